This is an optimization exercise on Yosys and OpenROAD, whose aim is small area, not a production implementation.
At most, simulation tests tie the RTL to the original design; equivalence was not proved.
Runs are listed by start time; runs that overlapped did not see each other's results, and the first one shown may already differ from the original design.
The series may have gaps, and a smaller design here may also do less where the tests do not look.
The RTL of runs 2, 3, 5, 7, 14 and 18 was laid out without a check of its function.
Power and IR drop assume default switching activity.

`config.mk`:
```
export PLATFORM = sky130hd
export DESIGN_NAME = ALU
export DESIGN_NICKNAME = ALU
export VERILOG_FILES = /design/flow/design.v
export SDC_FILE = /design/flow/constraint.sdc
export NUM_CORES = 4
export LEC_CHECK = 0
export CAP_MARGIN = 20
export CORE_MARGIN = 2
export CORE_UTILIZATION = 40
export SLEW_MARGIN = 20
```
`design.v`:
```
module ALU(
    input clk,  
  input [7:0] A,B,  
  input [3:0] opcode, 
  output reg [7:0] out 
);
  reg [7:0] acc;
always@(posedge clk)  
    begin
      case(opcode)
            4'b0000:   
                acc = A + B;
            4'b0001:   
                acc = A - B;
            4'b0010:   
                acc = B * A;
            4'b0011:   
                acc = (B == 8'd0) ? 8'hFF : A / B;
        	4'b0100:  
              	acc= acc + A;
        	4'b0101:  
              	acc= acc * A;
        	4'b0110:  
              	acc= acc + (A * B);
        	4'b0111:  
              	acc= A << 1;
        	4'b1000:  
              	acc= A >> 1;
        	4'b1001:  
              	acc= A & B;
        	4'b1010:  
              	acc= A | B;
        	4'b1011:  
              	acc= A ^ B;
        	4'b1100:  
              	acc= ~(A & B);
        	4'b1101:  
              begin
                if(A == B)
                  acc= 8'hFF;
                else
                  acc=0;
              end
        	4'b1110:  
              begin
                if(A>B)
                  acc=8'hFF;
                else
                  acc=0;
              end
        	4'b1111:  
              begin
                if (A<B)
                  acc=8'hFF;
                else
                  acc= 0;
              end
            default: acc = A;
        endcase
        out = acc;
    end    
endmodule 
```
`constraint.sdc`:
```
create_clock -name core_clock -period 15.0 [get_ports {clk}]
set_input_delay 3.0000 -clock core_clock [delete_from_list [all_inputs] [get_ports {clk}]]
set_output_delay 3.0000 -clock core_clock [all_outputs]
set_load 0.01 [all_outputs]
```
`run.sh`:
```
#!/bin/bash
# synth_recipe.tcl (not shown) runs the flow's synth.tcl, then flattens the netlist and writes it again
# the make line also repeats each setting of config.mk as NAME=value (left out here)
make -C /OpenROAD-flow-scripts/flow DESIGN_CONFIG=/design/flow/config.mk WORK_HOME=/design/flow/orfs CLKGATE_MAP_FILE= SYNTH_SCRIPT=/design/flow/synth_recipe.tcl finish
```
==> run_results.csv, run 1 <==
group,metric,value,unit
sta,hold_viol,0,
routing,post-route-drc-count,0,
floorplanning,fp.dieH,118,um
setup_path,arrival,14.24,ns
sta,worst_pin_slew,0.857,ns
place,dp_hpwl,13300,um
clocking,cts_tree,"built",
global_route,grt_pass1_wl,27400,um
setup_path,start_kind,"primary input",
layout,utilization,0.458,
sta,fin_crit_sh,0.941,
power,power_density,84.0,mW/mm2
sta,setup_violations,0,
setup_path,critPathRequiredTime,15.13,ns
layout,area_delta_synth_final,11.4,%
place,port_buffers,28,
floorplanning,io_pins,29,
sta,max_freq,0.0709,GHz
sta,slew_headroom,0.427,
routing,antenna_left,0,
layout,num-fill-cells,1333,
global_route,antenna_found_initial,0,
clocking,clk_latency,0.24,ns
clocking,cts.hold.buffers_added,0,
clocking,postCtsSetupBuffers,0,
power,peakVddDrop,0.0000368,V
routing,wl_per_cell,19.6,um
clocking,numClockSinks,8,
sta,worst_slack,0.886,ns
setup_path,rr_startpoint,"out[0]",
setup_path,critPathSlowestCell,"clkdlybuf4s50_1",
layout,drive_gt1_frac,0.0589,
synth,netlist_area,0.00524,mm2
floorplanning,core-area,0.0127,mm2
floorplanning,die_x,118,um
synth,synth_edf_count,0,
routing,drtIter0Drc,467,
synth,yosysWarnings,1,
global_route,grt-ovfl-total,0,
sta,slew_violations,0,
clocking,root_buffer,"clkbuf_16",
global_route,grt_usage,0.245,
place,place_ws,0.483,ns
min_path,whs_path_depth,3,
layout,largest_reg_flops,8,
routing,dr.pass1.iters,5,
synth,synth_cells,675,
setup_path,critPathKind,"in2reg",
layout,multi_input_area,0.00473,mm2
global_route,grt_max_degree,35,
global_route,grt_pass1_vias,5163,
place,globalplace.congestion,0.993,
setup_path,crit_top_cell,"o21a_1",
sta,period_needed,14.11,ns
clocking,ctsResizeCount,0,
layout,diodes,0,
layout,seqCellArea,160,um2
synth,ys_seq_area_frac,0.0306,
floorplanning,start_util,0.412,
clocking,cts.clk_slew.worst_paths,0.04,ns
synth,syn_nets,825,
routing,drt_wl_total,17000,um
outcome,outcome,"finished clean",
setup_path,r2r_cells,18,
setup_path,crit_path_max_incr_delay,0.53,ns
synth,synthArstFlopShare,0,
synth,synth.distinct_cells,68,
min_path,min_path_type,"reg2reg",
synth,ys.flop_type,"dfxtp_1",
clocking,htree_levels,1,
layout,final_nets,848,
power,p_leak,2.76,nW
setup_path,cp_max_fo,12,
power,finalPower,0.000490,W
synth,ys_ff_latch,8,
synth,avgSynthCellArea,7.76,um2
clocking,clk_path_buf_depth,2,
sta,fin_skew,0.00636,ns
clocking,numCtsBuffers,3,
floorplanning,dieArea,0.0140,mm2
setup_path,cp-end-kind,"flop",
min_path,hp-start,"out[7]",
setup_path,cp-startpoint,"B[2]",
floorplanning,fp-row-count,41,
job,max-cap-violations,0,
routing,vias_per_cell,5.90,
routing,vias,5121,
final timing paths:
path | slack [ns] | endpoint
worst min-delay path | 0.71 | out[7]
worst max register to register | 10.49 | out[7]
worst max-delay path | 0.89 | out[0]
worst min register to register | 0.71 | out[7]
worst max-delay path: cells and delay by family:
family          cells  cell delay (ns)
simple gates        8             1.38
buf+inv             1             0.53
compound gates     30             5.71
fa+ha+maj           7             2.04
mux                 5             1.54
cells by family after synthesis:
family / after synthesis / share of synthesized area
AOI/OAI and AO/OA: 169 / 0.218
xor gates and xnor gates: 51 / 0.0958
adders and majority gates: 129 / 0.347
buffers and inverters: 93 / 0.0667
DFF: 8 / 0.0306
muxes: 22 / 0.0504
and+or+nand+nor: 203 / 0.192
metal layers:
layer / share of wire / routed length [um] / vias up / GRT usage
met4: 0.028 / 469 / 0 / 0.0766
met1: 0.42 / 7150 / 2460 / 0.312
met5: 0 / 0 / - / 0
met3: 0.071 / 1210 / 39 / 0.0236
li1: - / - / 2423 / -
met2: 0.48 / 8160 / 199 / 0.434
cell type report:
type	instances	share of cell area
flip-flops and latches	8	0.0275
well taps	172	0.0369
repair buffers	43	0.0674
inverters	68	0.0438
multi-input cells	574	0.812
clock buffers	3	0.0129
cell usage after synthesis (9+ instances only):
| cell type | count | area share |
|---|---|---|
| a21o_1 | 14 | 0.020 |
| a21oi_1 | 34 | 0.032 |
| and2_1 | 19 | 0.023 |
| clkbuf_1 | 24 | 0.017 |
| fa_1 | 27 | 0.10 |
| ha_1 | 102 | 0.24 |
| inv_1 | 67 | 0.048 |
| mux2_2 | 9 | 0.019 |
| nand2_1 | 54 | 0.039 |
| nand2b_1 | 10 | 0.012 |
| nor2_1 | 57 | 0.041 |
| nor3_1 | 25 | 0.024 |
| o21a_1 | 25 | 0.036 |
| o21ai_0 | 33 | 0.032 |
| xnor2_1 | 34 | 0.057 |
| xor2_1 | 13 | 0.022 |
power breakdown:
group | internal (W) | leakage, nW | switching [W] | total [W]
clock | 0.0000346 | 0.0370 | 0.0000123 | 0.0000468
sequential | 0.0000276 | 0.0673 | 0.0000103 | 0.0000379
combinational | 0.000192 | 2.65 | 0.000214 | 0.000406
total | 0.000254 | 2.76 | 0.000236 | 0.000490
through the flow:
stage	cell area, um2	hold slack (ns)	cells	setup TNS [ns]
floorplan	5240	0.708	675	0
detailed placement	5750	0.703	865	0
global route	5830	0.795	868	-0.00406
finish	5830	0.707	868	0
CTS	5830	0.716	868	0
global placement	5750	0.716	865	0
cells in the final DEF (no fill, tap or decap), types with 19 or more instances in the layout:
cell type	n
o21ai_0	33
nand2_1	54
inv_1	67
nor3_1	25
ha_1	102
nor2_1	57
and2_1	19
fa_1	27
a21oi_1	33
xnor2_1	34
clkdlybuf4s50_1	28
o21a_1	25
==> run 2: changes to the inputs <==
==> design.v (replaced) <==
module ALU(
  input            clk,
  input      [7:0] A, B,
  input      [3:0] opcode,
  output reg [7:0] out
);
  wire op_add  = (opcode == 4'd0);
  wire op_sub  = (opcode == 4'd1);
  wire op_mul  = (opcode == 4'd2);
  wire op_div  = (opcode == 4'd3);
  wire op_adda = (opcode == 4'd4);
  wire op_mula = (opcode == 4'd5);
  wire op_mac  = (opcode == 4'd6);
  wire op_rol  = (opcode == 4'd7);
  wire op_cmp  = (opcode[3:2] == 2'b11) & (opcode[1:0] != 2'b00);
  reg [7:0] x, c;
  always @* begin
    x = 8'd0;
    c = 8'd0;
    if (op_add)  begin x = 8'd1; c = B;   end
    if (op_sub | op_cmp) begin x = 8'd1; c = ~B; end
    if (op_adda) begin x = 8'd1; c = out; end
    if (op_mul)  begin x = B;             end
    if (op_mula) begin x = out;           end
    if (op_mac)  begin x = B;    c = out; end
    if (op_rol)  begin x = 8'd2;          end
    if (op_div)  begin c = A;             end
  end
  wire [7:0] y    = op_div ? ~B : A;
  wire       cin0 = op_div | op_sub | op_cmp;
  wire [8:1] hz;
  genvar w;
  generate
    for (w = 1; w <= 8; w = w + 1) begin : g_hz
      if (w == 8) begin : g_top
        assign hz[w] = 1'b1;
      end else begin : g_mid
        assign hz[w] = ~|B[7:w];
      end
    end
  endgenerate
  wire [7:0] r7;  wire [7:0] q;
  wire [7:0] rr [0:8];
  assign rr[8] = 8'd0;
  wire       cout0;
  genvar k, j;
  generate
    for (k = 7; k >= 0; k = k - 1) begin : g_row
      localparam integer W = 8 - k;
      wire [W-1:0] xx, ss;
      wire [W:0]   cc;
      if (W == 1) begin : g_x1
        assign xx = c[k];
      end else begin : g_xn
        assign xx = {rr[k+1][W-2:0], c[k]};
      end
      assign cc[0] = (k == 0) ? cin0 : op_div;
      for (j = 0; j < W; j = j + 1) begin : g_bit
        assign ss[j]   = xx[j] ^ y[j] ^ cc[j];
        assign cc[j+1] = (xx[j] & y[j]) | (cc[j] & (xx[j] ^ y[j]));
      end
      wire sel = op_div ? (cc[W] & hz[W]) : x[k];
      assign q[k] = sel;
      assign rr[k] = {{(8-W){1'b0}}, (sel ? ss : xx)};
      if (k == 0) begin : g_c0
        assign cout0 = cc[W];
      end
    end
  endgenerate
  wire ge = cout0;             
  wire eq = (A == B);
  always @(posedge clk) begin
    case (opcode)
      4'd3:    out <= q;
      4'd8:    out <= {1'b0, A[7:1]};
      4'd9:    out <= A & B;
      4'd10:   out <= A | B;
      4'd11:   out <= A ^ B;
      4'd12:   out <= ~(A & B);
      4'd13:   out <= {8{eq}};
      4'd14:   out <= {8{ge & ~eq}};
      4'd15:   out <= {8{~ge}};
      default: out <= rr[0];
    endcase
  end
endmodule
==> run_results.csv, run 2 <==
group,metric,value,unit
sta,max_freq,0.0538,GHz
setup_path,critPathSlowestCell,"fa_2",
clocking,clk_path_buf_depth,2,
layout,diodes,0,
global_route,grt_pass1_wl,18900,um
routing,drt_wl_total,12000,um
routing,wl_per_cell,19.0,um
power,peakVddDrop,0.0000614,V
clocking,htree_levels,1,
layout,largest_reg_flops,8,
synth,syn_nets,454,
global_route,grt-ovfl-total,0,
layout,area_delta_synth_final,62.4,%
sta,worst_pin_slew,0.779,ns
setup_path,crit_path_max_incr_delay,0.41,ns
synth,synth_most_common_cell,"inv_1",
routing,drtIter0Drc,328,
layout,drive_gt1_frac,0.470,
clocking,numClockSinks,8,
setup_path,crit_top_cell,"fa_2",
sta,setup_violations,8,
clocking,cts.clk_slew.worst_paths,0.05,ns
setup_path,crit_buf_inv,13,
synth,synth_cells,381,
synth,synthArstFlopShare,0,
floorplanning,start_util,0.410,
global_route,grt_usage,0.296,
layout,utilization,0.667,
layout,layout_common_cells,"buf_4 (138), nand2_1 (30), inv_1 (29), fa_2 (29), nor2_1 (25)",
sta,hold_ws,0.938,ns
place,globalplace.congestion,0.936,
setup_path,arrival,18.72,ns
sta,period_needed,18.58,ns
synth,ys_seq_area_frac,0.0544,
sta,rsz0062_at_grt,"yes",
synth,yosys.area.top_type_share,0.245,
global_route,grt_pass1_vias,3638,
outcome,outcome,"failed layout checks",
job,max-cap-violations,0,
floorplanning,die_x,89.8,um
synth,netlist_area,0.00295,mm2
power,power_density,66.5,mW/mm2
sta,slew_violations,0,
power,finalPower,0.000318,W
sta,hold_viol,0,
place,dp_hpwl,8670,um
synth,yosysTopAreaCell,"fa_1",
layout,final_common_cell,"buf_4",
global_route,antenna_found_initial,0,
setup_path,start_kind,"primary input",
routing,dr.pass1.iters,5,
place,place_ws,-4.83,ns
clocking,clk_latency,0.25,ns
clocking,root_buffer,"clkbuf_8",
synth,synth.distinct_cells,64,
routing,antenna_left,0,
floorplanning,fp-row-count,31,
place,port_buffers,28,
global_route,use_met2,0.473,
global_route,use_met1,0.396,
synth,synthTopCellsByArea,"fa_1 (24%), ha_1 (6.8%), dfxtp_1 (5.4%), inv_1 (5.2%), mux2i_1 (5.1%)",
clocking,cts.hold.buffers_added,0,
power,p_leak,2.07,nW
global_route,top_usage_layer,"met2",
sta,fin_skew,0.00297,ns
global_route,grt_use_met3,0.0738,
setup_path,cp_max_fo,5,
routing,vias,3579,
floorplanning,fp.dieH,89.8,um
synth,ys.flop_type,"dfxtp_1",
layout,num-fill-cells,619,
outcome,failed_checks,"setup timing",
synth,ys_ff_latch,8,
layout,final_cell_count_no_fill,631,
clocking,numCtsBuffers,3,
synth,yosys-top-cells-count,"inv_1 (41), fa_1 (36), nand2_1 (34)",
clocking,cts_tree,"built",
setup_path,critPathKind,"in2reg",
routing,post-route-drc-count,0,
setup_path,cp-end-kind,"flop",
min_path,min_path_type,"reg2reg",
layout,final_nets,607,
synth,avgSynthCellArea,7.73,um2
setup_path,critPathRequiredTime,15.13,ns
floorplanning,dieArea,0.00807,mm2
synth,yosysWarnings,1,
routing,vias_per_cell,5.67,
floorplanning,io_pins,29,
sta,fin_crit_sh,1.24,
setup_path,critPathTopFamily,"adder cells",
synth,synth_edf_count,0,
place,dp.cells,584,
sta,slew_headroom,0.479,
sta,worst_slack,-3.58,ns
floorplanning,core-area,0.00718,mm2
global_route,grt_max_degree,38,
## run 2: cell types whose count changed after synthesis, sizes merged, moves of 14 or more
cell,change
ha,-86
xnor2,-34
nor2,-27
inv,-25
o21a,-23
nand2,-19
nor3,-16
clkbuf,-15
buf,+14
## run 2: area by class of cell
cell class              instances  area [um2]  area share
well taps                      99         124      0.0259
flip-flops and latches          8         160      0.0335
multi-input cells             308        2920       0.609
clock buffers                   3        41.3     0.00863
repair buffers                171        1380       0.289
inverters                      42         160      0.0335
## run 2: power breakdown
group / switching [W] / internal (W) / total [W]
combinational: 0.000123 / 0.000131 / 0.000255
clock: 0.0000118 / 0.0000177 / 0.0000295
sequential: 0.00000690 / 0.0000268 / 0.0000337
total: 0.000142 / 0.000176 / 0.000318
## run 2: worst register-to-register path, delay by kind of cell (launching register included)
kind                     cells  cell delay, ns
adder cells (fa/ha/maj)     29            9.23
AO/OA/AOI/OAI               17            2.96
AND/OR/NAND/NOR             11            1.45
multiplexers                 4            0.97
buffers and inverters       12            0.80
flip-flops                   1            0.41
## run 2: per-stage QoR
stage | instance area (um2) | setup TNS [ns]
after floorplan | 3200 | -30.72
after global placement | 4180 | -36.69
after global routing | 4780 | -33.68
after CTS | 4620 | -27.82
after detailed placement | 4180 | -37.81
final | 4780 | -28.29
## run 2: path summary, 6_finish.rpt
kind / to / from / slack [ns] / depth (start not counted)
max: out[2] / opcode[2] / -3.58 / 74
min: out[0] / out[0] / 0.94 / 5
max reg2reg: out[2] / out[7] / -0.96 / 73
min reg2reg: out[0] / out[0] / 0.94 / 5
## run 2: per-layer routing
metal | part of all wire | wire length, um
met1 | 0.41 | 4930
met2 | 0.47 | 5640
met3 | 0.092 | 1100
met4 | 0.027 | 320
met5 | 0 | 0
## run 2: kinds of logic after synthesis
group,Yosys count,synth area share
compound gates,121,0.281
fa+ha+maj,52,0.313
buf+inv,66,0.0896
flops,8,0.0544
mux,21,0.0739
simple gates,113,0.189
## run 2: what timing repair did
action | in CTS | in global routing
buffers inserted | 38 | 5
cloned | 1 | 0
pin swaps | 54 | 18
gates resized for setup | 61 | 27
endpoints found under the setup margin | 8 | 8
==> run 3: changes to the inputs <==
==> design.v (replaced) <==
module ALU(
  input            clk,
  input      [7:0] A, B,
  input      [3:0] opcode,
  output reg [7:0] out
);
  wire op_div  = (opcode == 4'd3);
  wire op_cmp  = (opcode[3:2] == 2'b11) & (opcode[1:0] != 2'b00);
  reg [7:0] x;
  always @* begin
    case (opcode)
      4'd0, 4'd1, 4'd4,
      4'd13, 4'd14, 4'd15: x = 8'd1;
      4'd2, 4'd6:          x = B;
      4'd5:                x = out;
      4'd7:                x = 8'd2;
      default:             x = 8'd0;
    endcase
  end
  reg [3:0] t;       
  reg       use_acc, use_sr;
  always @* begin
    t = 4'b0000; use_acc = 1'b0; use_sr = 1'b0;
    case (opcode)
      4'd0:                t = 4'b1010;    
      4'd1, 4'd13,
      4'd14, 4'd15:        t = 4'b0101;    
      4'd3:                t = 4'b1100;    
      4'd4, 4'd6:          use_acc = 1'b1;
      4'd8:                use_sr = 1'b1;
      4'd9:                t = 4'b1000;    
      4'd10:               t = 4'b1110;    
      4'd11:               t = 4'b0110;    
      4'd12:               t = 4'b0111;    
      default:             t = 4'b0000;
    endcase
  end
  wire [7:0] asr = {1'b0, A[7:1]};
  reg  [7:0] c;
  integer i;
  always @* begin
    for (i = 0; i < 8; i = i + 1)
      c[i] = t[{A[i], B[i]}] | (use_acc & out[i]) | (use_sr & asr[i]);
  end
  wire [7:0] y    = op_div ? ~B : A;
  wire       cin0 = op_div | op_cmp | (opcode == 4'd1);
  wire [7:0] q;
  wire [7:0] rr [0:8];
  assign rr[8] = 8'd0;
  wire       cout0;
  genvar k, j;
  generate
    for (k = 7; k >= 0; k = k - 1) begin : g_row
      localparam integer W = 8 - k;
      wire [W-1:0] xx, ss;
      wire [W:0]   cc;
      if (W == 1) begin : g_x1
        assign xx = c[k];
      end else begin : g_xn
        assign xx = {rr[k+1][W-2:0], c[k]};
      end
      assign cc[0] = (k == 0) ? cin0 : op_div;
      for (j = 0; j < W; j = j + 1) begin : g_bit
        assign ss[j]   = xx[j] ^ y[j] ^ cc[j];
        if (W <= 5) begin : g_fa assign cc[j+1] = (xx[j] & y[j]) | (cc[j] & (xx[j] ^ y[j])); end else begin : g_mx assign cc[j+1] = y[j] ? (xx[j] | cc[j]) : (xx[j] & cc[j]); end
      end
      wire hz;
      if (W == 8) begin : g8
        assign hz = 1'b1;
      end else begin : gn
        assign hz = ~|B[7:W];
      end
      wire sel = op_div ? (cc[W] & hz) : x[k];
      assign q[k] = sel;
      assign rr[k] = {{(8-W){1'b0}}, (sel ? ss : xx)};
      if (k == 0) begin : g_c0
        assign cout0 = cc[W];
      end
    end
  endgenerate
  wire eq = ~|rr[0];
  reg  flag;
  always @* begin
    case (opcode[1:0])
      2'd1:    flag = eq;
      2'd2:    flag = cout0 & ~eq;
      default: flag = ~cout0;
    endcase
  end
  always @(posedge clk) begin
    if (op_div)      out <= q;
    else if (op_cmp) out <= {8{flag}};
    else             out <= rr[0];
  end
endmodule
==> run_results.csv, run 3 <==
group,metric,value,unit
global_route,grt_pass1_wl,29100,um
global_route,top_usage_layer,"met2",
clocking,cts.hold.buffers_added,0,
outcome,outcome,"failed layout checks",
routing,wl_per_cell,20.3,um
setup_path,critPathSlowestCell,"or4_4",
routing,antenna_left,0,
synth,yosys-top-cells-count,"nand2_1 (72), nor2_1 (53), a21oi_1 (31)",
sta,setup_violations,8,
floorplanning,dieArea,0.0115,mm2
power,p_seq_frac,0.077,
synth,ys_ff_latch,8,
power,peakVddDrop,0.000109,V
power,netSwitchingFraction,0.487,
power,p_int,0.000309,W
synth,ys_seq_area_frac,0.0374,
setup_path,start_kind,"primary input",
power,p_sw,0.000293,W
setup_path,arrival,16.29,ns
sta,worst_slack,-1.18,ns
synth,synth.distinct_cells,106,
global_route,antenna_found_initial,0,
floorplanning,start_util,0.413,
min_path,hold_path_end,"out[0]",
synth,synth_edf_count,0,
place,place_ws,-1.85,ns
floorplanning,core-area,0.0104,mm2
layout,area_delta_synth_final,57.5,%
routing,drtIter0Drc,603,
synth,synth_most_common_cell,"nand2_1",
power,pwr-share-comb,0.880,
floorplanning,fp.dieH,107,um
clocking,numCtsBuffers,3,
clocking,root_buffer,"clkbuf_8",
min_path,min_path_type,"reg2reg",
sta,hold_ws,1.09,ns
routing,post-route-drc-count,0,
sta,max_freq,0.0618,GHz
layout,final_nets,842,
clocking,cts.clk_slew.worst_paths,0.04,ns
clocking,numClockSinks,8,
setup_path,crit_top_cell,"fa_2",
layout,layout_common_cells,"buf_4 (204), nand2_1 (64), nor2_1 (48)",
layout,final_common_cell,"buf_4",
synth,yosysTopAreaCell,"nand2_1",
global_route,grt-ovfl-total,0,
job,max-cap-violations,0,
floorplanning,die_x,107,um
setup_path,crit_path_max_incr_delay,0.59,ns
synth,synth_cells,600,
place,globalplace.congestion,1.06,
global_route,grt_pass1_vias,5637,
power,pwr-share-clk,0.043,
routing,vias,5856,
setup_path,rr_startpoint,"out[7]",
layout,largest_reg_flops,8,
min_path,hp-start,"out[0]",
global_route,grt_usage,0.317,
synth,yosys.area.top_type_share,0.0632,
synth,synthArstFlopShare,0,
synth,synthTopCellsByArea,"nand2_1 (6.3%), fa_1 (6.1%), xnor2_1 (5.9%), nor2_1 (4.7%), dfxtp_1 (3.7%)",
clocking,cts_tree,"built",
outcome,failed_checks,"setup timing",
setup_path,critPathKind,"in2reg",
synth,ys.flop_type,"dfxtp_1",
setup_path,cp-end-kind,"flop",
layout,utilization,0.650,
floorplanning,io_pins,29,
sta,fin_crit_sh,1.08,
sta,slew_violations,0,
clocking,clk_path_buf_depth,2,
routing,vias_per_cell,6.26,
setup_path,r2r_cells,61,
synth,syn_nets,640,
synth,netlist_area,0.00428,mm2
place,place_area,0.00616,mm2
sta,hold_viol,0,
place,port_buffers,28,
sta,period_needed,16.18,ns
layout,drive_gt1_frac,0.424,
layout,diodes,0,
global_route,use_met2,0.542,
sta,fin_skew,0.00197,ns
setup_path,cp_max_fo,5,
global_route,grt_max_degree,25,
routing,drt_wl_total,19000,um
clocking,htree_levels,1,
synth,avgSynthCellArea,7.13,um2
place,dp_hpwl,14800,um
sta,worst_pin_slew,1.01,ns
layout,stdcell_area,0.00674,mm2
power,power_density,89.3,mW/mm2
setup_path,critPathRequiredTime,15.11,ns
clocking,clk_latency,0.23,ns
sta,rsz0062_at_grt,"yes",
setup_path,r2r_setup_slack,1.91,ns
power,p_leak,2.85,nW
synth,yosysWarnings,1,
min_path,whs_path_depth,6,
global_route,use_met1,0.426,
setup_path,regToRegEndpoint,"out[3]",
global_route,grt_use_met3,0.0369,
sta,slew_headroom,0.321,
routing,dr.pass1.iters,6,
floorplanning,fp-row-count,37,
run 3: layout make-up:
type / instances / area, um2
fill: 915 / 3630
multi-input combinational: 527 / 4410
clock buffer: 3 / 41.3
inverter: 27 / 105
timing repair buffer: 235 / 1850
sequential: 8 / 160
tap: 136 / 170
run 3: metal layers:
| metal | up-vias | routed length, um |
|---|---|---|
| met5 | - | 0 |
| met4 | 0 | 483 |
| met3 | 54 | 1580 |
| met2 | 304 | 8920 |
| met1 | 2793 | 8050 |
| li1 | 2705 | - |
run 3: how the worst max path moves through the flow:
stage / cells past startpoint / end / start
after global placement: 61 / out[3] / opcode[0]
after CTS: 64 / out[3] / opcode[0]
after global routing: 65 / out[3] / opcode[0]
final: 65 / out[3] / opcode[0]
after detailed placement: 62 / out[3] / opcode[0]
after floorplan: 62 / out[3] / opcode[0]
run 3: worst max-delay path: cells and delay by family:
kind / cells / cell delay, ns
AOI/OAI and AO/OA: 23 / 4.41
xor gates and xnor gates: 3 / 0.44
adders and majority gates: 12 / 3.62
buffers and inverters: 9 / 0.94
muxes: 3 / 0.87
and+or+nand+nor: 15 / 2.96
run 3: cell families (layout without fill, tap and decap cells):
| family | count (synthesis) | count (layout) | synth area share |
|---|---|---|---|
| AO/OA/AOI/OAI | 211 | 211 | 0.390 |
| XOR/XNOR | 38 | 38 | 0.0778 |
| adder cells (fa/ha/maj) | 23 | 23 | 0.0886 |
| buffers and inverters | 65 | 265 | 0.0661 |
| flip-flops | 8 | 8 | 0.0374 |
| multiplexers | 14 | 14 | 0.0380 |
| AND/OR/NAND/NOR | 241 | 241 | 0.302 |
run 3: timing repair:
item | 4_1_cts | 5_1_grt
pin swaps | 39 | 31
cloned | 0 | 0
buffers inserted | 18 | 14
endpoints found under the hold margin | 0 | 0
gates resized for setup | 27 | 46
endpoints found under the setup margin | 8 | 8
run 3: power by group through the flow:
stage	logic [W]	registers (W)	clock network (W)
2_1_floorplan	0.000274	0.0000430	0
3_3_place_gp	0.000457	0.0000455	0
3_5_place_dp	0.000467	0.0000453	0
4_1_cts	0.000492	0.0000450	0.0000260
5_1_grt	0.000563	0.0000460	0.0000276
6_report	0.000529	0.0000464	0.0000257
run 3: through the flow:
| stage | power, W | instances | TNS, ns |
|---|---|---|---|
| after floorplan | 0.000317 | 600 | -7.11 |
| after global placement | 0.000503 | 902 | -10.89 |
| after detailed placement | 0.000512 | 902 | -13.85 |
| after CTS | 0.000563 | 923 | -9.35 |
| after global routing | 0.000637 | 936 | -11.23 |
| final | 0.000602 | 936 | -8.42 |
==> run 4: changes to the inputs <==
--- a/design.v
+++ b/design.v
@@ -64,3 +64,3 @@
         assign ss[j]   = xx[j] ^ y[j] ^ cc[j];
-        if (W <= 5) begin : g_fa assign cc[j+1] = (xx[j] & y[j]) | (cc[j] & (xx[j] ^ y[j])); end else begin : g_mx assign cc[j+1] = y[j] ? (xx[j] | cc[j]) : (xx[j] & cc[j]); end
+        assign cc[j+1] = y[j] ? (xx[j] | cc[j]) : (xx[j] & cc[j]);
       end
==> run_results.csv, run 4 <==
group,metric,value,unit
floorplanning,die_x,113,um
global_route,grt_pass1_vias,5234,
layout,stdcell_area,0.00518,mm2
setup_path,cp-end-kind,"flop",
synth,synth.distinct_cells,100,
synth,yosys.area.top_type_share,0.0610,
power,p_leak,1.84,nW
power,netSwitchingFraction,0.539,
floorplanning,core-area,0.0115,mm2
sta,setup_violations,0,
global_route,grt_max_degree,36,
routing,dr.pass1.iters,6,
setup_path,critPathSlowestCell,"clkdlybuf4s50_1",
global_route,grt_usage,0.270,
synth,netlist_area,0.00474,mm2
sta,rsz0062_at_grt,"no",
power,p_seq_frac,0.097,
synth,avgSynthCellArea,6.83,um2
setup_path,cp_max_fo,10,
job,max-cap-violations,0,
power,p_int,0.000210,W
setup_path,critPathKind,"in2reg",
synth,synthTopCellsByArea,"xnor2_1 (6.1%), a21oi_1 (5.3%), nand2_1 (5.2%), o21ai_0 (4.2%), nor2_1 (4.2%)",
power,p_sw,0.000245,W
synth,synth_most_common_cell,"nand2_1",
global_route,grt-ovfl-total,0,
clocking,cts.clk_slew.worst_paths,0.04,ns
routing,wl_per_cell,21.1,um
place,globalplace.congestion,0.959,
synth,syn_nets,720,
layout,area_delta_synth_final,9.30,%
sta,period_needed,14.18,ns
sta,slew_headroom,0.340,
synth,synth_cells,694,
routing,antenna_left,0,
setup_path,arrival,14.28,ns
sta,hold_viol,0,
layout,num-fill-cells,1166,
synth,ys_ff_latch,8,
routing,drtIter0Drc,549,
setup_path,crit_path_max_incr_delay,0.68,ns
clocking,numCtsBuffers,3,
sta,max_freq,0.0705,GHz
synth,yosys-top-cells-count,"nand2_1 (66), nor2_1 (53), a21oi_1 (50)",
layout,diodes,0,
routing,vias,5734,
clocking,cts_tree,"built",
floorplanning,io_pins,29,
synth,yosysWarnings,1,
global_route,grt_pass1_wl,28300,um
power,power_density,87.8,mW/mm2
sta,tns,0,ns
routing,post-route-drc-count,0,
layout,layout_common_cells,"nand2_1 (66), nor2_1 (53), a21oi_1 (50)",
place,place_area,0.00510,mm2
layout,utilization,0.452,
sta,worst_pin_slew,0.979,ns
clocking,clk_latency,0.23,ns
synth,yosysTopAreaCell,"xnor2_1",
clocking,root_buffer,"clkbuf_16",
layout,final_common_cell,"nand2_1",
routing,vias_per_cell,6.84,
floorplanning,dieArea,0.0127,mm2
synth,ys_seq_area_frac,0.0338,
layout,largest_reg_flops,8,
sta,fin_skew,0.000761,ns
place,dp_hpwl,13600,um
floorplanning,fp-row-count,39,
setup_path,start_kind,"primary input",
clocking,htree_levels,1,
power,pwr-share-clk,0.097,
setup_path,critPathTopFamily,"compound AO/OA/AOI/OAI gates",
floorplanning,fp.dieH,113,um
setup_path,crit_buf_inv,2,
clocking,numClockSinks,8,
synth,synthArstFlopShare,0,
synth,synth_edf_count,0,
layout,drive_gt1_frac,0.0978,
global_route,antenna_found_initial,0,
power,pwr-share-comb,0.806,
clocking,clk_path_buf_depth,2,
floorplanning,start_util,0.413,
power,finalPower,0.000455,W
min_path,min_path_type,"reg2reg",
sta,slew_violations,0,
power,peakVddDrop,0.0000966,V
synth,ys.flop_type,"dfxtp_1",
sta,fin_crit_sh,0.945,
layout,final_nets,723,
routing,drt_wl_total,17700,um
outcome,outcome,"finished clean",
clocking,cts.hold.buffers_added,0,
setup_path,critPathRequiredTime,15.10,ns
place,port_buffers,28,
[run 4: worst paths after layout]
kind,from,to,slack [ns],depth (start not counted)
worst max-delay path,opcode[1],out[6],0.82,38
worst min-delay path,out[7],out[7],0.92,4
worst max register to register,out[6],out[6],4.54,35
worst min register to register,out[7],out[7],0.92,4
[run 4: layout make-up]
| cell class | instances | area, um2 | area share |
|---|---|---|---|
| multi-input combinational | 630 | 4340 | 0.838 |
| timing repair buffer | 41 | 378 | 0.0730 |
| tap | 143 | 179 | 0.0346 |
| sequential | 8 | 160 | 0.0309 |
| clock buffer | 3 | 75.1 | 0.0145 |
| inverter | 13 | 48.8 | 0.00942 |
[run 4: layer usage]
metal,up-vias,global-route usage,part of all wire,wire [um]
met3,41,0.0289,0.087,1550
met1,2693,0.379,0.44,7790
met5,-,0,0,0
met4,0,0.0821,0.029,514
li1,2706,-,-,-
met2,294,0.434,0.44,7860
[run 4: cell families (layout without fill, tap and decap cells)]
kind of cell	after synthesis	in the layout	share of synthesized area
adders and majority gates	10	10	0.0238
AOI/OAI and AO/OA	285	285	0.450
buffers and inverters	56	57	0.0528
DFF	8	8	0.0338
xor gates and xnor gates	40	40	0.0755
and+or+nand+nor	269	269	0.298
muxes	26	26	0.0668
[run 4: worst reg2reg max path: cells and delay by family (launching register included)]
family,cells,cell delay [ns]
and+or+nand+nor,10,2.58
AOI/OAI and AO/OA,24,7.20
DFF,1,0.34
muxes,1,0.21
[run 4: metrics by stage]
stage               worst slack [ns]  hold slack [ns]  std cells
finish                         0.820            0.922        838
global route                   0.124             1.01        838
CTS                            0.990            0.908        838
detailed placement             0.779            0.902        835
global placement                1.05            0.902        835
floorplan                       2.61            0.755        694
[run 4: power groups by stage]
stage	Clock, W	Combinational (W)	Sequential (W)
floorplan	0	0.000262	0.0000421
global placement	0	0.000352	0.0000428
detailed placement	0	0.000357	0.0000431
CTS	0.0000448	0.000359	0.0000430
global route	0.0000461	0.000396	0.0000443
finish	0.0000441	0.000366	0.0000442
[run 4: timing repair]
item / 4_1_cts / 5_1_grt
endpoints found under the setup margin: 0 / 1
gates resized for setup: 0 / 1
setup buffers: 0 / 0
hold endpoints to repair: 0 / 0
==> run 5: changes to the inputs <==
--- a/design.v
+++ b/design.v
@@ -64,3 +64,3 @@
         assign ss[j]   = xx[j] ^ y[j] ^ cc[j];
-        assign cc[j+1] = y[j] ? (xx[j] | cc[j]) : (xx[j] & cc[j]);
+        if (W <= 5) begin : g_fa assign cc[j+1] = (xx[j] & y[j]) | (cc[j] & (xx[j] ^ y[j])); end else begin : g_mx assign cc[j+1] = y[j] ? (xx[j] | cc[j]) : (xx[j] & cc[j]); end
       end
--- a/config.mk
+++ b/config.mk
@@ -7,2 +7,3 @@
 export LEC_CHECK = 0
+export ABC_AREA = 1
 export CAP_MARGIN = 20
==> run_results.csv, run 5 <==
group,metric,value,unit
clocking,numClockSinks,8,
sta,slew_violations,0,
synth,ys.flop_type,"dfxtp_1",
setup_path,cp-end-kind,"flop",
routing,antenna_left,0,
routing,vias,3960,
synth,synth_most_common_cell,"nand2_1",
layout,stdcell_area,0.00465,mm2
floorplanning,io_pins,29,
setup_path,crit_top_cell,"nand2_2",
sta,setup_violations,0,
clocking,clk_latency,0.23,ns
min_path,min_path_type,"reg2reg",
clocking,numCtsBuffers,3,
synth,synthArstFlopShare,0,
clocking,root_buffer,"clkbuf_8",
floorplanning,start_util,0.417,
synth,yosys.area.top_type_share,0.231,
sta,max_freq,0.0712,GHz
synth,yosys-top-cells-count,"nand2_1 (188), inv_1 (76), nand3_1 (48)",
routing,wl_per_cell,13.5,um
sta,hold_viol,0,
synth,synth.distinct_cells,46,
sta,slew_headroom,0.312,
synth,avgSynthCellArea,5.67,um2
setup_path,r2r_cells,94,
floorplanning,die_x,91.4,um
floorplanning,fp-row-count,31,
place,globalplace.congestion,1.00,
place,dp_hpwl,8540,um
synth,ys_ff_latch,8,
setup_path,crit_path_max_incr_delay,0.54,ns
clocking,cts.clk_slew.worst_paths,0.05,ns
global_route,grt_usage,0.252,
synth,ys_seq_area_frac,0.0524,
setup_path,critPathTopFamily,"simple AND/OR/NAND/NOR gates",
routing,drt_wl_total,10600,um
layout,area_delta_synth_final,52.2,%
sta,period_needed,14.05,ns
power,peakVddDrop,0.0000638,V
routing,post-route-drc-count,0,
layout,final_nets,731,
place,port_buffers,28,
global_route,grt_max_degree,25,
global_route,grt_pass1_vias,3760,
synth,synth_edf_count,0,
sta,worst_pin_slew,1.02,ns
routing,vias_per_cell,5.03,
setup_path,r2r_setup_slack,4.11,ns
setup_path,arrival,14.16,ns
setup_path,start_kind,"primary input",
sta,fin_crit_sh,0.936,
routing,drtIter0Drc,224,
clocking,cts.hold.buffers_added,0,
setup_path,critPathKind,"in2reg",
setup_path,critPathRequiredTime,15.11,ns
power,p_leak,2.51,nW
place,place_area,0.00427,mm2
global_route,grt_pass1_wl,17500,um
sta,fin_skew,0.00884,ns
job,max-cap-violations,0,
setup_path,rr_startpoint,"out[7]",
synth,yosysTopAreaCell,"nand2_1",
layout,diodes,0,
synth,yosysWarnings,1,
synth,netlist_area,0.00306,mm2
synth,synth_cells,539,
global_route,grt-ovfl-total,0,
setup_path,worst-path-stages,97,
setup_path,cp-startpoint,"A[7]",
power,power_density,83.5,mW/mm2
power,finalPower,0.000388,W
clocking,htree_levels,1,
setup_path,critPathSlowestCell,"clkdlybuf4s50_1",
outcome,outcome,"finished clean",
clocking,clk_path_buf_depth,2,
floorplanning,dieArea,0.00835,mm2
setup_path,crit_buf_inv,14,
clocking,cts_tree,"built",
layout,largest_reg_flops,8,
routing,dr.pass1.iters,5,
layout,drive_gt1_frac,0.380,
setup_path,regToRegEndpoint,"out[0]",
floorplanning,fp.dieH,91.4,um
floorplanning,core-area,0.00733,mm2
synth,synthTopCellsByArea,"nand2_1 (23%), inv_1 (9.3%), fa_1 (8.5%), nand3_1 (7.9%), dfxtp_1 (5.2%)",
synth,syn_nets,579,
layout,layout_common_cells,"nand2_1 (162), buf_4 (123), inv_1 (73)",
setup_path,cp_max_fo,8,
global_route,antenna_found_initial,0,
setup_path,cp-endpoint,"out[0]",
layout,final_common_cell,"nand2_1",
sta,hold_ws,0.852,ns
run 5: changes by cell type after synthesis, sizes merged, moves of 14 or more:
cell / change
a211oi: -20
a21oi: -30
clkbuf: -29
inv: +75
nand2: +147
nand3: +40
nor2: -26
nor2b: -15
nor3: -20
o21ai: -20
or3: -14
xnor2: -31
run 5: cell type report:
type / count / area [um2]
multi-input cells: 437 / 2770
fillers: 668 / 2680
repair buffers: 152 / 1220
inverters: 89 / 337
flip-flops and latches: 8 / 160
well taps: 99 / 124
clock buffers: 3 / 41.3
run 5: where the power goes:
group | total (W) | internal (W) | switching (W)
clock network | 0.0000264 | 0.0000174 | 0.00000900
logic | 0.000325 | 0.000155 | 0.000169
registers | 0.0000374 | 0.0000290 | 0.00000834
run 5: worst min-delay path by stage:
stage                  end  slack, ns   start  cells past startpoint
floorplan           out[0]       0.77  out[0]                      6
CTS                 out[0]       0.85  out[0]                      6
global placement    out[0]       0.85  out[0]                      6
finish              out[0]       0.85  out[0]                      6
global route        out[0]       0.92  out[0]                      6
detailed placement  out[0]       0.83  out[0]                      6
run 5: logic make-up after synthesis:
group | count (synthesis) | share of synthesized area
simple gates | 321 | 0.494
buf+inv | 95 | 0.124
xor+xnor | 18 | 0.0516
fa+ha+maj | 19 | 0.110
flops | 8 | 0.0524
compound gates | 74 | 0.155
mux | 4 | 0.0131
run 5: per-layer routing:
metal / wire [um] / vias to the layer above / GRT usage
met2: 5120 / 104 / 0.438
met5: 0 / - / 0
li1: - / 2013 / -
met3: 444 / 22 / 0.0241
met1: 4740 / 1821 / 0.334
met4: 294 / 0 / 0.0606
run 5: worst register-to-register path: cells and delay by family, from the launching register on:
kind                     cells  cell delay [ns]
adder cells (fa/ha/maj)     11             3.25
flip-flops                   1             0.39
AO/OA/AOI/OAI                4             0.32
AND/OR/NAND/NOR             65             5.39
multiplexers                 2             0.56
buffers and inverters       12             0.90
run 5: repair_timing:
action / CTS / global route
resized for setup: 12 / 66
buffers inserted: 1 / 10
pin swaps: 4 / 19
endpoints found under the setup margin: 8 / 8
cloned: 1 / 0
run 5: through the flow:
stage | util | TNS (ns) | instances | setup slack, ns
global placement | 0.582 | -2.13 | 773 | -0.285
global route | 0.634 | -0.647 | 788 | -0.104
floorplan | - | 0 | 539 | 1.10
detailed placement | 0.582 | -3.83 | 773 | -0.501
CTS | 0.595 | 0 | 778 | 0.0172
finish | 0.634 | 0 | 788 | 0.954
==> run 6: changes to the inputs <==
--- a/design.v
+++ b/design.v
@@ -64,3 +64,3 @@
         assign ss[j]   = xx[j] ^ y[j] ^ cc[j];
-        if (W <= 5) begin : g_fa assign cc[j+1] = (xx[j] & y[j]) | (cc[j] & (xx[j] ^ y[j])); end else begin : g_mx assign cc[j+1] = y[j] ? (xx[j] | cc[j]) : (xx[j] & cc[j]); end
+        assign cc[j+1] = y[j] ? (xx[j] | cc[j]) : (xx[j] & cc[j]);
       end
==> run_results.csv, run 6 <==
group,metric,value,unit
clocking,numClockSinks,8,
setup_path,cp-end-kind,"flop",
layout,final_cell_count_no_fill,723,
min_path,hp-start,"out[7]",
floorplanning,start_util,0.414,
synth,syn_nets,621,
power,p_seq_frac,0.114,
synth,ys_seq_area_frac,0.0498,
synth,synth_edf_count,0,
routing,post-route-drc-count,0,
global_route,antenna_found_initial,0,
power,p_leak,1.98,nW
floorplanning,fp-row-count,32,
global_route,grt_max_degree,41,
setup_path,cp_max_fo,40,
synth,synthAdderAreaFrac,0.0195,
setup_path,critPathSlowestCell,"clkdlybuf4s50_1",
synth,synth-simple-area-share,0.587,
clocking,clk_latency,0.24,ns
place,place_ws,2.71,ns
synth,synthMuxAreaShare,0,
layout,area_delta_synth_final,13.5,%
routing,dr.pass1.iters,5,
sta,setup_violations,0,
clocking,postCtsSetupBuffers,0,
synth,synth_compound_area_frac,0.131,
clocking,root_buffer,"clkbuf_8",
place,globalplace.congestion,0.895,
power,p_int,0.000144,W
synth,synth_xor_area_frac,0.120,
place,port_buffers,28,
sta,tns,0,ns
job,max-cap-violations,0,
synth,synthArstFlopShare,0,
layout,layout_common_cells,"nand2_1 (219), nand3_1 (73), inv_1 (60)",
setup_path,start_kind,"primary input",
clocking,cts_tree,"built",
setup_path,r2r_setup_slack,7.33,ns
setup_path,rr_startpoint,"out[7]",
synth,ys.flop_type,"dfxtp_1",
setup_path,critPathRequiredTime,15.13,ns
layout,largest_reg_flops,8,
sta,fin_crit_sh,0.811,
floorplanning,die_x,93.7,um
sta,fin_skew,0.00264,ns
power,power_density,88.4,mW/mm2
clocking,htree_levels,1,
power,pwr-share-comb,0.792,
setup_path,critPathKind,"in2reg",
synth,synth_most_common_cell,"nand2_1",
floorplanning,core-area,0.00777,mm2
min_path,min_path_type,"reg2reg",
layout,final_common_cell,"nand2_1",
routing,vias,3888,
synth,yosys.area.top_type_share,0.256,
power,p_sw,0.000179,W
synth,yosys-top-cells-count,"nand2_1 (219), nand3_1 (73), inv_1 (60)",
routing,antenna_left,0,
clocking,numCtsBuffers,3,
clocking,cts.hold.buffers_added,0,
sta,worst_slack,2.83,ns
clocking,ctsResizeCount,0,
routing,drtIter0Drc,231,
synth,synth_cells,595,
sta,slew_violations,0,
setup_path,r2r_cells,83,
sta,period_needed,12.17,ns
power,netSwitchingFraction,0.554,
global_route,grt_pass1_vias,3748,
clocking,clk_path_buf_depth,2,
place,dp_hpwl,8630,um
setup_path,crit_path_max_incr_delay,0.65,ns
sta,hold_viol,0,
global_route,grt-ovfl-total,0,
global_route,grt_pass1_wl,17900,um
floorplanning,fp.dieH,93.7,um
routing,vias_per_cell,5.38,
outcome,outcome,"finished clean",
clocking,cts.clk_slew.worst_paths,0.05,ns
sta,rsz0062_at_grt,"no",
place,dp.cells,720,
sta,worst_pin_slew,0.815,ns
synth,netlist_area,0.00322,mm2
floorplanning,dieArea,0.00877,mm2
synth,avgSynthCellArea,5.40,um2
power,peakVddDrop,0.0000350,V
synth,synthTopCellsByArea,"nand2_1 (26%), nand3_1 (11%), xor2_1 (10%), inv_1 (7.0%), nand2_2 (6.8%)",
setup_path,regToRegEndpoint,"out[3]",
global_route,grt_usage,0.256,
routing,drt_wl_total,10900,um
sta,slew_headroom,0.451,
power,finalPower,0.000323,W
synth,yosysTopAreaCell,"nand2_1",
synth,synth.distinct_cells,40,
routing,wl_per_cell,15.1,um
min_path,hold_path_end,"out[7]",
power,pwr-share-clk,0.094,
synth,synth_top_family_by_area,"simple AND/OR/NAND/NOR gates",
sta,max_freq,0.0822,GHz
layout,drive_gt1_frac,0.132,
min_path,whs_path_depth,5,
layout,diodes,0,
setup_path,arrival,12.30,ns
setup_path,crit_top_cell,"nand2_1",
synth,ys_ff_latch,8,
synth,yosysWarnings,1,
layout,final_nets,649,
floorplanning,io_pins,29,
==> run 6: changes by cell type after synthesis, sizes merged, moves of 4 or more <==
cell,before,now
xnor2,3,7
fa,13,0
inv,88,70
nand3b,2,6
o21ai,34,23
nor2,28,20
a21boi,0,4
mux2i,4,0
nand4,1,9
nand3,60,85
or2,11,2
nand2,213,265
xor2,15,37
==> run 6: routing by layer <==
| layer | routed length, um | global-route usage | vias to the layer above | share of wire |
|---|---|---|---|---|
| met2 | 5070 | 0.443 | 118 | 0.46 |
| met4 | 211 | 0.0688 | 0 | 0.019 |
| met5 | 0 | 0 | - | 0 |
| met3 | 584 | 0.0377 | 20 | 0.054 |
| li1 | - | - | 1981 | - |
| met1 | 5050 | 0.330 | 1769 | 0.46 |
==> run 6: logic make-up after synthesis <==
| logic type | count (synthesis) |
|---|---|
| AO/OA/AOI/OAI | 69 |
| adder cells (fa/ha/maj) | 5 |
| buffers and inverters | 78 |
| flip-flops | 8 |
| AND/OR/NAND/NOR | 391 |
| XOR/XNOR | 44 |
==> run 6: power by group through the flow <==
stage                     Clock (W)  Sequential, W  Combinational [W]
after floorplan                   0      0.0000388           0.000184
after global placement            0      0.0000376           0.000251
after CTS                 0.0000299      0.0000369           0.000254
after detailed placement          0      0.0000371           0.000252
final                     0.0000303      0.0000368           0.000256
after global routing      0.0000315      0.0000378           0.000287
==> run 6: cell type report <==
class	count	area, um2
timing repair buffer	30	295
tap	102	128
clock buffer	3	41.3
sequential	8	160
fill	860	4120
inverter	71	267
multi-input combinational	509	2760
==> run 6: how the worst max path moves through the flow <==
stage	startpoint	end	slack [ns]	cells after the start
after floorplan	opcode[1]	out[6]	5.24	90
after global placement	opcode[0]	out[3]	2.94	89
after detailed placement	opcode[0]	out[3]	2.71	89
after CTS	opcode[0]	out[3]	2.94	89
after global routing	opcode[0]	out[3]	1.70	86
final	opcode[3]	out[3]	2.83	89
==> run 6: worst max-delay path, delay by kind of cell <==
family	cells	cell delay, ns
simple gates	86	8.29
buf+inv	2	0.71
compound gates	1	0.25
==> run 6: through the flow <==
| stage | hold WS, ns | area (um2) | util |
|---|---|---|---|
| floorplan | 0.764 | 3220 | - |
| global placement | 0.759 | 3610 | 0.464 |
| global route | 0.843 | 3650 | 0.470 |
| detailed placement | 0.784 | 3610 | 0.464 |
| finish | 0.796 | 3650 | 0.470 |
| CTS | 0.790 | 3650 | 0.470 |
==> run 7: changes to the inputs <==
--- a/design.v
+++ b/design.v
@@ -64,3 +64,3 @@
         assign ss[j]   = xx[j] ^ y[j] ^ cc[j];
-        assign cc[j+1] = y[j] ? (xx[j] | cc[j]) : (xx[j] & cc[j]);
+        if (W <= 5) begin : g_fa assign cc[j+1] = (xx[j] & y[j]) | (cc[j] & (xx[j] ^ y[j])); end else begin : g_mx assign cc[j+1] = y[j] ? (xx[j] | cc[j]) : (xx[j] & cc[j]); end
       end
--- a/config.mk
+++ b/config.mk
@@ -11,2 +11,3 @@
 export CORE_UTILIZATION = 40
+export GPL_TIMING_DRIVEN = 0
 export SLEW_MARGIN = 20
==> run_results.csv, run 7 <==
group,metric,value,unit
outcome,outcome,"finished clean",
routing,dr.pass1.iters,5,
layout,final_nets,646,
clocking,numCtsBuffers,3,
clocking,cts_tree,"built",
synth,synthMuxAreaShare,0.0131,
place,dp_hpwl,8010,um
floorplanning,start_util,0.417,
synth,syn_nets,579,
setup_path,start_kind,"primary input",
synth,synth_cells,539,
synth,synthTopCellsByArea,"nand2_1 (23%), inv_1 (9.3%), fa_1 (8.5%), nand3_1 (7.9%), dfxtp_1 (5.2%)",
setup_path,crit_path_max_incr_delay,0.39,ns
global_route,grt-ovfl-total,0,
routing,wl_per_cell,15.3,um
setup_path,cp-end-kind,"flop",
synth,ys.flop_type,"dfxtp_1",
sta,worst_pin_slew,0.961,ns
global_route,grt_usage,0.243,
routing,drt_wl_total,10800,um
power,peakVddDrop,0.0000519,V
clocking,cts.clk_slew.worst_paths,0.04,ns
sta,worst_slack,0.683,ns
floorplanning,io_pins,29,
global_route,grt_pass1_wl,16600,um
layout,area_delta_synth_final,34.3,%
routing,vias,3760,
layout,num-fill-cells,750,
routing,routed-wl-met3,464,um
layout,drive_gt1_frac,0.329,
synth,yosysTopAreaCell,"nand2_1",
layout,final_common_cell,"nand2_1",
layout,diodes,0,
floorplanning,dieArea,0.00835,mm2
layout,layout_common_cells,"nand2_1 (150), inv_1 (69), nand2_2 (52)",
sta,fin_skew,0.00569,ns
place,globalplace.congestion,0.948,
routing,topRoutingLayerUsed,"met4",
setup_path,regToRegEndpoint,"out[2]",
setup_path,r2r_cells,96,
routing,antenna_left,0,
floorplanning,fp.dieH,91.4,um
min_path,hold_path_end,"out[0]",
floorplanning,fp-row-count,31,
sta,slew_headroom,0.355,
synth,netlist_area,0.00306,mm2
setup_path,critPathKind,"in2reg",
power,power_density,83.6,mW/mm2
sta,setup_violations,0,
routing,post-route-drc-count,0,
synth,synthArstFlopShare,0,
place,place_ws,-1.27,ns
power,p_leak,2.11,nW
setup_path,critPathSlowestCell,"fa_2",
setup_path,arrival,14.43,ns
setup_path,cp_max_fo,8,
min_path,hp-start,"out[0]",
layout,multi_input_area,0.00287,mm2
synth,synth_top_family_by_area,"simple AND/OR/NAND/NOR gates",
synth,yosys-top-cells-count,"nand2_1 (188), inv_1 (76), nand3_1 (48)",
job,max-cap-violations,0,
synth,ys_ff_latch,8,
synth,yosysWarnings,1,
global_route,grt_pass1_vias,3410,
synth,avgSynthCellArea,5.67,um2
setup_path,r2r_setup_slack,3.85,ns
layout,final_cell_count_no_fill,703,
sta,period_needed,14.32,ns
synth,synth_edf_count,0,
synth,synth_most_common_cell,"nand2_1",
layout,largest_reg_flops,8,
synth,ys_seq_area_frac,0.0524,
routing,drtIter0Drc,168,
clocking,cts.hold.buffers_added,0,
sta,max_freq,0.0698,GHz
setup_path,critPathRequiredTime,15.11,ns
layout,seqCellArea,160,um2
sta,hold_viol,0,
min_path,whs_path_depth,6,
routing,wl_met1,4840,um
synth,synth.distinct_cells,46,
setup_path,crit_top_cell,"nand2_2",
clocking,htree_levels,1,
synth,synth_xor_area_frac,0.0516,
power,finalPower,0.000343,W
floorplanning,die_x,91.4,um
global_route,grt_max_degree,15,
min_path,min_path_type,"reg2reg",
clocking,clk_latency,0.23,ns
setup_path,rr_startpoint,"out[7]",
sta,slew_violations,0,
routing,met2_length,5310,um
place,dp.cells,666,
global_route,antenna_found_initial,0,
routing,vias_per_cell,5.35,
synth,synth-simple-area-share,0.494,
floorplanning,core-area,0.00733,mm2
clocking,clk_path_buf_depth,2,
clocking,root_buffer,"clkbuf_8",
synth,synth_compound_area_frac,0.155,
clocking,numClockSinks,8,
sta,fin_crit_sh,0.954,
synth,synthAdderAreaFrac,0.110,
place,port_buffers,28,
synth,yosys.area.top_type_share,0.231,
## run 7: cell types whose count changed after synthesis, moves of 5 or more
cell / delta
a21oi_2: +5
xor2_1: -22
or2_2: +5
nand4_1: -6
nand2_1: -31
nand2_4: -7
nand3_1: -25
fa_1: +13
inv_1: +16
a21oi_1: -7
nand2_2: -14
o21ai_0: +8
nor2_1: +6
## run 7: kinds of logic (layout without fill, tap and decap cells)
kind of cell | after synthesis | after routing
AND/OR/NAND/NOR | 321 | 322
buffers and inverters | 95 | 159
AO/OA/AOI/OAI | 74 | 74
adder cells (fa/ha/maj) | 19 | 19
XOR/XNOR | 18 | 18
flip-flops | 8 | 8
multiplexers | 4 | 4
## run 7: worst max-delay path by stage
stage | start | end | slack (ns) | cells past startpoint
after global placement | opcode[0] | out[2] | -1.19 | 100
after global routing | opcode[1] | out[2] | -0.16 | 92
after floorplan | opcode[0] | out[0] | 1.10 | 101
after detailed placement | opcode[0] | out[2] | -1.27 | 98
final | opcode[1] | out[2] | 0.68 | 103
after CTS | opcode[0] | out[2] | 0.03 | 104
## run 7: what timing repair did
item	4_1_cts	5_1_grt
endpoints found under the setup margin	8	8
cloned	1	0
resized for setup	33	89
setup buffers	10	23
pin swaps	9	37
## run 7: per-stage QoR
stage               hold slack (ns)  TNS [ns]  utilization  area [um2]
finish                        0.915         0        0.560        4100
global route                  0.949     -1.09        0.560        4100
CTS                           0.903         0        0.502        3680
detailed placement            0.882     -9.90        0.472        3460
global placement              0.890     -9.26        0.472        3460
floorplan                     0.774         0            -        3060
## run 7: layout make-up
class | instances | share of cell area
clock buffer | 3 | 0.0101
buffer | 6 | 0.0119
timing repair buffer | 61 | 0.127
tap | 99 | 0.0302
multi-input combinational | 437 | 0.699
sequential | 8 | 0.0390
inverter | 89 | 0.0820
## run 7: per-layer routing
layer	global-route usage	vias up
met5	0	-
met4	0.0391	0
met3	0.0224	15
met2	0.425	110
met1	0.328	1787
li1	-	1848
## run 7: power by group
part | internal [W] | switching [W] | leakage (nW) | total [W]
Combinational | 0.000113 | 0.000167 | 2.03 | 0.000280
Sequential | 0.0000290 | 0.00000765 | 0.0675 | 0.0000367
Clock | 0.0000174 | 0.00000891 | 0.0216 | 0.0000263
## run 7: critical path, delay by kind of cell
kind	cells	cell delay (ns)
simple gates	68	5.54
fa+ha+maj	12	3.54
buf+inv	15	1.05
compound gates	6	0.81
mux	2	0.49
==> run 8: changes to the inputs <==
--- a/design.v
+++ b/design.v
@@ -64,3 +64,3 @@
         assign ss[j]   = xx[j] ^ y[j] ^ cc[j];
-        if (W <= 5) begin : g_fa assign cc[j+1] = (xx[j] & y[j]) | (cc[j] & (xx[j] ^ y[j])); end else begin : g_mx assign cc[j+1] = y[j] ? (xx[j] | cc[j]) : (xx[j] & cc[j]); end
+        assign cc[j+1] = y[j] ? (xx[j] | cc[j]) : (xx[j] & cc[j]);
       end
==> run_results.csv, run 8 <==
group,metric,value,unit
floorplanning,core-area,0.00777,mm2
routing,dr.pass1.iters,6,
min_path,hold_path_end,"out[7]",
global_route,grt_pass1_vias,3453,
synth,yosysTopAreaCell,"nand2_1",
clocking,clk_path_buf_depth,2,
setup_path,rr_startpoint,"out[7]",
min_path,min_path_type,"reg2reg",
sta,period_needed,11.70,ns
floorplanning,io_pins,29,
setup_path,crit_top_cell,"nand2_1",
setup_path,cp-end-kind,"flop",
floorplanning,fp.dieH,93.7,um
setup_path,crit_buf_inv,5,
synth,netlist_area,0.00322,mm2
clocking,root_buffer,"clkbuf_8",
synth,synth_cells,595,
sta,slew_violations,0,
floorplanning,fp-row-count,32,
floorplanning,dieArea,0.00877,mm2
sta,fin_skew,0.00105,ns
sta,hold_viol,0,
synth,ys.flop_type,"dfxtp_1",
layout,final_cell_count_no_fill,726,
min_path,whs_path_depth,5,
routing,vias_per_cell,5.36,
clocking,ctsResizeCount,0,
setup_path,r2r_cells,75,
clocking,numCtsBuffers,3,
setup_path,critPathSlowestCell,"clkdlybuf4s50_1",
routing,antenna_left,0,
sta,fin_crit_sh,0.780,
layout,drive_gt1_frac,0.135,
sta,max_freq,0.0855,GHz
synth,yosys.area.top_type_share,0.256,
global_route,grt_pass1_wl,17300,um
min_path,hp-start,"out[7]",
layout,area_delta_synth_final,13.3,%
clocking,cts.clk_slew.worst_paths,0.05,ns
routing,wl_per_cell,14.8,um
floorplanning,die_x,93.7,um
sta,tns,0,ns
place,dp.cells,723,
synth,synth_most_common_cell,"nand2_1",
synth,synth.distinct_cells,40,
setup_path,cp_max_fo,10,
routing,drt_wl_total,10700,um
floorplanning,start_util,0.414,
setup_path,start_kind,"primary input",
routing,post-route-drc-count,0,
synth,avgSynthCellArea,5.40,um2
routing,vias,3889,
global_route,antenna_found_initial,0,
clocking,postCtsSetupBuffers,0,
setup_path,critPathTopFamily,"simple AND/OR/NAND/NOR gates",
layout,diodes,0,
synth,ys_seq_area_frac,0.0498,
synth,syn_nets,621,
sta,rsz0062_at_grt,"no",
layout,final_common_cell,"nand2_1",
setup_path,r2r_setup_slack,7.18,ns
power,p_leak,1.97,nW
layout,layout_common_cells,"nand2_1 (219), nand3_1 (73), inv_1 (60)",
clocking,htree_levels,1,
power,power_density,87.6,mW/mm2
place,port_buffers,26,
global_route,grt_usage,0.247,
clocking,cts.hold.buffers_added,0,
layout,final_nets,652,
synth,yosysWarnings,1,
layout,largest_reg_flops,8,
setup_path,crit_path_max_incr_delay,0.54,ns
routing,drtIter0Drc,303,
global_route,grt_max_degree,11,
setup_path,critPathRequiredTime,15.13,ns
synth,ys_ff_latch,8,
clocking,numClockSinks,8,
sta,worst_pin_slew,0.830,ns
clocking,cts_tree,"built",
job,max-cap-violations,0,
synth,yosys-top-cells-count,"nand2_1 (219), nand3_1 (73), inv_1 (60)",
synth,synth_edf_count,0,
place,dp_hpwl,8630,um
sta,slew_headroom,0.443,
sta,setup_violations,0,
outcome,outcome,"finished clean",
place,globalplace.congestion,0.944,
power,peakVddDrop,0.0000380,V
clocking,clk_latency,0.24,ns
global_route,grt-ovfl-total,0,
setup_path,critPathKind,"in2reg",
synth,synthTopCellsByArea,"nand2_1 (26%), nand3_1 (11%), xor2_1 (10%), inv_1 (7.0%), nand2_2 (6.8%)",
setup_path,regToRegEndpoint,"out[6]",
synth,synthArstFlopShare,0,
setup_path,arrival,11.83,ns
[run 8: worst max-delay path by stage]
stage | start | endpoint | slack, ns | depth (start not counted)
after floorplan | opcode[1] | out[6] | 5.24 | 90
after global placement | opcode[0] | out[6] | 3.23 | 78
after detailed placement | opcode[0] | out[6] | 3.13 | 86
after CTS | opcode[0] | out[6] | 3.36 | 86
after global routing | opcode[0] | out[6] | 2.41 | 87
final | opcode[0] | out[6] | 3.30 | 82
[run 8: metal layers]
| metal | track usage | routed length [um] |
|---|---|---|
| met5 | 0 | 0 |
| met4 | 0.0423 | 100 |
| met3 | 0.0305 | 688 |
| met2 | 0.416 | 5000 |
| met1 | 0.344 | 4940 |
[run 8: kinds of logic (layout without fill, tap and decap cells)]
kind of cell	count (synthesis)	count (layout)	synth area share
AND/OR/NAND/NOR	391	391	0.587
XOR/XNOR	44	44	0.120
flip-flops	8	8	0.0498
buffers and inverters	78	107	0.0926
AO/OA/AOI/OAI	69	69	0.131
adder cells (fa/ha/maj)	5	5	0.0195
[run 8: metrics by stage]
stage	hold WS [ns]	instance area, um2	utilization	power [W]	setup WS [ns]
floorplan	0.764	3220	-	0.000223	5.24
finish	0.787	3640	0.469	0.000319	3.30
global route	0.832	3640	0.469	0.000351	2.41
global placement	0.760	3600	0.464	0.000285	3.23
detailed placement	0.776	3600	0.464	0.000288	3.13
CTS	0.783	3640	0.469	0.000318	3.36
[run 8: final cells by class]
type,instances,area (um2)
well taps,102,128
multi-input cells,509,2760
repair buffers,26,260
plain buffers,7,31.3
inverters,71,267
clock buffers,3,41.3
fillers,868,4120
flip-flops and latches,8,160
[run 8: worst register-to-register path, delay by kind of cell (launching register included)]
family	cells	cell delay (ns)
AOI/OAI and AO/OA	2	0.63
buffers and inverters	2	0.13
DFF	1	0.32
and+or+nand+nor	71	6.65
[run 8: power breakdown]
group	leakage (nW)	switching (W)	internal (W)
logic	1.88	0.000157	0.0000961
registers	0.0675	0.00000785	0.0000294
clock network	0.0216	0.0000114	0.0000177
==> run 9: changes to the inputs <==
==> flow/run.sh (new file) <==
#!/bin/bash
# Own layout flow: the standard flow (standard.sh) with two changes:
#  - synthesis maps with an area-oriented ABC script (flow/abc.script),
#    otherwise the same as synth_recipe.tcl (same registers, flatten, renames);
#  - port buffers are sky130_fd_sc_hd__buf_1 instead of the resizer's default.
set -euo pipefail
here=$(pwd)
export MY_ABC_SCRIPT=$here/flow/abc.script
bash standard.sh "SYNTH_SCRIPT=$here/flow/synth.tcl" \
  "BUFFER_PORTS_ARGS=-buffer_cell sky130_fd_sc_hd__buf_1" finish > $here/flow.log 2>&1
==> flow/abc.script (new file) <==
strash
dch
map -a
topo
stime -c
==> flow/synth.tcl (new file) <==
proc synth {args} { yosys synth -nofsm -noshare {*}$args }
proc abc {args} {
  if {[info exists ::env(MY_ABC_SCRIPT)] && $::env(MY_ABC_SCRIPT) ne ""} {
    set i [lsearch -exact $args -script]
    if {$i >= 0} { set args [lreplace $args [expr {$i+1}] [expr {$i+1}] $::env(MY_ABC_SCRIPT)] }
  }
  yosys abc {*}$args
}
source $::env(SCRIPTS_DIR)/synth.tcl
# left out here: clear keep_hierarchy, flatten, clean up, hide names made inside functions, write 1_2_yosys.v
==> standard.sh (new file) <==
#!/bin/bash
# synth_recipe.tcl (not shown) runs the flow's synth.tcl, then flattens the netlist and writes it again
# the make line also repeats each setting of config.mk as NAME=value (left out here)
make -C /OpenROAD-flow-scripts/flow DESIGN_CONFIG=/design/flow/config.mk WORK_HOME=/design/flow/orfs CLKGATE_MAP_FILE= SYNTH_SCRIPT=/design/flow/synth_recipe.tcl "${@:-finish}"
removed: run.sh
==> run_results.csv, run 9 <==
group,metric,value,unit
outcome,outcome,"finished clean",
synth,synth_most_common_cell,"nand2_1",
global_route,grt_max_degree,25,
layout,final_common_cell,"nand2_1",
place,place_area,0.00273,mm2
clocking,numClockSinks,8,
sta,slew_headroom,0.239,
power,p_leak,1.56,nW
routing,drtIter0Drc,306,
power,peakVddDrop,0.0000620,V
global_route,antenna_found_initial,0,
floorplanning,die_x,83.3,um
floorplanning,start_util,0.420,
setup_path,cp-end-kind,"flop",
layout,final_cell_count_no_fill,653,
clocking,cts_tree,"built",
clocking,htree_levels,1,
synth,synthTopCellsByArea,"nand2_1 (19%), nor2_1 (12%), clkinv_1 (11%), a21oi_1 (11%), xor2_1 (11%)",
floorplanning,fp.dieH,83.3,um
setup_path,critPathSlowestCell,"nor4_4",
clocking,root_buffer,"clkbuf_8",
layout,final_nets,606,
routing,antenna_left,0,
routing,met2_length,4610,um
global_route,grt_pass1_vias,3319,
synth,netlist_area,0.00251,mm2
clocking,numCtsBuffers,3,
sta,hold_viol,0,
sta,max_freq,0.0702,GHz
sta,fin_skew,0.0132,ns
synth,synth_edf_count,0,
clocking,clk_path_buf_depth,2,
clocking,cts.hold.buffers_added,0,
sta,fin_crit_sh,0.950,
layout,diodes,0,
synth,avgSynthCellArea,5.10,um2
setup_path,critPathRequiredTime,15.16,ns
sta,tns,0,ns
synth,yosys.area.top_type_share,0.193,
synth,synthArstFlopShare,0,
layout,drive_gt1_frac,0.272,
setup_path,cp_max_fo,7,
place,dp_hpwl,6790,um
routing,topRoutingLayerUsed,"met4",
floorplanning,dieArea,0.00694,mm2
routing,vias_per_cell,5.64,
routing,drt_wl_total,9910,um
global_route,grt_pass1_wl,15300,um
setup_path,crit_path_max_incr_delay,0.30,ns
clocking,cts.clk_slew.worst_paths,0.06,ns
synth,ys.flop_type,"dfxtp_1",
sta,period_needed,14.25,ns
routing,dr.pass1.iters,6,
sta,worst_pin_slew,1.11,ns
power,power_density,92.2,mW/mm2
routing,routed-wl-met3,826,um
sta,setup_violations,0,
synth,ys_seq_area_frac,0.0637,
layout,area_delta_synth_final,44.2,%
min_path,min_path_type,"reg2reg",
job,max-cap-violations,0,
routing,vias,3681,
setup_path,arrival,14.41,ns
floorplanning,fp-row-count,28,
floorplanning,core-area,0.00599,mm2
layout,largest_reg_flops,8,
synth,yosysTopAreaCell,"nand2_1",
synth,yosys-top-cells-count,"nand2_1 (129), nor2_1 (80), clkinv_1 (76)",
clocking,clk_latency,0.25,ns
place,globalplace.congestion,0.914,
sta,slew_violations,0,
synth,ys_ff_latch,8,
layout,num-fill-cells,572,
floorplanning,io_pins,29,
place,dp.cells,596,
layout,layout_common_cells,"nand2_1 (116), clkinv_1 (62), nor2_1 (61)",
routing,wl_met1,4110,um
synth,yosysWarnings,1,
synth,syn_nets,519,
layout,stdcell_area,0.00363,mm2
routing,post-route-drc-count,0,
synth,synth_cells,493,
synth,synth.distinct_cells,27,
place,port_buffers,28,
global_route,grt_usage,0.267,
global_route,grt-ovfl-total,0,
setup_path,critPathKind,"in2reg",
setup_path,start_kind,"primary input",
setup_path,crit_top_cell,"nand2_1",
routing,wl_per_cell,15.2,um
[run 9: cell families after synthesis]
kind of cell,share of synthesized area
simple gates,0.372
mux,0.00398
fa+ha+maj,0.0249
flops,0.0637
compound gates,0.279
xor+xnor,0.143
buf+inv,0.113
[run 9: metrics by stage]
step | utilization | hold slack [ns] | power (W) | worst slack (ns)
4_1_cts | 0.532 | 0.959 | 0.000291 | 0.00600
6_report | 0.605 | 0.939 | 0.000334 | 0.747
2_1_floorplan | - | 0.774 | 0.000184 | 0.0281
5_1_grt | 0.605 | 1.00 | 0.000361 | -0.175
3_5_place_dp | 0.456 | 0.827 | 0.000230 | -3.39
3_3_place_gp | 0.456 | 0.822 | 0.000227 | -3.16
[run 9: area by class of cell]
type                            instances  area [um2]  share of cell area
Clock buffer                            3        41.3              0.0114
Tap cell                               75        93.8              0.0259
Inverter                               76         305              0.0842
Timing Repair Buffer                   81         515               0.142
Sequential cell                         8         160              0.0442
Multi-Input combinational cell        410        2510               0.692
[run 9: final timing paths]
| path | startpoint | to | slack, ns | cells past startpoint |
|---|---|---|---|---|
| max | opcode[3] | out[6] | 0.75 | 99 |
| min | out[7] | out[7] | 0.94 | 6 |
| max reg2reg | out[7] | out[6] | 4.23 | 92 |
| min reg2reg | out[7] | out[7] | 0.94 | 6 |
[run 9: worst max-delay path, delay by kind of cell]
kind / cells / cell delay, ns
simple gates: 46 / 4.41
buf+inv: 22 / 2.60
xor+xnor: 6 / 1.08
compound gates: 25 / 3.28
[run 9: routing by layer]
metal	vias up	GRT usage
met5	-	0.0303
met4	0	0.0969
met3	49	0.0467
met2	180	0.449
met1	1665	0.338
li1	1787	-
[run 9: repair_timing]
action | in CTS | in global routing
pin swaps | 19 | 38
setup endpoints to repair | 8 | 8
gates resized for setup | 58 | 84
buffers inserted | 32 | 21
cloned | 1 | 0
[run 9: where the power goes]
part / internal, W / switching, W
Sequential: 0.0000295 / 0.00000742
Clock: 0.0000177 / 0.0000126
Combinational: 0.000106 / 0.000161
==> run 10: changes to the inputs <==
==> flow/abc.script (replaced) <==
strash
dch
map -B 0.9
topo
stime -c
==> run_results.csv, run 10 <==
group,metric,value,unit
outcome,outcome,"finished clean",
global_route,grt_pass1_vias,3463,
synth,synthTopCellsByArea,"nand2_1 (34%), nand3_1 (15%), xor2_1 (11%), clkinv_1 (9.1%), dfxtp_1 (5.5%)",
setup_path,cp-end-kind,"flop",
sta,hold_viol,0,
synth,avgSynthCellArea,4.97,um2
clocking,clk_path_buf_depth,2,
setup_path,critPathRequiredTime,15.13,ns
synth,ys_ff_latch,8,
power,p_int,0.000123,W
clocking,numClockSinks,8,
power,peakVddDrop,0.0000384,V
floorplanning,fp.dieH,89.4,um
routing,vias,3894,
clocking,cts_tree,"built",
layout,utilization,0.447,
layout,final_cell_count_no_fill,719,
global_route,antenna_found_initial,0,
place,port_buffers,28,
place,dp.cells,716,
place,place_area,0.00316,mm2
global_route,grt_usage,0.260,
synth,netlist_area,0.00292,mm2
synth,synth_most_common_cell,"nand2_1",
power,power_density,88.9,mW/mm2
place,globalplace.congestion,1.01,
setup_path,arrival,13.47,ns
routing,vias_per_cell,5.42,
routing,drtIter0Drc,258,
global_route,grt-ovfl-total,0,
power,p_leak,1.58,nW
layout,area_delta_synth_final,9.90,%
setup_path,critPathSlowestCell,"nand2_1",
global_route,grt_pass1_wl,16400,um
floorplanning,core-area,0.00718,mm2
power,finalPower,0.000285,W
min_path,min_path_type,"reg2reg",
sta,tns,0,ns
synth,yosys-top-cells-count,"nand2_1 (265), nand3_1 (85), clkinv_1 (71)",
synth,synth.distinct_cells,26,
floorplanning,start_util,0.407,
clocking,htree_levels,1,
clocking,numCtsBuffers,3,
routing,wl_per_cell,13.8,um
power,netSwitchingFraction,0.568,
setup_path,critPathKind,"in2reg",
setup_path,crit_path_max_incr_delay,0.44,ns
setup_path,cp_max_fo,40,
clocking,cts.clk_slew.worst_paths,0.05,ns
setup_path,start_kind,"primary input",
sta,slew_headroom,0.331,
clocking,root_buffer,"clkbuf_8",
floorplanning,fp-row-count,31,
layout,final_nets,648,
floorplanning,dieArea,0.00800,mm2
sta,worst_pin_slew,0.993,ns
sta,rsz0062_at_grt,"no",
routing,dr.pass1.iters,5,
floorplanning,io_pins,29,
power,pwr-share-comb,0.770,
synth,synth_cells,588,
sta,period_needed,13.34,ns
synth,synth_edf_count,0,
clocking,clk_latency,0.24,ns
place,dp_hpwl,7940,um
sta,slew_violations,0,
global_route,grt_max_degree,41,
layout,largest_reg_flops,8,
sta,fin_skew,0.00395,ns
routing,post-route-drc-count,0,
synth,yosys.area.top_type_share,0.341,
sta,fin_crit_sh,0.890,
synth,synthArstFlopShare,0,
routing,antenna_left,0,
sta,max_freq,0.0749,GHz
power,pwr-share-clk,0.102,
layout,drive_gt1_frac,0.0194,
layout,layout_common_cells,"nand2_1 (264), nand3_1 (85), clkinv_1 (71)",
routing,drt_wl_total,9950,um
layout,stdcell_area,0.00321,mm2
layout,final_common_cell,"nand2_1",
synth,ys_seq_area_frac,0.0548,
power,p_seq_frac,0.128,
clocking,postCtsSetupBuffers,0,
power,p_sw,0.000162,W
synth,yosysTopAreaCell,"nand2_1",
synth,yosysWarnings,1,
clocking,cts.hold.buffers_added,0,
job,max-cap-violations,0,
floorplanning,die_x,89.4,um
setup_path,crit_top_cell,"nand2_1",
sta,setup_violations,0,
synth,ys.flop_type,"dfxtp_1",
synth,syn_nets,614,
clocking,ctsResizeCount,0,
layout,diodes,0,
==> run 10: cell count changes in the layout (fill, tap and decap cells not counted), sizes merged, moves of 8 or more <==
| cell | delta |
|---|---|
| nand2 | +136 |
| o21ai | -20 |
| a21oi | -32 |
| nand4 | +8 |
| nand3 | +70 |
| buf | -52 |
| inv | -11 |
| nor2 | -61 |
==> run 10: area by class of cell <==
cell class | count | area, um2
multi-input cells | 509 | 2500
inverters | 71 | 267
clock buffers | 3 | 41.3
fillers | 829 | 3970
repair buffers | 29 | 113
well taps | 99 | 124
flip-flops and latches | 8 | 160
==> run 10: critical path, delay by kind of cell <==
kind                   cells  cell delay [ns]
AND/OR/NAND/NOR           85             9.94
AO/OA/AOI/OAI              1             0.29
buffers and inverters      2             0.23
==> run 10: power groups by stage <==
stage                     Clock [W]  Combinational [W]  Sequential, W
final                     0.0000290           0.000220      0.0000366
after detailed placement          0           0.000217      0.0000367
after CTS                 0.0000285           0.000218      0.0000364
after global routing      0.0000297           0.000250      0.0000375
after floorplan                   0           0.000164      0.0000388
after global placement            0           0.000213      0.0000367
==> run 10: per-stage QoR <==
step                      hold WS [ns]  setup slack (ns)
after floorplan                  0.761              2.92
after global placement           0.759            -0.665
after detailed placement         0.770              1.18
after CTS                        0.779              1.38
after global routing             0.847             0.189
final                            0.788              1.66
==> run 10: logic make-up (layout without fill, tap and decap cells) <==
family                   count (synthesis)  after routing  synth area share
buffers and inverters                   71            103            0.0913
adder cells (fa/ha/maj)                  5              5            0.0214
flip-flops                               8              8            0.0548
AND/OR/NAND/NOR                        391            391             0.560
XOR/XNOR                                44             44             0.132
AO/OA/AOI/OAI                           69             69             0.141
==> run 10: worst paths after layout <==
check / from / end / slack (ns) / cells after the start
setup reg to reg: out[7] / out[4] / 5.46 / 81
hold reg to reg: out[7] / out[7] / 0.79 / 5
hold / removal: out[7] / out[7] / 0.79 / 5
setup / recovery: opcode[3] / out[4] / 1.66 / 88
==> run 10: routing by layer <==
metal  GRT usage  wire length, um
met5           0                0
met3      0.0212              677
met4      0.0719              160
met1       0.351             4460
met2       0.443             4650
==> run 11: changes to the inputs <==
==> flow/abc.script (replaced) <==
strash
balance
rewrite
refactor
balance
rewrite
rewrite -z
balance
refactor -z
rewrite -z
balance
dch
map -B 0.9
topo
stime -c
--- a/config.mk
+++ b/config.mk
@@ -11,2 +11,3 @@
 export CORE_UTILIZATION = 40
+export CTS_BUF_LIST = sky130_fd_sc_hd__clkbuf_1 sky130_fd_sc_hd__clkbuf_2
 export GPL_TIMING_DRIVEN = 0
==> run_results.csv, run 11 <==
group,metric,value,unit
setup_path,critPathRequiredTime,15.14,ns
synth,synth_cells,570,
setup_path,critPathSlowestCell,"o21ai_1",
layout,largest_reg_flops,8,
setup_path,crit_top_cell,"nand2_1",
setup_path,cp_max_fo,18,
power,p_int,0.0000955,W
outcome,outcome,"finished clean",
power,p_leak,1.48,nW
floorplanning,fp.dieH,86.6,um
power,peakVddDrop,0.0000496,V
synth,synth_edf_count,0,
place,dp_hpwl,7200,um
routing,post-route-drc-count,0,
clocking,clk_path_buf_depth,2,
routing,drt_wl_total,8870,um
power,power_density,77.2,mW/mm2
synth,synth_most_common_cell,"nand2_1",
synth,ys_seq_area_frac,0.0587,
clocking,cts_tree,"built",
power,netSwitchingFraction,0.583,
routing,antenna_left,0,
setup_path,arrival,13.62,ns
routing,dr.pass1.iters,5,
floorplanning,core-area,0.00668,mm2
setup_path,cp-end-kind,"flop",
power,pwr-share-comb,0.783,
synth,yosysWarnings,1,
setup_path,critPathTopFamily,"simple AND/OR/NAND/NOR gates",
synth,synthTopCellsByArea,"nand2_1 (35%), nand3_1 (16%), clkinv_1 (11%), xor2_1 (8.3%), dfxtp_1 (5.9%)",
routing,wl_per_cell,13.0,um
synth,syn_nets,596,
sta,period_needed,13.48,ns
power,finalPower,0.000229,W
global_route,grt_pass1_vias,3164,
layout,area_delta_synth_final,8.90,%
place,place_ws,0.792,ns
sta,hold_viol,0,
setup_path,cp-startpoint,"opcode[0]",
setup_path,regToRegEndpoint,"out[5]",
clocking,htree_levels,1,
sta,slew_headroom,0.231,
synth,netlist_area,0.00273,mm2
sta,setup_violations,0,
job,max-cap-violations,0,
synth,yosysTopAreaCell,"nand2_1",
clocking,clk_latency,0.26,ns
power,p_sw,0.000134,W
sta,rsz0062_at_grt,"no",
layout,drive_gt1_frac,0.0199,
place,port_buffers,28,
global_route,grt_pass1_wl,14600,um
global_route,grt_usage,0.240,
setup_path,r2r_cells,83,
synth,ys.flop_type,"dfxtp_1",
sta,slew_violations,0,
min_path,min_path_type,"reg2reg",
routing,vias,3631,
routing,vias_per_cell,5.32,
floorplanning,dieArea,0.00750,mm2
layout,final_nets,631,
layout,final_common_cell,"nand2_1",
global_route,grt_max_degree,19,
layout,num-fill-cells,772,
setup_path,start_kind,"primary input",
sta,fin_skew,0.00620,ns
sta,worst_pin_slew,1.14,ns
place,globalplace.congestion,0.940,
floorplanning,die_x,86.6,um
synth,avgSynthCellArea,4.79,um2
global_route,grt-ovfl-total,0,
synth,synthArstFlopShare,0,
setup_path,crit_path_max_incr_delay,0.34,ns
global_route,antenna_found_initial,0,
sta,tns,0,ns
synth,ys_ff_latch,8,
clocking,numCtsBuffers,3,
floorplanning,fp-row-count,30,
synth,yosys-top-cells-count,"nand2_1 (251), nand3_1 (87), clkinv_1 (83)",
clocking,root_buffer,"clkbuf_2",
floorplanning,start_util,0.408,
synth,yosys.area.top_type_share,0.345,
floorplanning,io_pins,29,
setup_path,worst-path-stages,83,
routing,drtIter0Drc,271,
clocking,cts.clk_slew.worst_paths,0.09,ns
setup_path,critPathKind,"in2reg",
power,p_seq_frac,0.155,
sta,max_freq,0.0742,GHz
setup_path,r2r_setup_slack,5.16,ns
clocking,numClockSinks,8,
sta,worst_slack,1.52,ns
power,pwr-share-clk,0.062,
setup_path,crit_buf_inv,6,
layout,diodes,0,
layout,layout_common_cells,"nand2_1 (249), nand3_1 (86), clkinv_1 (83)",
sta,fin_crit_sh,0.899,
layout,final_cell_count_no_fill,683,
clocking,cts.hold.buffers_added,0,
setup_path,rr_startpoint,"out[7]",
place,dp.cells,680,
setup_path,cp-endpoint,"out[5]",
synth,synth.distinct_cells,22,
[run 11: tightest hold or removal path, cell delays in order (launching register included)]
cell,delay [ns]
dfxtp_1,0.35
nand2_1,0.09
nand4_1,0.09
nand2_1,0.10
o21ai_0,0.10
clkinv_1,0.05
nand2_1,0.04
[run 11: what timing repair did]
action,CTS,global route
resized for setup,0,8
hold endpoints to repair,0,0
setup buffers,0,0
setup endpoints to repair,0,8
[run 11: cell families (layout without fill, tap and decap cells)]
logic type | after synthesis | after routing | synth area share
AND/OR/NAND/NOR | 374 | 374 | 0.564
multiplexers | 1 | 1 | 0.00413
AO/OA/AOI/OAI | 67 | 67 | 0.133
buffers and inverters | 83 | 116 | 0.114
adder cells (fa/ha/maj) | 5 | 5 | 0.0229
flip-flops | 8 | 8 | 0.0587
XOR/XNOR | 32 | 32 | 0.103
[run 11: worst min-delay path by stage]
| stage | startpoint | end | cells after the start |
|---|---|---|---|
| after global routing | out[7] | out[7] | 6 |
| after floorplan | out[7] | out[7] | 6 |
| after detailed placement | out[7] | out[7] | 6 |
| after CTS | out[7] | out[7] | 6 |
| after global placement | out[7] | out[7] | 6 |
| final | out[7] | out[7] | 6 |
[run 11: stage by stage]
step                      utilization  hold slack (ns)  cell area (um2)
after floorplan                     -            0.764             2730
after global placement          0.439            0.851             2930
after detailed placement        0.441            0.863             2950
after CTS                       0.443            0.878             2960
after global routing            0.445            0.991             2970
final                           0.445            0.870             2970
[run 11: layout make-up]
type | count | area [um2] | area share
inverter | 83 | 312 | 0.105
clock buffer | 3 | 15.0 | 0.00505
multi-input combinational | 479 | 2270 | 0.763
sequential | 8 | 160 | 0.0539
timing repair buffer | 30 | 118 | 0.0396
tap | 80 | 100 | 0.0337
[run 11: per-layer routing]
layer	track usage	vias up	part of all wire
met5	0	-	0
met4	0.0398	0	0.011
met3	0.0248	11	0.067
met2	0.410	129	0.47
met1	0.330	1602	0.45
li1	-	1889	-
[run 11: power by group through the flow]
stage / Clock [W] / Sequential (W) / Combinational (W)
after floorplan: 0 / 0.0000367 / 0.000134
after global placement: 0 / 0.0000355 / 0.000173
after detailed placement: 0 / 0.0000359 / 0.000176
after CTS: 0.0000136 / 0.0000354 / 0.000178
after global routing: 0.0000149 / 0.0000364 / 0.000205
final: 0.0000142 / 0.0000355 / 0.000180
==> run 12: changes to the inputs <==
--- a/design.v
+++ b/design.v
@@ -54,3 +54,3 @@
       localparam integer W = 8 - k;
-      wire [W-1:0] xx, ss;
+      wire [W-1:0] xx;
       wire [W:0]   cc;
@@ -62,4 +62,5 @@
       assign cc[0] = (k == 0) ? cin0 : op_div;
+      wire [W-1:0] tt;
       for (j = 0; j < W; j = j + 1) begin : g_bit
-        assign ss[j]   = xx[j] ^ y[j] ^ cc[j];
+        assign tt[j]   = y[j] ^ cc[j];
         assign cc[j+1] = y[j] ? (xx[j] | cc[j]) : (xx[j] & cc[j]);
@@ -74,3 +75,3 @@
       assign q[k] = sel;
-      assign rr[k] = {{(8-W){1'b0}}, (sel ? ss : xx)};
+      assign rr[k] = {{(8-W){1'b0}}, xx ^ (tt & {W{sel}})};
       if (k == 0) begin : g_c0
==> flow/abc.script (replaced) <==
strash
dc2
dch
map -a
topo
stime -c
==> run_results.csv, run 12 <==
group,metric,value,unit
sta,fin_crit_sh,1.01,
clocking,root_buffer,"clkbuf_2",
setup_path,critPathRequiredTime,15.16,ns
power,netSwitchingFraction,0.521,
global_route,grt_max_degree,13,
routing,drtIter0Drc,553,
sta,max_freq,0.0660,GHz
global_route,grt_usage,0.347,
floorplanning,start_util,0.408,
routing,wl_per_cell,19.0,um
place,dp_hpwl,5860,um
synth,yosysTopAreaCell,"nand2_1",
layout,area_delta_synth_final,82.6,%
sta,worst_slack,-0.147,ns
setup_path,r2r_cells,96,
clocking,numClockSinks,8,
setup_path,start_kind,"primary input",
power,p_leak,1.61,nW
synth,synthArstFlopShare,0,
global_route,grt-ovfl-total,0,
synth,ys_ff_latch,8,
sta,slew_violations,0,
clocking,cts.hold.buffers_added,0,
sta,worst_pin_slew,1.28,ns
synth,ys_seq_area_frac,0.0722,
layout,final_common_cell,"buf_4",
power,pwr-share-comb,0.837,
floorplanning,die_x,78.5,um
synth,avgSynthCellArea,5.49,um2
synth,yosysWarnings,1,
synth,synth-simple-area-share,0.378,
synth,synth_most_common_cell,"nand2_1",
place,globalplace.congestion,0.904,
floorplanning,io_pins,29,
clocking,htree_levels,1,
sta,slew_headroom,0.138,
setup_path,cp_max_fo,11,
global_route,antenna_found_initial,0,
power,p_sw,0.000166,W
sta,period_needed,15.15,ns
synth,yosys-top-cells-count,"nand2_1 (80), clkinv_1 (53), nor2_1 (52)",
layout,diodes,0,
routing,vias,3697,
min_path,whs_path_depth,6,
layout,utilization,0.745,
routing,dr.pass1.iters,7,
setup_path,regToRegEndpoint,"out[4]",
power,power_density,78.8,mW/mm2
power,peakVddDrop,0.0000559,V
outcome,outcome,"failed layout checks",
synth,synth_cells,404,
layout,num-fill-cells,396,
place,dp.cells,504,
synth,synth.distinct_cells,26,
synth,synthAdderAreaFrac,0.0282,
min_path,hold_path_end,"out[7]",
setup_path,critPathSlowestCell,"a21oi_1",
synth,synth_xor_area_frac,0.154,
synth,netlist_area,0.00222,mm2
setup_path,critPathKind,"in2reg",
setup_path,rr_startpoint,"out[7]",
floorplanning,dieArea,0.00616,mm2
layout,layout_common_cells,"buf_4 (97), nand2_1 (54), a21oi_1 (25), nand3_1 (25)",
sta,setup_violations,8,
global_route,grt_pass1_vias,3501,
sta,hold_ws,1.01,ns
clocking,clk_path_buf_depth,2,
clocking,cts.clk_slew.worst_paths,0.09,ns
floorplanning,fp-row-count,27,
place,port_buffers,28,
setup_path,cp-end-kind,"flop",
min_path,min_path_type,"reg2reg",
power,p_seq_frac,0.117,
setup_path,crit_path_max_incr_delay,0.58,ns
setup_path,r2r_setup_slack,2.98,ns
sta,fin_skew,0.00292,ns
power,pwr-share-clk,0.046,
job,max-cap-violations,0,
layout,largest_reg_flops,8,
synth,syn_nets,430,
synth,synthMuxAreaShare,0,
layout,drive_gt1_frac,0.496,
min_path,hp-start,"out[7]",
synth,synthTopCellsByArea,"nand2_1 (14%), a21oi_1 (10%), xor2_1 (9.5%), clkinv_1 (9.0%), nor2_1 (8.8%)",
routing,post-route-drc-count,0,
floorplanning,fp.dieH,78.5,um
routing,drt_wl_total,11500,um
sta,hold_viol,0,
sta,rsz0062_at_grt,"yes",
global_route,grt_pass1_wl,17000,um
clocking,clk_latency,0.26,ns
clocking,numCtsBuffers,3,
setup_path,arrival,15.30,ns
synth,synth_top_family_by_area,"simple AND/OR/NAND/NOR gates",
layout,final_cell_count_no_fill,608,
floorplanning,core-area,0.00544,mm2
setup_path,crit_top_cell,"buf_4",
routing,antenna_left,0,
layout,final_nets,564,
outcome,failed_checks,"setup timing",
synth,synth_edf_count,0,
power,p_int,0.000153,W
clocking,cts_tree,"built",
routing,vias_per_cell,6.08,
synth,ys.flop_type,"dfxtp_1",
synth,yosys.area.top_type_share,0.135,
synth,synth_compound_area_frac,0.277,
-- run 12: cell count changes in the layout (fill, tap and decap cells not counted), sizes merged, moves of 22 or more --
cell    delta
nand2    -171
buf       +98
nand3     -57
clkinv    -44
nor2      +27
a21oi     +22
-- run 12: per-layer routing --
layer  part of all wire  up-vias  track usage
li1                   -     1632            -
met1               0.38     1681        0.427
met2               0.47      282        0.590
met3              0.087      102       0.0437
met4              0.063        0        0.181
met5                  0        -            0
-- run 12: layout make-up --
| cell class | count | area [um2] | share of cell area |
|---|---|---|---|
| well taps | 72 | 90.1 | 0.0222 |
| multi-input cells | 344 | 2600 | 0.643 |
| inverters | 53 | 267 | 0.0658 |
| flip-flops and latches | 8 | 160 | 0.0395 |
| clock buffers | 3 | 15.0 | 0.00371 |
| repair buffers | 128 | 915 | 0.226 |
-- run 12: logic make-up after synthesis --
kind of cell | Yosys count
AOI/OAI and AO/OA | 107
xor gates and xnor gates | 39
adders and majority gates | 5
buffers and inverters | 53
DFF | 8
and+or+nand+nor | 192
-- run 12: worst max-delay path: cells and delay by family --
family	cells	cell delay [ns]
compound gates	18	2.79
xor+xnor	6	1.29
simple gates	38	4.24
buf+inv	32	3.97
-- run 12: repair_timing --
action | in CTS | in global routing
resized for setup | 163 | 77
endpoints found under the hold margin | 0 | 0
pin swaps | 69 | 70
gates cloned | 1 | 0
buffers inserted | 87 | 14
setup endpoints to repair | 8 | 8
-- run 12: worst max path at each step --
| stage | startpoint | to | slack, ns | cells after the start |
|---|---|---|---|---|
| 6_report | opcode[3] | out[4] | -0.15 | 94 |
| 5_1_grt | opcode[0] | out[6] | -0.85 | 110 |
| 4_1_cts | opcode[1] | out[6] | -0.21 | 109 |
| 3_5_place_dp | opcode[0] | out[6] | -3.18 | 103 |
| 3_3_place_gp | opcode[0] | out[6] | -2.93 | 103 |
| 2_1_floorplan | opcode[0] | out[4] | 0.02 | 102 |
-- run 12: metrics by stage --
| step | setup TNS (ns) | worst slack (ns) | total power (W) | cell area [um2] |
|---|---|---|---|---|
| 6_report | -0.861 | -0.147 | 0.000319 | 4050 |
| 5_1_grt | -6.61 | -0.852 | 0.000336 | 4050 |
| 4_1_cts | -1.35 | -0.208 | 0.000264 | 3670 |
| 3_5_place_dp | -24.30 | -3.18 | 0.000170 | 2430 |
| 3_3_place_gp | -22.31 | -2.93 | 0.000169 | 2430 |
| 2_1_floorplan | 0 | 0.0165 | 0.000135 | 2240 |
-- run 12: power groups by stage --
stage	sequential, W	clock [W]	combinational (W)
after floorplan	0.0000382	0	0.0000969
after global placement	0.0000363	0	0.000133
after detailed placement	0.0000364	0	0.000134
after CTS	0.0000359	0.0000145	0.000214
after global routing	0.0000374	0.0000153	0.000284
final	0.0000373	0.0000147	0.000267
==> run 13: changes to the inputs <==
==> flow/abc.script (replaced) <==
strash
dc2
dch
map -B 0.7
topo
stime -c
==> run_results.csv, run 13 <==
group,metric,value,unit
outcome,outcome,"finished clean",
setup_path,arrival,13.48,ns
setup_path,rr_startpoint,"out[6]",
setup_path,critPathSlowestCell,"o21ai_0",
synth,yosysTopAreaCell,"nand2_1",
setup_path,crit_top_cell,"nand2_1",
clocking,htree_levels,1,
setup_path,r2r_setup_slack,5.34,ns
power,p_leak,1.35,nW
global_route,grt_pass1_vias,3144,
floorplanning,start_util,0.407,
clocking,clk_path_buf_depth,2,
synth,avgSynthCellArea,4.77,um2
routing,dr.pass1.iters,5,
clocking,cts_tree,"built",
synth,synth.distinct_cells,18,
setup_path,critPathRequiredTime,15.15,ns
sta,setup_violations,0,
routing,drt_wl_total,8760,um
sta,period_needed,13.33,ns
min_path,hp-start,"out[7]",
synth,synth_cells,536,
setup_path,r2r_cells,80,
global_route,antenna_found_initial,0,
place,dp.cells,641,
layout,largest_reg_flops,8,
routing,antenna_left,0,
global_route,grt_max_degree,18,
setup_path,critPathTopFamily,"simple AND/OR/NAND/NOR gates",
job,max-cap-violations,0,
synth,synth_edf_count,0,
clocking,root_buffer,"clkbuf_2",
layout,diodes,0,
setup_path,crit_buf_inv,5,
sta,slew_headroom,0.439,
sta,fin_crit_sh,0.889,
synth,synthArstFlopShare,0,
sta,max_freq,0.0750,GHz
min_path,whs_path_depth,4,
setup_path,cp-end-kind,"flop",
floorplanning,die_x,84.0,um
sta,fin_skew,0.0160,ns
routing,wl_per_cell,13.5,um
layout,final_nets,600,
sta,worst_pin_slew,0.832,ns
setup_path,critPathKind,"in2reg",
setup_path,start_kind,"primary input",
synth,syn_nets,562,
clocking,clk_latency,0.26,ns
routing,vias_per_cell,5.47,
clocking,numClockSinks,8,
sta,rsz0062_at_grt,"no",
floorplanning,fp-row-count,29,
synth,ys.flop_type,"dfxtp_1",
layout,final_common_cell,"nand2_1",
synth,ys_seq_area_frac,0.0626,
clocking,cts.hold.buffers_added,0,
clocking,numCtsBuffers,3,
synth,yosysWarnings,1,
sta,hold_viol,0,
place,dp_hpwl,6820,um
synth,synth_most_common_cell,"nand2_1",
synth,yosys-top-cells-count,"nand2_1 (238), nand3_1 (106), clkinv_1 (73)",
floorplanning,io_pins,29,
global_route,grt_pass1_wl,14500,um
setup_path,cp_max_fo,16,
layout,area_delta_synth_final,11.4,%
floorplanning,fp.dieH,84.0,um
floorplanning,dieArea,0.00705,mm2
synth,synthTopCellsByArea,"nand2_1 (35%), nand3_1 (21%), clkinv_1 (11%), dfxtp_1 (6.3%), xor2_1 (5.5%)",
min_path,min_path_type,"reg2reg",
routing,vias,3549,
power,peakVddDrop,0.0000453,V
setup_path,crit_path_max_incr_delay,0.65,ns
layout,final_cell_count_no_fill,649,
sta,slew_violations,0,
synth,yosys.area.top_type_share,0.349,
place,globalplace.congestion,0.903,
global_route,grt_usage,0.247,
sta,worst_slack,1.67,ns
routing,post-route-drc-count,0,
synth,netlist_area,0.00256,mm2
sta,tns,0,ns
clocking,cts.clk_slew.worst_paths,0.09,ns
min_path,hold_path_end,"out[7]",
layout,drive_gt1_frac,0.0420,
setup_path,regToRegEndpoint,"out[6]",
power,power_density,71.1,mW/mm2
global_route,grt-ovfl-total,0,
floorplanning,core-area,0.00628,mm2
layout,layout_common_cells,"nand2_1 (235), nand3_1 (105), clkinv_1 (71)",
routing,drtIter0Drc,261,
layout,utilization,0.454,
place,port_buffers,28,
place,place_ws,0.235,ns
synth,ys_ff_latch,8,
-- run 13: cell count changes after synthesis, moves of 8 or more --
cell / before / now
nor3b_1: 9 / 0
xor2_1: 24 / 16
nand2_1: 80 / 238
nor2_1: 52 / 17
nand3_1: 30 / 106
a22oi_1: 12 / 0
a21oi_1: 46 / 14
clkinv_1: 53 / 73
xnor2_1: 15 / 7
-- run 13: worst max-delay path by stage --
stage / from / cells past startpoint / to / slack, ns
after floorplan: opcode[0] / 83 / out[0] / 3.04
after global placement: opcode[3] / 82 / out[6] / 0.43
after detailed placement: opcode[0] / 82 / out[6] / 0.23
after CTS: opcode[0] / 82 / out[4] / 0.51
after global routing: opcode[0] / 89 / out[4] / 0.04
final: opcode[0] / 76 / out[6] / 1.67
-- run 13: area by class of cell --
| type | count | area (um2) |
|---|---|---|
| clock buffers | 3 | 15.0 |
| fillers | 731 | 3430 |
| inverters | 73 | 278 |
| multi-input cells | 455 | 2160 |
| flip-flops and latches | 8 | 160 |
| well taps | 77 | 96.3 |
| repair buffers | 33 | 144 |
-- run 13: worst min-delay path: stages, from the launching register on --
cell	delay (ns)
dfxtp_1	0.33
nand2_1	0.08
nand4_1	0.11
nand2_1	0.11
a21oi_1	0.08
-- run 13: logic make-up after synthesis --
group	after synthesis	share of synthesized area
AND/OR/NAND/NOR	382	0.633
adder cells (fa/ha/maj)	5	0.0245
flip-flops	8	0.0626
XOR/XNOR	23	0.0788
buffers and inverters	73	0.107
AO/OA/AOI/OAI	45	0.0944
-- run 13: power breakdown --
part	switching (W)	internal, W	leakage [nW]
clock network	0.00000968	0.00000545	0.0125
logic	0.000104	0.0000486	1.27
registers	0.00000627	0.0000280	0.0674
-- run 13: what timing repair did --
item,CTS,global route
buffers inserted,0,5
endpoints found under the setup margin,0,8
resized for setup,0,10
-- run 13: metrics by stage --
| step | area [um2] | total power, W | hold slack [ns] |
|---|---|---|---|
| 2_1_floorplan | 2560 | 0.000145 | 0.664 |
| 3_3_place_gp | 2760 | 0.000180 | 0.751 |
| 3_5_place_dp | 2760 | 0.000183 | 0.732 |
| 4_1_cts | 2770 | 0.000198 | 0.750 |
| 5_1_grt | 2850 | 0.000226 | 0.824 |
| 6_report | 2850 | 0.000202 | 0.771 |
-- run 13: layer usage --
| layer | track usage | vias to the layer above | part of all wire |
|---|---|---|---|
| met5 | 0 | - | 0 |
| met4 | 0.0616 | 0 | 0.016 |
| met2 | 0.418 | 140 | 0.46 |
| met1 | 0.333 | 1571 | 0.45 |
| li1 | - | 1823 | - |
| met3 | 0.0287 | 15 | 0.078 |
==> run 14: changes to the inputs <==
--- a/design.v
+++ b/design.v
@@ -65,3 +65,3 @@
         assign tt[j]   = y[j] ^ cc[j];
-        assign cc[j+1] = y[j] ? (xx[j] | cc[j]) : (xx[j] & cc[j]);
+        assign cc[j+1] = tt[j] ? xx[j] : y[j];
       end
==> flow/abc.script (replaced) <==
strash
balance
rewrite
refactor
balance
rewrite
rewrite -z
balance
refactor -z
rewrite -z
balance
dch
map -B 0.9
topo
stime -c
==> run_results.csv, run 14 <==
group,metric,value,unit
setup_path,crit_path_max_incr_delay,0.58,ns
sta,rsz0062_at_grt,"no",
clocking,cts_tree,"built",
synth,syn_nets,535,
synth,ys.flop_type,"dfxtp_1",
layout,final_common_cell,"nand2_1",
floorplanning,io_pins,29,
layout,num-fill-cells,657,
routing,vias,3325,
setup_path,critPathRequiredTime,15.11,ns
clocking,htree_levels,1,
setup_path,start_kind,"primary input",
global_route,grt_usage,0.252,
synth,avgSynthCellArea,4.82,um2
sta,tns,0,ns
layout,final_cell_count_no_fill,619,
setup_path,cp-startpoint,"opcode[3]",
job,max-cap-violations,0,
sta,fin_skew,0.00437,ns
layout,stdcell_area,0.00273,mm2
min_path,hp-start,"out[7]",
layout,largest_reg_flops,8,
sta,hold_ws,0.914,ns
synth,yosys-top-cells-count,"nand2_1 (201), nand3_1 (87), clkinv_1 (84)",
clocking,numCtsBuffers,3,
clocking,clk_latency,0.22,ns
sta,max_freq,0.0748,GHz
sta,setup_violations,0,
power,peakVddDrop,0.0000475,V
layout,drive_gt1_frac,0.0349,
place,port_buffers,28,
sta,period_needed,13.36,ns
layout,area_delta_synth_final,11.2,%
synth,synth_most_common_cell,"nand2_1",
synth,synth_cells,509,
clocking,cts.clk_slew.worst_paths,0.07,ns
setup_path,crit_buf_inv,6,
synth,netlist_area,0.00245,mm2
global_route,grt_max_degree,17,
setup_path,crit_top_cell,"nand2_1",
sta,slew_headroom,0.304,
floorplanning,die_x,82.3,um
synth,ys_ff_latch,8,
clocking,root_buffer,"clkbuf_2",
place,dp_hpwl,6620,um
layout,layout_common_cells,"nand2_1 (198), nand3_1 (87), clkinv_1 (82)",
setup_path,critPathTopFamily,"simple AND/OR/NAND/NOR gates",
setup_path,critPathKind,"in2reg",
synth,synth.distinct_cells,20,
clocking,numClockSinks,8,
sta,hold_viol,0,
place,dp.cells,612,
place,globalplace.congestion,0.924,
setup_path,cp-end-kind,"flop",
sta,fin_crit_sh,0.891,
floorplanning,fp.dieH,82.3,um
setup_path,arrival,13.47,ns
synth,yosys.area.top_type_share,0.308,
global_route,grt_pass1_vias,2843,
min_path,min_path_type,"reg2reg",
synth,synth_edf_count,0,
sta,slew_violations,0,
global_route,grt_pass1_wl,13300,um
layout,final_nets,572,
routing,drtIter0Drc,272,
floorplanning,start_util,0.414,
synth,yosysTopAreaCell,"nand2_1",
synth,synthTopCellsByArea,"nand2_1 (31%), nand3_1 (18%), clkinv_1 (13%), o21ai_0 (6.9%), dfxtp_1 (6.5%)",
clocking,clk_path_buf_depth,2,
routing,wl_per_cell,13.1,um
setup_path,cp_max_fo,16,
layout,diodes,0,
floorplanning,core-area,0.00592,mm2
power,power_density,70.6,mW/mm2
routing,drt_wl_total,8130,um
outcome,outcome,"finished clean",
sta,worst_pin_slew,1.03,ns
global_route,grt-ovfl-total,0,
synth,ys_seq_area_frac,0.0653,
synth,yosysWarnings,1,
setup_path,rr_startpoint,"out[7]",
synth,synthArstFlopShare,0,
place,place_area,0.00265,mm2
routing,vias_per_cell,5.37,
floorplanning,dieArea,0.00677,mm2
power,p_leak,1.22,nW
setup_path,critPathSlowestCell,"o21ai_0",
routing,antenna_left,0,
routing,post-route-drc-count,0,
global_route,antenna_found_initial,0,
routing,dr.pass1.iters,6,
clocking,cts.hold.buffers_added,0,
floorplanning,fp-row-count,28,
==> run 14: cell count changes after synthesis, sizes merged, moves of 3 or more <==
| cell | delta |
|---|---|
| a22oi | +7 |
| a31oi | -4 |
| clkinv | +11 |
| nand2 | -37 |
| nand3 | -19 |
| nand4 | -10 |
| nor2 | +9 |
| o211ai | +6 |
| o21ai | +11 |
| or2 | -3 |
| xnor2 | +4 |
| xor2 | -6 |
==> run 14: metrics by stage <==
stage	total power [W]	setup WS, ns	util
2_1_floorplan	0.000139	3.01	-
3_3_place_gp	0.000174	0.175	0.448
3_5_place_dp	0.000177	-0.0196	0.448
4_1_cts	0.000190	0.189	0.450
5_1_grt	0.000215	0.0191	0.460
6_report	0.000192	1.64	0.460
==> run 14: worst register-to-register path: cells and delay by family (launching register included) <==
family                    cells  cell delay, ns
and+or+nand+nor              71            7.15
xor gates and xnor gates      5            1.24
buffers and inverters         4            0.40
DFF                           1            0.36
AOI/OAI and AO/OA             2            0.28
==> run 14: cell families (layout without fill, tap and decap cells) <==
logic type      count (synthesis)  count (layout)  synth area share
fa+ha+maj                       5               5            0.0255
xor+xnor                       21              21            0.0750
flops                           8               8            0.0653
compound gates                 67              67             0.154
buf+inv                        84             119             0.129
simple gates                  324             324             0.552
==> run 14: what timing repair did <==
action / in CTS / in global routing
setup endpoints to repair: 0 / 8
setup buffers: 0 / 4
gates resized for setup: 0 / 9
==> run 14: report_power, final <==
part           internal, W  switching (W)
clock           0.00000545     0.00000663
combinational    0.0000462       0.000100
sequential       0.0000281     0.00000588
==> run 14: path summary, 6_finish.rpt <==
kind / cells past startpoint / slack [ns] / endpoint
worst max-delay path: 85 / 1.64 / out[3]
worst max register to register: 82 / 5.40 / out[3]
worst min register to register: 6 / 0.91 / out[7]
worst min-delay path: 6 / 0.91 / out[7]
==> run 14: layout make-up <==
class                   count  area (um2)  share of cell area
clock buffers               3        15.0             0.00551
inverters                  84         323               0.118
multi-input cells         417        2000               0.733
flip-flops and latches      8         160              0.0587
well taps                  75        93.8              0.0344
repair buffers             32         135              0.0496
==> run 14: per-layer routing <==
layer | vias to the layer above | track usage | part of all wire
li1 | 1715 | - | -
met1 | 1467 | 0.361 | 0.47
met2 | 133 | 0.406 | 0.45
met3 | 10 | 0.0185 | 0.064
met4 | 0 | 0.0633 | 0.011
met5 | - | 0 | 0
==> run 15: changes to the inputs <==
--- a/design.v
+++ b/design.v
@@ -65,3 +65,3 @@
         assign tt[j]   = y[j] ^ cc[j];
-        assign cc[j+1] = tt[j] ? xx[j] : y[j];
+        assign cc[j+1] = (xx[j] & y[j]) | (cc[j] & (xx[j] | y[j]));
       end
==> flow/abc.script (replaced) <==
strash
dc2
dch
map -B 0.7
topo
stime -c
==> run_results.csv, run 15 <==
group,metric,value,unit
outcome,outcome,"finished clean",
synth,synth.distinct_cells,18,
min_path,whs_path_depth,4,
floorplanning,start_util,0.412,
global_route,antenna_found_initial,0,
setup_path,cp_max_fo,16,
sta,fin_skew,0.0106,ns
clocking,clk_path_buf_depth,2,
sta,max_freq,0.0742,GHz
setup_path,start_kind,"primary input",
layout,final_common_cell,"nand2_1",
layout,stdcell_area,0.00267,mm2
sta,period_needed,13.47,ns
setup_path,crit_top_cell,"nand2_1",
global_route,grt_usage,0.247,
synth,synth_cells,498,
sta,rsz0062_at_grt,"no",
routing,wl_per_cell,13.1,um
clocking,cts.clk_slew.worst_paths,0.07,ns
sta,fin_crit_sh,0.898,
power,peakVddDrop,0.0000392,V
setup_path,r2r_cells,83,
floorplanning,fp-row-count,28,
routing,vias_per_cell,5.41,
synth,yosysWarnings,1,
place,place_area,0.00262,mm2
sta,worst_pin_slew,0.818,ns
setup_path,crit_path_max_incr_delay,0.31,ns
synth,yosys-top-cells-count,"nand2_1 (186), nand3_1 (90), clkinv_1 (87)",
power,p_leak,1.15,nW
setup_path,critPathSlowestCell,"xnor2_1",
place,globalplace.congestion,0.905,
synth,ys_seq_area_frac,0.0661,
layout,drive_gt1_frac,0.0264,
sta,slew_violations,0,
clocking,root_buffer,"clkbuf_2",
synth,ys_ff_latch,8,
setup_path,cp-end-kind,"flop",
sta,tns,0,ns
synth,synthArstFlopShare,0,
layout,final_nets,558,
clocking,htree_levels,1,
global_route,grt_pass1_wl,13100,um
routing,antenna_left,0,
synth,avgSynthCellArea,4.86,um2
synth,synthTopCellsByArea,"nand2_1 (29%), nand3_1 (19%), clkinv_1 (13%), dfxtp_1 (6.6%), o21ai_0 (4.3%)",
routing,drt_wl_total,7910,um
routing,vias,3281,
routing,dr.pass1.iters,5,
place,port_buffers,28,
sta,slew_headroom,0.449,
floorplanning,core-area,0.00589,mm2
floorplanning,io_pins,29,
setup_path,arrival,13.56,ns
global_route,grt-ovfl-total,0,
synth,yosysTopAreaCell,"nand2_1",
floorplanning,dieArea,0.00669,mm2
clocking,cts_tree,"built",
min_path,min_path_type,"reg2reg",
job,max-cap-violations,0,
routing,post-route-drc-count,0,
clocking,numClockSinks,8,
synth,syn_nets,523,
floorplanning,die_x,81.8,um
clocking,cts.hold.buffers_added,0,
synth,yosys.area.top_type_share,0.288,
synth,synth_most_common_cell,"nand2_1",
setup_path,critPathKind,"in2reg",
synth,synth_edf_count,0,
place,dp_hpwl,6600,um
floorplanning,fp.dieH,81.8,um
min_path,hp-start,"out[7]",
sta,hold_ws,0.805,ns
synth,netlist_area,0.00242,mm2
layout,area_delta_synth_final,10.1,%
power,power_density,70.4,mW/mm2
sta,hold_viol,0,
global_route,grt_pass1_vias,2795,
layout,layout_common_cells,"nand2_1 (183), nand3_1 (89), clkinv_1 (85)",
layout,diodes,0,
setup_path,rr_startpoint,"out[6]",
synth,ys.flop_type,"dfxtp_1",
global_route,grt_max_degree,17,
sta,setup_violations,0,
clocking,numCtsBuffers,3,
clocking,clk_latency,0.23,ns
routing,drtIter0Drc,192,
layout,largest_reg_flops,8,
setup_path,cp-startpoint,"opcode[3]",
setup_path,critPathRequiredTime,15.09,ns
-- run 15: what timing repair did --
action,4_1_cts,5_1_grt
buffers inserted,0,2
setup endpoints to repair,0,8
resized for setup,0,6
hold endpoints to repair,0,0
-- run 15: metal layers --
layer | GRT usage | part of all wire | wire length (um) | vias to the layer above
met1 | 0.346 | 0.47 | 3690 | 1473
li1 | - | - | - | 1695
met5 | 0 | 0 | 0 | -
met2 | 0.410 | 0.45 | 3600 | 111
met4 | 0.0550 | 0.0024 | 19 | 0
met3 | 0.0220 | 0.077 | 611 | 2
-- run 15: cell type report --
cell class | instances | area (um2)
Sequential cell | 8 | 160
Fill cell | 715 | 3220
Clock buffer | 3 | 15.0
Inverter | 87 | 330
Multi-Input combinational cell | 403 | 1950
Tap cell | 75 | 93.8
Timing Repair Buffer | 30 | 120
-- run 15: cell families (layout without fill, tap and decap cells) --
| kind of cell | Yosys count | in the layout | synth area share |
|---|---|---|---|
| fa+ha+maj | 4 | 4 | 0.0207 |
| flops | 8 | 8 | 0.0661 |
| compound gates | 64 | 64 | 0.151 |
| xor+xnor | 21 | 21 | 0.0759 |
| buf+inv | 87 | 120 | 0.135 |
| simple gates | 314 | 314 | 0.552 |
-- run 15: final timing paths --
check           end  slack, ns
max          out[1]       1.53
min          out[7]       0.80
max reg2reg  out[1]       5.00
min reg2reg  out[7]       0.80
-- run 15: critical path, delay by kind of cell --
kind	cells	cell delay, ns
AO/OA/AOI/OAI	2	0.35
XOR/XNOR	2	0.59
buffers and inverters	3	0.63
AND/OR/NAND/NOR	81	8.95
-- run 15: metrics by stage --
| step | setup WS (ns) | utilization | total power [W] | cells |
|---|---|---|---|---|
| 6_report | 1.53 | 0.453 | 0.000188 | 606 |
| 3_3_place_gp | 0.745 | 0.445 | 0.000171 | 601 |
| 4_1_cts | 0.794 | 0.448 | 0.000186 | 604 |
| 2_1_floorplan | 3.46 | - | 0.000138 | 498 |
| 5_1_grt | 0.0403 | 0.453 | 0.000212 | 606 |
| 3_5_place_dp | 0.551 | 0.445 | 0.000173 | 601 |
-- run 15: power by group --
part | internal (W) | total, W | switching [W]
clock | 0.00000545 | 0.0000126 | 0.00000720
sequential | 0.0000279 | 0.0000346 | 0.00000669
combinational | 0.0000459 | 0.000141 | 0.0000948
total | 0.0000793 | 0.000188 | 0.000109
==> run 16: changes to the inputs <==
--- a/config.mk
+++ b/config.mk
@@ -10,3 +10,3 @@
 export CORE_MARGIN = 2
-export CORE_UTILIZATION = 40
+export CORE_UTILIZATION = 75
 export CTS_BUF_LIST = sky130_fd_sc_hd__clkbuf_1 sky130_fd_sc_hd__clkbuf_2
==> run_results.csv, run 16 <==
group,metric,value,unit
place,port_buffers,28,
layout,utilization,0.856,
synth,avgSynthCellArea,4.86,um2
routing,dr.pass1.iters,5,
synth,yosys-top-cells-count,"nand2_1 (186), nand3_1 (90), clkinv_1 (87)",
power,p_seq_frac,0.176,
sta,period_needed,13.72,ns
sta,fin_crit_sh,0.915,
floorplanning,start_util,0.793,
layout,area_delta_synth_final,7.90,%
layout,seqCellArea,160,um2
sta,setup_violations,0,
clocking,htree_levels,1,
clocking,clk_path_buf_depth,2,
clocking,postCtsSetupBuffers,0,
power,netSwitchingFraction,0.588,
global_route,grt_max_degree,17,
global_route,grt_usage,0.434,
clocking,cts.hold.buffers_added,0,
global_route,grt_pass1_wl,12200,um
clocking,root_buffer,"clkbuf_2",
power,p_int,0.0000791,W
global_route,grt-ovfl-total,0,
layout,largest_reg_flops,8,
layout,drive_gt1_frac,0.0189,
power,p_leak,1.14,nW
place,globalplace.congestion,1.01,
setup_path,crit_path_max_incr_delay,0.37,ns
job,max-cap-violations,0,
sta,slew_headroom,0.460,
floorplanning,die_x,60.8,um
sta,hold_viol,0,
setup_path,critPathKind,"in2reg",
synth,yosysTopAreaCell,"nand2_1",
global_route,use_met1,0.525,
floorplanning,io_pins,29,
clocking,ctsResizeCount,0,
floorplanning,core-area,0.00305,mm2
synth,netlist_area,0.00242,mm2
global_route,grt_pass1_vias,2818,
place,dp_hpwl,6350,um
routing,post-route-drc-count,0,
clocking,numCtsBuffers,3,
floorplanning,fp-row-count,20,
power,p_sw,0.000113,W
synth,syn_nets,523,
power,pwr-share-clk,0.071,
synth,ys_seq_area_frac,0.0661,
layout,final_common_cell,"nand2_1",
clocking,cts.clk_slew.worst_paths,0.08,ns
outcome,outcome,"finished clean",
global_route,use_met2,0.708,
layout,final_nets,556,
synth,ys.flop_type,"dfxtp_1",
sta,tns,0,ns
synth,ys_ff_latch,8,
global_route,antenna_found_initial,0,
power,peakVddDrop,0.0000266,V
clocking,clk_latency,0.24,ns
setup_path,critPathSlowestCell,"ha_1",
floorplanning,dieArea,0.00370,mm2
synth,yosys.area.top_type_share,0.288,
synth,yosysWarnings,1,
global_route,top_usage_layer,"met2",
layout,layout_common_cells,"nand2_1 (183), nand3_1 (90), clkinv_1 (86)",
sta,fin_skew,0.00131,ns
routing,wl_per_cell,13.7,um
synth,synthTopCellsByArea,"nand2_1 (29%), nand3_1 (19%), clkinv_1 (13%), dfxtp_1 (6.6%), o21ai_0 (4.3%)",
routing,drt_wl_total,7850,um
layout,num-fill-cells,228,
setup_path,critPathRequiredTime,15.11,ns
synth,synth_edf_count,0,
min_path,min_path_type,"reg2reg",
layout,multi_input_area,0.00195,mm2
clocking,numClockSinks,8,
global_route,grt_use_met3,0.124,
setup_path,crit_top_cell,"nand2_1",
power,power_density,73.5,mW/mm2
power,pwr-share-comb,0.753,
place,place_ws,0.742,ns
sta,slew_violations,0,
sta,worst_slack,1.28,ns
routing,vias_per_cell,6.09,
routing,vias,3487,
synth,synth_most_common_cell,"nand2_1",
setup_path,start_kind,"primary input",
setup_path,cp_max_fo,16,
layout,diodes,0,
synth,synth_cells,498,
routing,antenna_left,0,
routing,drtIter0Drc,493,
synth,synth.distinct_cells,18,
setup_path,cp-end-kind,"flop",
floorplanning,fp.dieH,60.8,um
sta,worst_pin_slew,0.802,ns
sta,rsz0062_at_grt,"no",
setup_path,arrival,13.83,ns
synth,synthArstFlopShare,0,
clocking,cts_tree,"built",
sta,max_freq,0.0729,GHz
## run 16: power by group through the flow
stage | sequential [W] | clock [W] | combinational (W)
5_1_grt | 0.0000344 | 0.0000142 | 0.000161
6_report | 0.0000339 | 0.0000136 | 0.000145
3_3_place_gp | 0.0000332 | 0 | 0.000132
2_1_floorplan | 0.0000353 | 0 | 0.000103
4_1_cts | 0.0000334 | 0.0000133 | 0.000140
3_5_place_dp | 0.0000337 | 0 | 0.000139
## run 16: cells by family after synthesis
kind of cell    count (synthesis)  share of synthesized area
buf+inv                        87                      0.135
flops                           8                     0.0661
fa+ha+maj                       4                     0.0207
xor+xnor                       21                     0.0759
simple gates                  314                      0.552
compound gates                 64                      0.151
## run 16: layout make-up
cell class,count,share of cell area
clock buffer,3,0.00574
inverter,87,0.126
multi-input combinational,403,0.745
sequential,8,0.0613
tap,44,0.0211
timing repair buffer,28,0.0402
## run 16: per-stage QoR
step	hold WS [ns]	power, W	area, um2	std cells
5_1_grt	0.928	0.000210	2610	573
6_report	0.906	0.000192	2610	573
2_1_floorplan	0.664	0.000138	2420	498
4_1_cts	0.833	0.000187	2600	573
3_5_place_dp	0.819	0.000173	2580	570
3_3_place_gp	0.750	0.000166	2580	570
## run 16: final timing paths
kind                  start  endpoint  slack [ns]  cells after the start
hold reg to reg      out[7]    out[7]        0.91                      4
setup / recovery  opcode[0]    out[0]        1.28                     88
setup reg to reg     out[6]    out[0]        4.78                     83
hold / removal       out[7]    out[7]        0.91                      4
## run 16: routing by layer
metal  wire length, um  vias to the layer above
met2              3520                      261
met1              3000                     1482
met4               275                        0
met5                 0                        -
met3              1050                       48
li1                  -                     1696
## run 16: critical path: cells and delay by family
kind / cells / cell delay [ns]
AOI/OAI and AO/OA: 3 / 0.51
xor gates and xnor gates: 2 / 0.58
adders and majority gates: 1 / 0.37
buffers and inverters: 4 / 0.54
and+or+nand+nor: 78 / 8.81
==> run 17: changes to the inputs <==
--- a/config.mk
+++ b/config.mk
@@ -10,3 +10,3 @@
 export CORE_MARGIN = 2
-export CORE_UTILIZATION = 75
+export CORE_UTILIZATION = 60
 export CTS_BUF_LIST = sky130_fd_sc_hd__clkbuf_1 sky130_fd_sc_hd__clkbuf_2
==> run_results.csv, run 17 <==
group,metric,value,unit
power,peakVddDrop,0.0000269,V
clocking,htree_levels,1,
sta,worst_slack,1.35,ns
clocking,clk_path_buf_depth,2,
place,globalplace.congestion,1.03,
synth,synth_cells,498,
synth,synth_edf_count,0,
place,port_buffers,28,
clocking,numCtsBuffers,3,
sta,worst_pin_slew,1.03,ns
synth,yosys.area.top_type_share,0.288,
routing,vias_per_cell,5.67,
clocking,cts.clk_slew.worst_paths,0.07,ns
setup_path,start_kind,"primary input",
floorplanning,dieArea,0.00456,mm2
clocking,cts.hold.buffers_added,0,
sta,fin_crit_sh,0.910,
layout,area_delta_synth_final,8.32,%
layout,diodes,0,
routing,wl_met1,3420,um
routing,wl_per_cell,13.1,um
setup_path,cp_max_fo,16,
job,max-cap-violations,0,
synth,ys_ff_latch,8,
synth,netlist_area,0.00242,mm2
setup_path,cp-end-kind,"flop",
setup_path,critPathSlowestCell,"o21ai_0",
place,place_area,0.00259,mm2
synth,yosys-top-cells-count,"nand2_1 (186), nand3_1 (90), clkinv_1 (87)",
clocking,root_buffer,"clkbuf_2",
clocking,numClockSinks,8,
synth,yosysTopAreaCell,"nand2_1",
layout,layout_common_cells,"nand2_1 (183), nand3_1 (90), clkinv_1 (86)",
sta,tns,0,ns
outcome,outcome,"finished clean",
synth,synthArstFlopShare,0,
layout,stdcell_area,0.00262,mm2
routing,drt_wl_total,7610,um
layout,final_common_cell,"nand2_1",
floorplanning,core-area,0.00394,mm2
floorplanning,start_util,0.614,
place,dp_hpwl,6310,um
sta,slew_headroom,0.309,
layout,drive_gt1_frac,0.0208,
clocking,cts_tree,"built",
layout,final_nets,556,
global_route,grt_max_degree,17,
clocking,ctsResizeCount,0,
global_route,grt_usage,0.344,
routing,met2_length,3360,um
power,power_density,71.7,mW/mm2
sta,rsz0062_at_grt,"no",
global_route,antenna_found_initial,0,
setup_path,arrival,13.75,ns
layout,num-fill-cells,427,
routing,drtIter0Drc,321,
sta,max_freq,0.0733,GHz
floorplanning,fp.dieH,67.5,um
layout,final_cell_count_no_fill,579,
routing,routed-wl-met3,748,um
synth,ys_seq_area_frac,0.0661,
global_route,grt_pass1_wl,12000,um
place,dp.cells,576,
routing,vias,3281,
synth,synth.distinct_cells,18,
setup_path,critPathRequiredTime,15.10,ns
global_route,grt_pass1_vias,2681,
synth,synthTopCellsByArea,"nand2_1 (29%), nand3_1 (19%), clkinv_1 (13%), dfxtp_1 (6.6%), o21ai_0 (4.3%)",
sta,period_needed,13.65,ns
clocking,clk_latency,0.24,ns
min_path,min_path_type,"reg2reg",
setup_path,crit_top_cell,"nand2_1",
setup_path,critPathKind,"in2reg",
global_route,grt-ovfl-total,0,
routing,dr.pass1.iters,5,
synth,avgSynthCellArea,4.86,um2
floorplanning,die_x,67.5,um
clocking,postCtsSetupBuffers,0,
synth,yosysWarnings,1,
synth,synth_most_common_cell,"nand2_1",
place,place_ws,0.815,ns
setup_path,crit_path_max_incr_delay,0.87,ns
routing,antenna_left,0,
floorplanning,fp-row-count,23,
synth,syn_nets,523,
floorplanning,io_pins,29,
sta,setup_violations,0,
sta,fin_skew,0.00125,ns
routing,topRoutingLayerUsed,"met4",
sta,hold_viol,0,
routing,post-route-drc-count,0,
layout,largest_reg_flops,8,
synth,ys.flop_type,"dfxtp_1",
power,p_leak,1.14,nW
sta,slew_violations,0,
[run 17: cell counts after synthesis]
Identical to the previous run, type by type.
[run 17: layout make-up]
type                    instances  area [um2]  area share
repair buffers                 28         105      0.0401
well taps                      50        62.6      0.0238
inverters                      87         330       0.126
flip-flops and latches          8         160      0.0610
clock buffers                   3        15.0     0.00572
multi-input cells             403        1950       0.743
[run 17: cell families (layout without fill, tap and decap cells)]
kind of cell,after synthesis,after routing,synth area share
and+or+nand+nor,314,314,0.552
buffers and inverters,87,118,0.135
AOI/OAI and AO/OA,64,64,0.151
xor gates and xnor gates,21,21,0.0759
DFF,8,8,0.0661
adders and majority gates,4,4,0.0207
[run 17: worst paths after layout]
| kind | from | to | slack [ns] | cells past startpoint |
|---|---|---|---|---|
| hold reg to reg | out[7] | out[7] | 0.79 | 4 |
| setup reg to reg | out[6] | out[0] | 5.02 | 83 |
| hold / removal | out[7] | out[7] | 0.79 | 4 |
| setup / recovery | opcode[0] | out[0] | 1.35 | 78 |
[run 17: worst max-delay path: cells and delay by family]
family | cells | cell delay, ns
AND/OR/NAND/NOR | 71 | 8.18
AO/OA/AOI/OAI | 2 | 1.04
buffers and inverters | 3 | 0.93
XOR/XNOR | 1 | 0.30
adder cells (fa/ha/maj) | 1 | 0.28
[run 17: where the power goes]
part	switching, W	internal [W]
logic	0.0000956	0.0000460
clock network	0.00000753	0.00000545
registers	0.00000577	0.0000279
[run 17: layer usage]
metal	global-route usage	vias up
li1	-	1694
met1	0.462	1421
met2	0.566	154
met3	0.0583	12
met4	0.0842	0
met5	0	-
[run 17: metrics by stage]
stage	util	hold slack [ns]	total power (W)
global placement	0.657	0.747	0.000169
floorplan	-	0.664	0.000138
CTS	0.661	0.773	0.000185
global route	0.666	0.859	0.000209
detailed placement	0.657	0.760	0.000172
finish	0.666	0.790	0.000188
==> run 18: changes to the inputs <==
--- a/design.v
+++ b/design.v
@@ -27,3 +27,3 @@
       4'd14, 4'd15:        t = 4'b0101;    
-      4'd3:                t = 4'b1100;    
+      4'd3:                t = 4'b0011;    
       4'd4, 4'd6:          use_acc = 1'b1;
@@ -44,4 +44,4 @@
   end
-  wire [7:0] y    = op_div ? ~B : A;
-  wire       cin0 = op_div | op_cmp | (opcode == 4'd1);
+  wire [7:0] y    = op_div ? B : A;
+  wire       cin0 = op_cmp | (opcode == 4'd1);
   wire [7:0] q;
@@ -61,3 +61,3 @@
       end
-      assign cc[0] = (k == 0) ? cin0 : op_div;
+      assign cc[0] = (k == 0) ? cin0 : 1'b0;
       wire [W-1:0] tt;
@@ -73,3 +73,3 @@
       end
-      wire sel = op_div ? (cc[W] & hz) : x[k];
+      wire sel = op_div ? (~cc[W] & hz) : x[k];
       assign q[k] = sel;
==> run_results.csv, run 18 <==
group,metric,value,unit
synth,yosysWarnings,1,
synth,yosysTopAreaCell,"nand2_1",
global_route,grt_max_degree,21,
place,dp.cells,598,
routing,vias_per_cell,5.92,
sta,setup_violations,0,
floorplanning,start_util,0.625,
clocking,htree_levels,1,
place,place_ws,-0.727,ns
synth,synth_cells,518,
global_route,grt_pass1_wl,12500,um
routing,antenna_left,0,
synth,synth.distinct_cells,24,
clocking,cts_tree,"built",
sta,slew_headroom,0.354,
setup_path,rr_startpoint,"out[6]",
setup_path,cp-end-kind,"flop",
setup_path,cp-startpoint,"opcode[3]",
sta,slew_violations,0,
global_route,antenna_found_initial,0,
synth,synthTopCellsByArea,"nand2_1 (33%), nand3_1 (17%), clkinv_1 (11%), dfxtp_1 (6.4%), xor2_1 (5.6%)",
clocking,numClockSinks,8,
layout,num-fill-cells,411,
synth,synth_edf_count,0,
clocking,cts.hold.buffers_added,0,
synth,netlist_area,0.00252,mm2
setup_path,r2r_cells,86,
sta,hold_viol,0,
min_path,whs_path_depth,7,
floorplanning,core-area,0.00403,mm2
clocking,clk_path_buf_depth,2,
place,dp_hpwl,6460,um
setup_path,crit_path_max_incr_delay,0.31,ns
power,peakVddDrop,0.0000407,V
setup_path,critPathSlowestCell,"nor2_4",
layout,layout_common_cells,"nand2_1 (221), nand3_1 (85), clkinv_1 (71)",
synth,synthArstFlopShare,0,
synth,yosys-top-cells-count,"nand2_1 (223), nand3_1 (85), clkinv_1 (74)",
setup_path,start_kind,"primary input",
routing,drt_wl_total,8140,um
setup_path,arrival,13.64,ns
setup_path,r2r_setup_slack,5.15,ns
layout,area_delta_synth_final,9.19,%
sta,fin_crit_sh,0.898,
global_route,grt-ovfl-total,0,
layout,drive_gt1_frac,0.0380,
sta,rsz0062_at_grt,"no",
routing,wl_per_cell,13.5,um
routing,post-route-drc-count,0,
global_route,grt_pass1_vias,2808,
clocking,postCtsSetupBuffers,0,
place,globalplace.congestion,1.05,
floorplanning,die_x,68.8,um
floorplanning,fp-row-count,23,
floorplanning,io_pins,29,
routing,dr.pass1.iters,8,
sta,worst_pin_slew,0.959,ns
clocking,numCtsBuffers,3,
clocking,cts.clk_slew.worst_paths,0.11,ns
job,max-cap-violations,0,
place,port_buffers,28,
layout,utilization,0.683,
sta,worst_slack,1.53,ns
clocking,root_buffer,"clkbuf_2",
global_route,grt_usage,0.348,
setup_path,cp_max_fo,16,
min_path,min_path_type,"reg2reg",
synth,syn_nets,544,
sta,max_freq,0.0742,GHz
routing,vias,3562,
floorplanning,dieArea,0.00473,mm2
outcome,outcome,"finished clean",
clocking,clk_latency,0.26,ns
setup_path,critPathRequiredTime,15.16,ns
layout,largest_reg_flops,8,
floorplanning,fp.dieH,68.8,um
layout,final_nets,580,
synth,yosys.area.top_type_share,0.332,
synth,avgSynthCellArea,4.86,um2
power,power_density,72.5,mW/mm2
setup_path,critPathKind,"in2reg",
synth,ys_seq_area_frac,0.0636,
layout,diodes,0,
layout,final_cell_count_no_fill,602,
synth,ys.flop_type,"dfxtp_1",
layout,final_common_cell,"nand2_1",
sta,fin_skew,0.000488,ns
sta,period_needed,13.47,ns
setup_path,cp-endpoint,"out[4]",
setup_path,regToRegEndpoint,"out[4]",
synth,synth_most_common_cell,"nand2_1",
power,p_leak,1.26,nW
synth,ys_ff_latch,8,
setup_path,crit_top_cell,"nand2_1",
routing,drtIter0Drc,339,
-- run 18: changes by cell type in the layout (fill, tap and decap cells not counted), sizes merged, moves of 4 or more --
cell	previous run	this run
xor2	12	16
nor3	6	2
o21ai	21	27
nand2	186	223
clkinv	86	71
xnor2	9	4
or2	0	6
o22ai	8	4
a21oi	19	14
nand3	90	85
-- run 18: critical path, delay by kind of cell --
family                 cells  cell delay [ns]
AND/OR/NAND/NOR           85             9.45
buffers and inverters      4             0.84
AO/OA/AOI/OAI              1             0.31
-- run 18: worst min-delay path by stage --
| stage | startpoint | endpoint | slack, ns |
|---|---|---|---|
| after floorplan | out[7] | out[6] | 0.81 |
| after global placement | out[7] | out[6] | 0.82 |
| after detailed placement | out[7] | out[6] | 0.85 |
| after CTS | out[7] | out[6] | 0.86 |
| after global routing | out[7] | out[6] | 0.94 |
| final | out[7] | out[6] | 0.89 |
-- run 18: final cells by class --
| class | instances | area, um2 | area share |
|---|---|---|---|
| sequential | 8 | 160 | 0.0582 |
| inverter | 74 | 282 | 0.102 |
| tap | 50 | 62.6 | 0.0227 |
| timing repair buffer | 30 | 118 | 0.0428 |
| clock buffer | 3 | 15.0 | 0.00546 |
| multi-input combinational | 437 | 2110 | 0.768 |
-- run 18: stage by stage --
step | setup TNS, ns | hold slack, ns | area (um2) | total power (W)
after floorplan | 0 | 0.806 | 2520 | 0.000143
after global placement | -4.50 | 0.821 | 2690 | 0.000175
after detailed placement | -5.40 | 0.848 | 2700 | 0.000180
after CTS | 0 | 0.862 | 2720 | 0.000195
after global routing | 0 | 0.935 | 2750 | 0.000221
final | 0 | 0.887 | 2750 | 0.000199
-- run 18: kinds of logic (layout without fill, tap and decap cells) --
family,Yosys count,after routing,share of synthesized area
compound gates,66,66,0.152
xor+xnor,20,20,0.0695
buf+inv,74,107,0.110
fa+ha+maj,5,5,0.0248
simple gates,345,346,0.580
flops,8,8,0.0636
-- run 18: where the power goes --
group / internal [W] / total [W] / switching, W
clock network: 0.00000545 / 0.0000159 / 0.0000104
registers: 0.0000279 / 0.0000333 / 0.00000533
logic: 0.0000475 / 0.000150 / 0.000103
total: 0.0000809 / 0.000199 / 0.000119
-- run 18: metal layers --
layer  wire length (um)  track usage
met4                231        0.115
met3                735       0.0471
met1               3480        0.461
met5                  0            0
met2               3690        0.581
-- run 18: timing repair --
item	in CTS	in global routing
gates resized for setup	1	10
cloned	0	1
pin swaps	0	1
endpoints found under the setup margin	8	8
==> run 19: changes to the inputs <==
--- a/design.v
+++ b/design.v
@@ -27,3 +27,3 @@
       4'd14, 4'd15:        t = 4'b0101;    
-      4'd3:                t = 4'b0011;    
+      4'd3:                t = 4'b1100;    
       4'd4, 4'd6:          use_acc = 1'b1;
@@ -44,4 +44,4 @@
   end
-  wire [7:0] y    = op_div ? B : A;
-  wire       cin0 = op_cmp | (opcode == 4'd1);
+  wire [7:0] y    = op_div ? ~B : A;
+  wire       cin0 = op_div | op_cmp | (opcode == 4'd1);
   wire [7:0] q;
@@ -61,3 +61,3 @@
       end
-      assign cc[0] = (k == 0) ? cin0 : 1'b0;
+      assign cc[0] = (k == 0) ? cin0 : op_div;
       wire [W-1:0] tt;
@@ -73,3 +73,3 @@
       end
-      wire sel = op_div ? (~cc[W] & hz) : x[k];
+      wire sel = op_div ? (cc[W] & hz) : x[k];
       assign q[k] = sel;
==> flow/run.sh (replaced) <==
#!/bin/bash
# Own layout flow: the standard flow (standard.sh) with three changes:
#  - synthesis maps with an area-oriented ABC script (flow/abc.script),
#    otherwise the same as synth_recipe.tcl (same registers, flatten, renames);
#  - port buffers are sky130_fd_sc_hd__buf_1 instead of the resizer's default;
#  - setup repair only resizes gates and swaps pins (no buffering or cloning).
set -euo pipefail
here=$(pwd)
export MY_ABC_SCRIPT=$here/flow/abc.script
bash standard.sh "SYNTH_SCRIPT=$here/flow/synth.tcl" \
  "BUFFER_PORTS_ARGS=-buffer_cell sky130_fd_sc_hd__buf_1" \
  "SETUP_MOVE_SEQUENCE=unbuffer,sizeup,swap" finish > $here/flow.log 2>&1
==> flow/abc.script (replaced) <==
strash
dc2
dch
map -a
topo
stime -c
==> run_results.csv, run 19 <==
group,metric,value,unit
setup_path,cp_max_fo,8,
sta,tns,-10.06,ns
synth,netlist_area,0.00217,mm2
floorplanning,fp-row-count,21,
synth,synth-simple-area-share,0.429,
synth,synthMuxAreaShare,0,
place,place_area,0.00240,mm2
sta,hold_viol,0,
global_route,antenna_found_initial,0,
routing,drtIter0Drc,420,
outcome,failed_checks,"setup timing",
synth,ys_seq_area_frac,0.0738,
power,peakVddDrop,0.0000622,V
sta,max_freq,0.0610,GHz
layout,area_delta_synth_final,36.5,%
synth,synthAdderAreaFrac,0.0231,
clocking,cts.clk_slew.worst_paths,0.07,ns
synth,synth_compound_area_frac,0.242,
synth,synthArstFlopShare,0,
synth,syn_nets,431,
global_route,grt_max_degree,15,
setup_path,crit_top_cell,"nand2_1",
routing,vias,3198,
layout,drive_gt1_frac,0.304,
sta,period_needed,16.39,ns
synth,synth_cells,406,
routing,post-route-drc-count,0,
layout,final_common_cell,"nand2_1",
synth,yosys.area.top_type_share,0.157,
synth,synth_xor_area_frac,0.149,
floorplanning,dieArea,0.00412,mm2
sta,setup_violations,8,
setup_path,critPathRequiredTime,15.07,ns
floorplanning,core-area,0.00342,mm2
setup_path,critPathTopFamily,"simple AND/OR/NAND/NOR gates",
job,max-cap-violations,0,
setup_path,crit_buf_inv,10,
setup_path,arrival,16.46,ns
clocking,clk_latency,0.25,ns
synth,synth_most_common_cell,"nand2_1",
synth,synth.distinct_cells,24,
setup_path,start_kind,"primary input",
layout,stdcell_area,0.00296,mm2
sta,worst_pin_slew,1.21,ns
setup_path,worst-path-stages,103,
setup_path,critPathSlowestCell,"o211ai_1",
min_path,min_path_type,"reg2reg",
clocking,numClockSinks,8,
synth,ys.flop_type,"dfxtp_1",
global_route,grt_pass1_wl,12900,um
layout,final_nets,464,
synth,yosys-top-cells-count,"nand2_1 (91), nor2_1 (76), clkinv_1 (48)",
floorplanning,io_pins,29,
sta,fin_skew,0.00573,ns
power,power_density,80.2,mW/mm2
place,port_buffers,28,
routing,wl_per_cell,18.1,um
clocking,clk_path_buf_depth,2,
routing,vias_per_cell,6.62,
clocking,cts.hold.buffers_added,0,
synth,synth_top_family_by_area,"simple AND/OR/NAND/NOR gates",
global_route,grt-ovfl-total,0,
clocking,root_buffer,"clkbuf_2",
place,globalplace.congestion,0.986,
synth,yosysTopAreaCell,"nand2_1",
synth,synth_edf_count,0,
layout,diodes,0,
layout,largest_reg_flops,8,
clocking,cts_tree,"built",
setup_path,critPathKind,"in2reg",
synth,ys_ff_latch,8,
sta,rsz0062_at_grt,"yes",
floorplanning,fp.dieH,64.2,um
sta,slew_violations,0,
min_path,whs_path_depth,4,
global_route,grt_pass1_vias,2799,
clocking,htree_levels,1,
floorplanning,start_util,0.636,
outcome,outcome,"failed layout checks",
synth,synthTopCellsByArea,"nand2_1 (16%), nor2_1 (13%), clkinv_1 (8.3%), xor2_1 (8.1%), a21oi_1 (7.6%)",
sta,worst_slack,-1.39,ns
clocking,numCtsBuffers,3,
routing,antenna_left,0,
floorplanning,die_x,64.2,um
synth,yosysWarnings,1,
place,dp_hpwl,5610,um
global_route,grt_usage,0.392,
sta,fin_crit_sh,1.09,
synth,avgSynthCellArea,5.35,um2
setup_path,r2r_cells,96,
setup_path,cp-end-kind,"flop",
setup_path,crit_path_max_incr_delay,0.33,ns
routing,dr.pass1.iters,7,
sta,slew_headroom,0.175,
clocking,postCtsSetupBuffers,0,
routing,drt_wl_total,8740,um
power,p_leak,1.15,nW
layout,layout_common_cells,"nand2_1 (67), nor2_1 (49), clkinv_1 (28)",
## run 19: cell count changes in the layout (fill, tap and decap cells not counted), sizes merged, moves of 10 or more
cell / delta
a21oi: +19
clkinv: -34
nand2: -132
nand3: -66
nor2: +59
nor3: +10
xnor2: +13
## run 19: area by class of cell
cell class | count | area [um2]
clock buffers | 3 | 15.0
fillers | 210 | 452
inverters | 48 | 215
multi-input cells | 350 | 2380
flip-flops and latches | 8 | 160
well taps | 46 | 57.6
repair buffers | 28 | 135
## run 19: power breakdown
| part | total [W] | internal, W | switching (W) |
|---|---|---|---|
| registers | 0.0000380 | 0.0000291 | 0.00000892 |
| logic | 0.000187 | 0.0000638 | 0.000123 |
| clock network | 0.0000130 | 0.00000543 | 0.00000760 |
## run 19: cell families after synthesis
group           after synthesis
compound gates               89
xor+xnor                     37
fa+ha+maj                     4
buf+inv                      48
flops                         8
simple gates                220
## run 19: per-layer routing
layer	routed length, um	GRT usage
met1	3190	0.517
met5	0	0
met2	3840	0.643
met4	516	0.106
met3	1190	0.0880
## run 19: worst reg2reg max path, delay by kind of cell, from the launching register on
kind	cells	cell delay [ns]
xor+xnor	8	1.64
buf+inv	7	0.65
simple gates	57	6.58
flops	1	0.40
compound gates	24	3.57
## run 19: final timing paths
kind | from | slack [ns] | endpoint
worst max register to register | out[7] | 2.01 | out[0]
worst max-delay path | opcode[1] | -1.39 | out[0]
worst min register to register | out[7] | 0.88 | out[7]
worst min-delay path | out[7] | 0.88 | out[7]
## run 19: per-stage QoR
step | std cells | worst slack (ns) | utilization | hold WS (ns) | power [W]
after detailed placement | 480 | -2.65 | 0.703 | 0.860 | 0.000171
after global routing | 483 | -2.06 | 0.868 | 0.962 | 0.000251
after global placement | 480 | -2.23 | 0.703 | 0.871 | 0.000168
final | 483 | -1.39 | 0.868 | 0.877 | 0.000238
after floorplan | 406 | 0.00657 | - | 0.809 | 0.000137
after CTS | 483 | -1.16 | 0.805 | 0.861 | 0.000209
## run 19: what timing repair did
| action | in CTS | in global routing |
|---|---|---|
| endpoints found under the setup margin | 8 | 8 |
| pin swaps | 60 | 72 |
| resized for setup | 104 | 58 |

[separate check: timing with driven ports]
Ports are ideal in the flow. The routed layouts listed here were re-timed in OpenROAD. Step 1 assumes that a clkbuf_16 drives the clock port and a buf_2 every other input. Step 2, shift: input delay + t, output delay - t, t = (earliest + latest rising clock arrival at the registers) / 2. This alone moves slack from input paths to output paths. Three values: no drivers, after step 1, after step 2; two values: the first two.
run	t (ns)	slack for setup (ns)	worst register clock-pin slew, ns
run 1	0.271	0.886 / 0.902 / 0.631	0.04 / 0.04
run 2	0.266	-3.583 / -3.605 / -3.870	0.05 / 0.05
run 3	0.245	-1.178 / -1.229 / -1.474	0.04 / 0.04
run 4	0.252	0.820 / 0.810 / 0.558	0.04 / 0.04
run 5	0.251	0.954 / 0.944 / 0.693	0.05 / 0.05
run 6	0.270	2.832 / 2.834 / 2.564	0.05 / 0.05
run 7	0.254	0.683 / 0.678 / 0.424	0.04 / 0.04
run 8	0.264	3.301 / 3.300 / 3.037	0.05 / 0.05
run 9	0.272	0.747 / 0.753 / 0.482	0.06 / 0.06
run 10	0.266	1.656 / 1.662 / 1.396	0.05 / 0.05
run 11	0.275	1.516 / 1.515 / 1.240	0.09 / 0.09
run 12	0.282	-0.147 / -0.180 / -0.462	0.09 / 0.09
run 13	0.280	1.668 / 1.672 / 1.392	0.11 / 0.11
run 14	0.236	1.635 / 1.629 / 1.392	0.07 / 0.07
run 15	0.248	1.531 / 1.528 / 1.280	0.08 / 0.08
run 16	0.260	1.277 / 1.273 / 1.014	0.09 / 0.09
run 17	0.260	1.352 / 1.350 / 1.091	0.07 / 0.07
run 18	0.285	1.529 / 1.532 / 1.246	0.11 / 0.11
run 19	0.268	-1.391 / -1.411 / -1.679	0.07 / 0.07
For run 12, which loses most, drivers alone change the setup slack by -0.033 ns; drivers and shift together by -0.315 ns.
